This design comes from an exercise in tuning for small area on the open sky130 flow, not from production work.
The RTL was checked by simulation tests, not by an equivalence proof against the original design.
Order is by start time. A run may have started before the one above it ended, and the first run may already hold edits.
The series may have gaps, and a smaller design here may also do less where the tests do not look.

**run.sh**
```bash
#!/bin/bash
# synth_recipe.tcl (not shown) runs the flow's synth.tcl, then flattens the netlist and writes it again
# the make line also repeats each setting of config.mk as NAME=value (left out here)
make -C /OpenROAD-flow-scripts/flow DESIGN_CONFIG=/design/flow/config.mk WORK_HOME=/design/flow/orfs CLKGATE_MAP_FILE= SYNTH_SCRIPT=/design/flow/synth_recipe.tcl finish
```
**config.mk**
```make
export PLATFORM = sky130hd
export DESIGN_NAME = snake_vga
export DESIGN_NICKNAME = snake_vga
export VERILOG_FILES = /design/flow/design.v
export SDC_FILE = /design/flow/constraint.sdc
export NUM_CORES = 4
export LEC_CHECK = 0
export CAP_MARGIN = 20
export CORE_MARGIN = 2
export CORE_UTILIZATION = 40
export SLEW_MARGIN = 20
```
**constraint.sdc**
```tcl
create_clock -name core_clock -period 20.0 [get_ports {clk}]
set_input_delay 4.0000 -clock core_clock [delete_from_list [all_inputs] [get_ports {clk}]]
set_output_delay 4.0000 -clock core_clock [all_outputs]
set_load 0.01 [all_outputs]
```
**design.v**
```verilog
`timescale 1ns / 1ps
module DifficultySelector(
    input [3:0] ScoreThousands,
	 input [3:0] ScoreHundreds,
	 input [3:0] ScoreTens,
	 input [3:0] ScoreOnes,
    input [7:0] Switches,
	 output [3:0] Difficulty,
	 output [7:0] Leds
    );
	 parameter Score8Thresh = 70;
	 parameter Score7Thresh = 60;
	 parameter Score6Thresh = 50;
	 parameter Score5Thresh = 40;
	 parameter Score4Thresh = 30;
	 parameter Score3Thresh = 20;
	 parameter Score2Thresh = 10;
	 reg	[31:0] totalScore;
	 reg	[3:0] diffReg;
	 reg	[7:0] ledsReg;
	 always @(*)
	 begin
		 totalScore = ScoreThousands * 1000 + ScoreHundreds * 100 + ScoreTens * 10 + ScoreOnes;
		 if( Switches[7] == 1 || totalScore >= Score8Thresh )
		 begin
			diffReg = 8;
			ledsReg = 8'b10000000;
		 end
		 else if( Switches[6] == 1 || totalScore >= Score7Thresh )
		 begin
			diffReg = 7;
			ledsReg = 8'b01000000;
		 end
		 else if( Switches[5] == 1 || totalScore >= Score6Thresh )
		 begin
			diffReg = 6;
			ledsReg = 8'b00100000;
		 end
		 else if( Switches[4] == 1 || totalScore >= Score5Thresh )
		 begin
			diffReg = 5;
			ledsReg = 8'b00010000;
		 end
		 else if( Switches[3] == 1 || totalScore >= Score4Thresh )
		 begin
			diffReg = 4;
			ledsReg = 8'b00001000;
		 end
		 else if( Switches[2] == 1 || totalScore >= Score3Thresh )
		 begin
			diffReg = 3;
			ledsReg = 8'b00000100;
		 end
		 else if( Switches[1] == 1 || totalScore >= Score2Thresh )
		 begin
			diffReg = 2;
			ledsReg = 8'b00000010;
		 end
		 else
		 begin
			diffReg = 1;
			ledsReg = 8'b00000001;
		 end
	 end
	 assign Difficulty = diffReg;
	 assign Leds = ledsReg;
endmodule
`timescale 1ns / 1ps
module Game(
    input Clock,
    input Reset,
    input Tick,
    input [10:0] X,
    input [10:0] Y,
    input [4:0] Buttons,
	 input [3:0] Difficulty,
    output [3:0] ScoreThousands,
	 output [3:0] ScoreHundreds,
	 output [3:0] ScoreTens,
	 output [3:0] ScoreOnes,
    output [2:0] R,
    output [2:0] G,
    output [1:0] B
    );
	 parameter SquareSize = 20;
	 parameter initialX = SquareSize * 3;
	 parameter initialY = SquareSize * 3;
     parameter MAXTAIL = 10;
	 parameter initialFoodX = SquareSize * 15;
	 parameter initialFoodY = SquareSize * 15;
	 parameter foodScore = 5;
	 parameter RIGHT = 0;
	 parameter DOWN = 1;
	 parameter LEFT = 2;
	 parameter UP = 3;
	 parameter RIGHTLIMIT = 800;
	 parameter DOWNLIMIT = 600;
	 parameter LEFTLIMIT = 0;
	 parameter UPLIMIT = 0;
	 reg	GameOver;
	 reg	[10:0] snakeHeadX;
	 reg	[10:0] snakeHeadY;
	 reg	[3:0] numActiveBodyPieces;
	 reg	[10:0] snakeBodyPiecesX [9:0];
	 reg	[10:0] snakeBodyPiecesY [9:0];
	 reg	[10:0] tailToAddX;
	 reg	[10:0] tailToAddY;
	 reg	addPiece;
	 integer	pieceIndex;
	 integer	paintIndex;
	 reg    paintBody;
	 reg	[2:0] red;
	 reg	[2:0] green;
	 reg	[1:0] blue;
	 reg	[3:0] scoreThou;
	 reg	[3:0] scoreHund;
	 reg	[3:0] scoreTen;
	 reg	[3:0] scoreOne;
	 reg	[1:0] direction;
	 reg	[1:0] nextDirection;
     reg    [1:0] tailDirections [9:0];
	 reg	[10:0] foodX;
	 reg	[10:0] foodY;
	 always @(posedge Clock)
	 begin
		if( Reset == 1 )
		begin
			snakeHeadX = initialX;
			snakeHeadY = initialY;
			foodX = initialFoodX;
			foodY = initialFoodY;
			scoreThou = 0;
			scoreHund = 0;
			scoreTen = 0;
			scoreOne = 0;
			addPiece = 0;
			direction = RIGHT;
			nextDirection = RIGHT;
			numActiveBodyPieces = 0;
			GameOver = 0;
		end
		if( Tick == 1 && GameOver == 0 )
		begin
			if( numActiveBodyPieces > 0 )
			begin
                for( pieceIndex = 0; pieceIndex < MAXTAIL; pieceIndex = pieceIndex + 1 )
                if( pieceIndex < numActiveBodyPieces )
                begin
                    if( tailDirections[pieceIndex] == RIGHT )
                    begin
                        snakeBodyPiecesX[pieceIndex] = snakeBodyPiecesX[pieceIndex] + 1;
                    end
                    else if( tailDirections[pieceIndex] == DOWN )
                    begin
                        snakeBodyPiecesY[pieceIndex] = snakeBodyPiecesY[pieceIndex] + 1;
                    end
                    else if( tailDirections[pieceIndex] == LEFT )
                    begin
                        snakeBodyPiecesX[pieceIndex] = snakeBodyPiecesX[pieceIndex] - 1;
                    end
                    else
                    begin
                        snakeBodyPiecesY[pieceIndex] = snakeBodyPiecesY[pieceIndex] - 1;
                    end
                end
            end
			if( direction == RIGHT )
			begin
				snakeHeadX = snakeHeadX + 1;
			end
			else if( direction == DOWN )
			begin
				snakeHeadY = snakeHeadY + 1;
			end
			else if( direction == LEFT )
			begin
				snakeHeadX = snakeHeadX - 1;
			end
			else
			begin
				snakeHeadY = snakeHeadY - 1;
			end
			if( (snakeHeadX - SquareSize) % (SquareSize * 2) == 0 &&
				 (snakeHeadY - SquareSize) % (SquareSize * 2) == 0 )
			begin
                if( numActiveBodyPieces > 0 )
                begin
                    for( pieceIndex = 0; pieceIndex < MAXTAIL - 1; pieceIndex = pieceIndex + 1 )
                    begin
                        if( MAXTAIL - pieceIndex > 0 )
                        begin
                            tailDirections[MAXTAIL - pieceIndex - 1] = tailDirections[MAXTAIL - pieceIndex - 2];
                        end
                    end
                end
                tailDirections[0] = direction;
				direction = nextDirection;
				if( addPiece == 1 )
				begin
					addPiece = 0;
					numActiveBodyPieces = numActiveBodyPieces + 1;
					snakeBodyPiecesX[numActiveBodyPieces - 1] = tailToAddX;
					snakeBodyPiecesY[numActiveBodyPieces - 1] = tailToAddY;
				end
				if( numActiveBodyPieces == 0 )
				begin
					tailToAddX = snakeHeadX;
					tailToAddY = snakeHeadY;
				end
				else
				begin
					tailToAddX = snakeBodyPiecesX[numActiveBodyPieces-1];
					tailToAddY = snakeBodyPiecesY[numActiveBodyPieces-1];
				end
                for( pieceIndex = 0; pieceIndex < MAXTAIL; pieceIndex = pieceIndex + 1 )
                if( pieceIndex < numActiveBodyPieces )
                begin
                    if( snakeHeadX == snakeBodyPiecesX[pieceIndex] &&
                        snakeHeadY == snakeBodyPiecesY[pieceIndex] )
                    begin
                        GameOver = 1;
                    end
                end
			end
			if( snakeHeadX > RIGHTLIMIT - SquareSize || 
				 snakeHeadX < LEFTLIMIT + SquareSize || 
				 snakeHeadY > DOWNLIMIT - SquareSize || 
				 snakeHeadY < UPLIMIT + SquareSize )
			begin
				GameOver = 1;
			end
			if( snakeHeadX == foodX &&
				 snakeHeadY == foodY )
			begin
                if( numActiveBodyPieces < MAXTAIL )
                begin
                    addPiece = 1;
                end
				scoreOne = scoreOne + foodScore;
				if( scoreOne > 9 )  
				begin
					scoreOne = scoreOne - 10;
					if( scoreTen == 9 )  
					begin
						scoreTen = 0;
						if( scoreHund == 9 )  
						begin
							scoreHund = 0;
							if( scoreThou == 9 )  
							begin
								scoreThou = 0;
							end
							else
							begin
								scoreThou = scoreThou + 1;
							end
						end
						else
						begin
							scoreHund = scoreHund + 1;
						end
					end
					else
					begin
						scoreTen = scoreTen + 1;
					end
				end
				foodX = (foodX + SquareSize * 16) % RIGHTLIMIT;
				foodY = (foodY + SquareSize * 22) % DOWNLIMIT;
			end
			if( Buttons[4] == 1 )
			begin
				if( direction == UP || direction == DOWN )
				begin
					nextDirection = RIGHT;
				end
			end
			else if( Buttons[2] == 1 )
			begin
				if( direction == UP || direction == DOWN )
				begin
					nextDirection = LEFT;
				end
			end
			else if( Buttons[1] == 1 )
			begin
				if( direction == LEFT || direction == RIGHT )
				begin
					nextDirection = UP;
				end
			end
			else if( Buttons[3] == 1 )
			begin
				if( direction == LEFT || direction == RIGHT )
				begin
					nextDirection = DOWN;
				end
			end
		 end
	 end
	 always @(*)
	 begin
        paintBody = 0;
        if( numActiveBodyPieces > 0 )
        begin
            for( paintIndex = 0; paintIndex < MAXTAIL; paintIndex = paintIndex + 1 )
            if( paintIndex < numActiveBodyPieces )
            begin
                if( X <= snakeBodyPiecesX[paintIndex] + SquareSize && X + SquareSize >= snakeBodyPiecesX[paintIndex] &&
                    Y <= snakeBodyPiecesY[paintIndex] + SquareSize && Y + SquareSize >= snakeBodyPiecesY[paintIndex] )
                begin
                    paintBody = 1;
                end
            end
        end
		if( X <= snakeHeadX + SquareSize && X + SquareSize >= snakeHeadX &&
			 Y <= snakeHeadY + SquareSize && Y + SquareSize >= snakeHeadY )
		begin
			red = 3'b111;
			green = 3'b111;
			blue = 2'b11;
		end
        else if( paintBody )
        begin
            red = 3'b111;
			green = 3'b111;
			blue = 2'b11;
        end
		else if( X % (SquareSize*2) == 0 )
		begin
			red = 3'b111;
			green = 3'b000;
			blue = 2'b00;
		end
		else if( Y % (SquareSize*2) == 0 )
		begin
			red = 3'b111;
			green = 3'b000;
			blue = 2'b00;
		end
		else if( X <= foodX + SquareSize && X + SquareSize >= foodX &&
					Y <= foodY + SquareSize && Y + SquareSize >= foodY )
		begin
			red = 3'b111;
			green = 3'b000;
			blue = 2'b11;
		end
		else
		begin
			 if( Difficulty == 8 )
			 begin
				red = 3'b100;
				green = 3'b011;
				blue = 2'b01;
			 end
			 else if( Difficulty == 7 )
			 begin
				red = 3'b011;
				green = 3'b011;
				blue = 2'b01;
			 end
			 else if( Difficulty == 6 )
			 begin
				red = 3'b010;
				green = 3'b010;
				blue = 2'b11;
			 end
			 else if( Difficulty == 5 )
			 begin
				red = 3'b101;
				green = 3'b001;
				blue = 2'b01;
			 end
			 else if( Difficulty == 4 )
			 begin
				red = 3'b000;
				green = 3'b001;
				blue = 2'b01;
			 end
			 else if( Difficulty == 3 )
			 begin
				red = 3'b011;
				green = 3'b001;
				blue = 2'b01;
			 end
			 else if( Difficulty == 2 )
			 begin
				red = 3'b000;
				green = 3'b001;
				blue = 2'b10;
			 end
			 else  
			 begin
				red = 3'b000;
				green = 3'b110;
				blue = 2'b11;
			 end
		 end
	end
	assign R = red;
	assign G = green;
	assign B = blue;
	assign ScoreThousands = scoreThou;
	assign ScoreHundreds = scoreHund;
	assign ScoreTens = scoreTen;
	assign ScoreOnes = scoreOne;
endmodule
`timescale 1ns / 1ps
module SevenSegmentDisplay(
    input Clock,
    input Reset,
    input Enable,
    input [3:0] Thousands,
    input [3:0] Hundreds,
    input [3:0] Tens,
    input [3:0] Ones,
    output [3:0] Anodes,
    output [7:0] Cathodes
    );
	reg [1:0] anodeIndex;
	reg [3:0] valueToDisplay;
	reg [3:0] anodeReg;
	reg [7:0] cathodeReg;
	always @ (posedge Clock)
	begin
		if( Reset )
		begin
			anodeIndex = 0;
			valueToDisplay = 0;
			anodeReg = 4'b0000;
			cathodeReg = 8'b11111111;
		end
		else if( Enable )
		begin
			if( anodeIndex == 3 )
			begin
				anodeReg = 4'b0111;
				valueToDisplay = Thousands;
			end
			if( anodeIndex == 2 )
			begin
				anodeReg = 4'b1011;
				valueToDisplay = Hundreds;
			end
			if( anodeIndex == 1 )
			begin
				anodeReg = 4'b1101;
				valueToDisplay[3] = 0;
				valueToDisplay = Tens;
			end
			if( anodeIndex == 0 )
			begin
				anodeReg = 4'b1110;
				valueToDisplay = Ones;
			end
			if(valueToDisplay == 0)
			begin
				cathodeReg = 8'b11000000;
			end
			if(valueToDisplay == 1)
			begin
				cathodeReg = 8'b11111001;
			end
			if(valueToDisplay == 2)
			begin
				cathodeReg = 8'b10100100;
			end
			if(valueToDisplay == 3)
			begin
				cathodeReg = 8'b10110000;
			end
			if(valueToDisplay == 4)
			begin
				cathodeReg = 8'b10011001;
			end
			if(valueToDisplay == 5)
			begin
				cathodeReg = 8'b10010010;
			end
			if(valueToDisplay == 6)
			begin
				cathodeReg = 8'b10000010;
			end
			if(valueToDisplay == 7)
			begin
				cathodeReg = 8'b11111000;
			end
			if(valueToDisplay == 8)
			begin
				cathodeReg = 8'b10000000;
			end
			if(valueToDisplay == 9)
			begin
				 cathodeReg = 8'b10010000;
			end
			if(valueToDisplay > 9)
			begin
				cathodeReg = 8'b10110110;  
			end
			if( anodeIndex == 3 )
			begin
				anodeIndex = 0;
			end
			else
			begin
				anodeIndex = anodeIndex + 1;
			end
		end
	end
	assign Anodes = anodeReg;
	assign Cathodes = cathodeReg;
endmodule
module vga_800x600(input wire Clock,
input wire Reset,
output reg hsync,
output reg vsync,
output reg [10:0] X,
output reg [10:0] Y,
output reg vidon
    );
parameter TotalHorizontalPixels = 11'd1040;
parameter HorizontalSyncWidth = 11'd120;
parameter VerticalSyncWidth = 11'd6;
parameter TotalVerticalLines = 11'd666;
parameter HorizontalBackPorchTime = 11'd184 ;
parameter HorizontalFrontPorchTime = 11'd984 ;
parameter VerticalBackPorchTime = 11'd43 ;
parameter VerticalFrontPorchTime = 11'd643;
reg VerticalSyncEnable;
reg [10:0] HorizontalCounter;
reg [10:0] VerticalCounter;
always @(posedge Clock)
begin
	if( Reset == 1 )
    begin
		HorizontalCounter <= 0;
        VerticalCounter<=0;
        VerticalSyncEnable <= 0;
    end
	else
    begin
        if( HorizontalCounter == TotalHorizontalPixels - 1 )
        begin  
            HorizontalCounter<=0;
            VerticalSyncEnable <= 1;
        end
        else
        begin 
            HorizontalCounter<=HorizontalCounter+1; 
            VerticalSyncEnable <=0;
        end
        if( VerticalSyncEnable == 1 )
        begin
            if( VerticalCounter == TotalVerticalLines - 1 )
            begin
                VerticalCounter<=0;
            end
            else
            begin
                VerticalCounter<=VerticalCounter+1;
            end
        end
    end
end
always @(*)
begin
	if( HorizontalCounter < HorizontalSyncWidth )
    begin
		hsync = 1;
    end
	else
    begin
		hsync = 0;
    end
    if( VerticalCounter < VerticalSyncWidth )
    begin
		vsync = 1;
    end
	else
    begin
		vsync = 0;
    end
end
always @(posedge Clock)
begin
	if( HorizontalCounter < HorizontalFrontPorchTime && 
        HorizontalCounter > HorizontalBackPorchTime && 
        VerticalCounter < VerticalFrontPorchTime && 
        VerticalCounter > VerticalBackPorchTime )
    begin
        vidon <= 1;
        X<= HorizontalCounter - HorizontalBackPorchTime;
        Y<= VerticalCounter - VerticalBackPorchTime;
    end
	else
    begin
        vidon <= 0;
        X<=0;
        Y<=0;
    end
end
endmodule
module snake_vga(input clk,
                 input rst,
                 input [3:0] buttons,
                 input [7:0] switches,
                 input game_tick,
                 input scan_tick,
                 output hsync,
                 output vsync,
                 output [2:0] red,
                 output [2:0] green,
                 output [1:0] blue,
                 output [7:0] leds,
                 output [3:0] anodes,
                 output [7:0] cathodes);
	 wire hsync_out;
	 wire vsync_out;
	 wire vidon;
	 wire [10:0] X;
	 wire [10:0] Y;
	 wire [3:0] ScoreThousands;
	 wire [3:0] ScoreHundreds;
	 wire [3:0] ScoreTens;
	 wire [3:0] ScoreOnes;
	 wire	[3:0] Difficulty;
	 wire	[2:0] R;
	 wire	[2:0] G;
	 wire	[1:0] B;
	 assign hsync = ~hsync_out;
	 assign vsync = ~vsync_out;
	 DifficultySelector diffSel(.ScoreThousands(ScoreThousands),.ScoreHundreds(ScoreHundreds),.ScoreTens(ScoreTens),.ScoreOnes(ScoreOnes),.Switches(switches),.Difficulty(Difficulty),.Leds(leds));
	 Game game(.Clock(clk),.Reset(rst),.Tick(game_tick),.X(X),.Y(Y),.Buttons({buttons, rst}),.Difficulty(Difficulty),.ScoreThousands(ScoreThousands),.ScoreHundreds(ScoreHundreds),.ScoreTens(ScoreTens),.ScoreOnes(ScoreOnes),.R(R),.G(G),.B(B));
	 SevenSegmentDisplay scoreDisplay(.Clock(clk),.Reset(rst),.Enable(scan_tick),.Thousands(ScoreThousands),.Hundreds(ScoreHundreds),.Tens(ScoreTens),.Ones(ScoreOnes),.Anodes(anodes),.Cathodes(cathodes));
	 assign red   = vidon ? R : 3'b000;
	 assign green = vidon ? G : 3'b000;
	 assign blue  = vidon ? B : 2'b00;
	 vga_800x600 display(.Clock(clk),.Reset(rst),.hsync(hsync_out),.vsync(vsync_out),.X(X),.Y(Y),.vidon(vidon));
endmodule
```
==> run notes, run 1 <==
* Cell area after synthesis at about 53000 um2
* Vias after detailed routing at between 50000 and 60000
* Crit path DAT at between 8000 and 9000 ps
* Ranking of synthesized cells by area: ha_1 15%, edfxtp_1 15%, xnor2_1 10%
* Synth Net Count at 7381
* Yosys warning count at 7
* RePlAce Congestion at about 1.1
* Critical path class: flip-flop to primary output
* Max_cap viols at 0
* First-pass GRT wire length at 327000 um
* Period utilization at about three fifths
* Critical Path RT at around 16000 ps
* GR Layer Usage met1 at 43.0%
* Post-route minimum period at roughly 12000 ps
* Core ar. at ~130000 um2
* Post-CTS sizing at 0
* CP Depth at 17
* Worst skew pair latency at between 600 and 700 ps
* Routed len/inst at 26.9 um
* Max Root-Sink Buffers at 3
* Grt met3 use at between 5 and 6%
* Initial antenna violation count at 9
* Worst Skew at around 36 ps
* Final WL at around 230000 um
* Final setup fails at 0
* Flops & latches, synth at 395
* Crit start category: flip-flop
* CTS tree: yes
* Synth unique cells at about 120
* Max H-tree Level at 2
* Gr ovfl total at 0
* Worst Tran Pin Value at roughly 1300 ps
* Ys flop type: edfxtp_1
* Final hold violation count at 0
* Die Y at between 300 and 400 um
* Max Freq at 81.6 MHz
* Yosys top cell by area: ha_1
* Hold depth at 2
* CP Capture Type: primary output
* R2R Setup Slk at 12440 ps
* Ys async rst share at 0%
* Met2 GRT Util at around half
* Die area at about 140000 um2
* Slowest-stage cell, CP: a211oi_1
* CTS sink cnt at between 300 and 400
* Cts hold-fix bufs at 0
* Most frequent cell after synthesis: ha_1
* Post-synth top cells: 657 x ha_1, 621 x xnor2_1, 600 x nor2_1
* Total track usage at between 30% and 40%
* TNS Setup at 0 ps
* HPWL Detailed at between 150000 and 200000 um
* Routed vias/inst at approximately 6.3
* Share of the yosys chip area belonging to registers at slightly below 20%
* Buffer count from post-CTS setup fixing at 0
* NumNets Final at 7292
* Max FO, Critical Path at 19
* Unrepaired setup endpoints after global routing: no
* Max Transition Viols Final at 0
* Buf+Inv Stages, Crit Path at 4
* Initial Util at 40.4%
* Post-route ant nets at 0
* Die Span X at roughly 370 um
* Post-synth top area share at around 15%
* Vias in the first global route at 49100
* Hold/Removal Path Class: flip-flop to flip-flop
* Syn_area_per_cell at between 7 and 8 um2
* TritonCTS buffer count at 53
* DRT iter0 DRCs at around 6400
* FF-to-FF path depth at 21
* Top Family by Delay on Critical Path: compound AO/OA/AOI/OAI gates
* Mapped Cells at about 6700
* CTS clock-pin slew for the worst setup and hold paths at about 60 ps
* Root buffer cell: clkbuf_16
* CP max stage delay at 1150 ps
* I/O Buffers at 43
* Outcome: no timing/DRC/antenna violations
* Ports at 46
* GRT busiest layer: met2
* Ratio of cells with drive above 1 in the final layout at between 6 and 7%
* First-pass DRT Iterations at 6
* Syn-to-layout area delta at 8.24%
* Max_slew headroom at 12.0%
* # rows at around 130
* Crit path cell chain: buf_4 -> ha_1 -> o21ai_0 -> xnor2_2 -> buf_4 -> ha_1 -> a21o_1 -> a21oi_1 -> o21a_1 -> a2111oi_0 -> buf_4 -> a32oi_1 -> nand4_1 -> a211oi_1 -> and4_4 -> a21oi_1 -> clkdlybuf4s50_1
* # DRC at 0
* Post-synth EDFFs at 262
* Largest net degree at the start of global routing at 165
* Most frequent cell on the critical path: buf_4
==> metal layers <==
layer  part of all wire [%]  up-vias
li1                       -    24200
met1                     42    25300
met2                     42     2541
met3                    9.6      580
met4                    6.5        2
met5                 0.0058        -
==> logic make-up after synthesis <==
family / synth area share [%]
compound gates: 20.9
xor+xnor: 12.4
fa+ha+maj: 16.3
buf+inv: 5.67
flops: 19.8
mux: 5.08
other cells: 0.00706
simple gates: 19.9
==> registers in the layout, indices dropped and copies added (netlist names), 11 cells and up <==
signal / count
display.HorizontalCounter: 11
display.VerticalCounter: 11
display.X: 11
display.Y: 11
game.foodX: 11
game.foodY: 11
game.snakeBodyPiecesX: 110
game.snakeBodyPiecesY: 110
game.snakeHeadX: 11
game.snakeHeadY: 11
game.tailDirections: 20
game.tailToAddX: 11
game.tailToAddY: 11
==> cells in the final DEF (no fill, tap or decap), types with 71 or more instances in the layout <==
| cell type | Yosys | routed |
|---|---|---|
| mux2i_1 | 237 | 235 |
| ha_1 | 657 | 657 |
| o21a_1 | 147 | 147 |
| nand3_1 | 191 | 191 |
| inv_1 | 381 | 379 |
| a21o_1 | 183 | 183 |
| nand2_1 | 436 | 435 |
| nor2_1 | 600 | 591 |
| o22ai_1 | 75 | 75 |
| edfxtp_1 | 262 | 262 |
| dfxtp_1 | 133 | 121 |
| a21oi_1 | 435 | 434 |
| a211oi_1 | 71 | 71 |
| xnor2_1 | 621 | 606 |
| xor2_1 | 130 | 129 |
| nand2b_1 | 84 | 84 |
| buf_4 | 12 | 163 |
| o21ai_0 | 379 | 376 |
| nor4_1 | 101 | 101 |
| nor3_1 | 200 | 197 |
| nor2b_1 | 74 | 73 |
| nand4_1 | 157 | 157 |
==> final timing paths <==
kind | to | startpoint
worst min register to register | scoreDisplay.cathodeReg[2] | scoreDisplay.cathodeReg[2]
worst max-delay path | red[1] | display.Y[3]
worst min-delay path | scoreDisplay.cathodeReg[2] | scoreDisplay.cathodeReg[2]
worst max register to register | game.snakeBodyPiecesX[8][8] | game.snakeHeadX[0]
==> tightest hold or removal path, cell delays in order, from the launching register on <==
cell     delay, ps
dfxtp_1        320
a21oi_1         60
nand2_1         60
==> through the flow <==
step	std cells	hold slack (ps)	util (%)	instance area, um2	worst slack (ps)
final	8404	476	43.7	57500	7750
after global routing	8398	488	43.7	57500	8000
after CTS	8398	476	43.7	57500	8190
after detailed placement	8302	459	42.3	55700	8370
after global placement	8302	459	42.3	55700	8530
after floorplan	6691	424	-	53100	8360
==> cell type report <==
| class | instances | area [um2] |
|---|---|---|
| multi-input cells | 5543 | 39800 |
| clock buffers | 71 | 1480 |
| well taps | 1755 | 2200 |
| repair buffers | 206 | 1660 |
| flip-flops and latches | 395 | 10500 |
| diodes | 6 | 15.0 |
| clock inverters | 25 | 254 |
| fillers | 13200 | 74100 |
| inverters | 403 | 1520 |
Power of run 1 is not shown: the default activity estimate is doubtful for this run.
==> run 2, diff against run 1 <==
==> design.v (replaced) <==
module DifficultySelector(
    input [3:0] ScoreThousands,
    input [3:0] ScoreHundreds,
    input [3:0] ScoreTens,
    input [7:0] Switches,
    output [2:0] Level,         
    output [7:0] Leds
    );
    reg [2:0] lvl;
    always @(*)
    begin
        if (Switches[7] || ScoreThousands != 0 || ScoreHundreds != 0 || ScoreTens >= 7) lvl = 3'd7;
        else if (Switches[6] || ScoreTens >= 6) lvl = 3'd6;
        else if (Switches[5] || ScoreTens >= 5) lvl = 3'd5;
        else if (Switches[4] || ScoreTens >= 4) lvl = 3'd4;
        else if (Switches[3] || ScoreTens >= 3) lvl = 3'd3;
        else if (Switches[2] || ScoreTens >= 2) lvl = 3'd2;
        else if (Switches[1] || ScoreTens >= 1) lvl = 3'd1;
        else lvl = 3'd0;
    end
    assign Level = lvl;
    assign Leds = 8'd1 << lvl;
endmodule
module Game(
    input Clock,
    input Reset,
    input Tick,
    input [3:0] Buttons,        
    input [4:0] PX,             
    input [5:0] RX,             
    input [4:0] PY,
    input [5:0] RY,
    input [2:0] Level,          
    output [3:0] ScoreThousands,
    output [3:0] ScoreHundreds,
    output [3:0] ScoreTens,
    output [3:0] ScoreOnes,
    output reg [2:0] R,
    output reg [2:0] G,
    output reg [1:0] B
    );
    localparam RIGHT = 2'd0, DOWN = 2'd1, LEFT = 2'd2, UP = 2'd3;
    function [4:0] incdec5(input [4:0] x, input en, input ng);
        reg c; integer j;
        begin
            c = en;
            for (j = 0; j < 5; j = j + 1) begin
                incdec5[j] = x[j] ^ c;
                c = c & (x[j] ^ ng);
            end
        end
    endfunction
    function [3:0] incdec4(input [3:0] x, input en, input ng);
        reg c; integer j;
        begin
            c = en;
            for (j = 0; j < 4; j = j + 1) begin
                incdec4[j] = x[j] ^ c;
                c = c & (x[j] ^ ng);
            end
        end
    endfunction
    function [5:0] inc6(input [5:0] a);
        reg c; integer j;
        begin
            c = 1'b1;
            for (j = 0; j < 6; j = j + 1) begin
                inc6[j] = a[j] ^ c;
                c = c & a[j];
            end
        end
    endfunction
    function [3:0] inc4(input [3:0] a);
        reg c; integer j;
        begin
            c = 1'b1;
            for (j = 0; j < 4; j = j + 1) begin
                inc4[j] = a[j] ^ c;
                c = c & a[j];
            end
        end
    endfunction
    function [3:0] incbcd(input [3:0] d);
        begin
            incbcd[0] = !d[0];
            incbcd[1] = (d[1] ^ d[0]) && !d[3];
            incbcd[2] = d[2] ^ (d[1] && d[0]);
            incbcd[3] = (d[3] && !d[0]) || (d[2] && d[1] && d[0]);
        end
    endfunction
    reg [4:0] gx;
    reg [3:0] gy;
    reg [5:0] s;
    reg [1:0] dir;
    reg [1:0] ndir;
    reg [19:0] td;
    reg [3:0] n;
    reg addp;
    reg over;
    reg [3:0] fy;           
    reg so;                 
    reg [3:0] sten, shun, stho;
    function [2:0] food_a(input [3:0] y);
        reg [15:0] oh;
        begin
            oh = 16'd1 << y;
            food_a[0] = |(oh & 16'b0011000110001100);
            food_a[1] = |(oh & 16'b0010010100101001);
            food_a[2] = |(oh & 16'b0000100001000010);
        end
    endfunction
    function [3:0] food_next(input [3:0] y);
        reg [15:0] oh;
        begin
            oh = 16'd1 << y;
            food_next[0] = |(oh & 16'b0010101010100101);
            food_next[1] = |(oh & 16'b0100110011001001);
            food_next[2] = |(oh & 16'b0000111100001110);
            food_next[3] = |(oh & 16'b0111000000001111);
        end
    endfunction
    reg [4:0] bgx, ngx;
    reg [3:0] bgy, ngy;
    reg [5:0] bs, ns;
    reg [1:0] bdir, nd;
    reg [1:0] bndir, nnd;
    reg [19:0] ntd;
    reg [3:0] bn, nn;
    reg badd, nadd;
    reg bover, nover;
    reg [3:0] bfy, nfy;
    reg bso, nso;
    reg [3:0] bten, nten, bhun, nhun, btho, ntho;
    reg grid, wall, coll, hit;
    reg [3:0] qx, qy;
    integer m;
    always @(*)
    begin
        if (Reset) begin
            bgx = 5'd1; bgy = 4'd1; bs = 6'd0; bdir = RIGHT; bndir = RIGHT;
            bn = 4'd0; badd = 1'b0; bover = 1'b0; bfy = 4'd7;
            bso = 1'b0; bten = 4'd0; bhun = 4'd0; btho = 4'd0;
        end else begin
            bgx = gx; bgy = gy; bs = s; bdir = dir; bndir = ndir;
            bn = n; badd = addp; bover = over; bfy = fy;
            bso = so; bten = sten; bhun = shun; btho = stho;
        end
        ngx = bgx; ngy = bgy; ns = bs; nd = bdir; nnd = bndir; ntd = td;
        nn = bn; nadd = badd; nover = bover; nfy = bfy;
        nso = bso; nten = bten; nhun = bhun; ntho = btho;
        grid = 1'b0; wall = 1'b0; coll = 1'b0; hit = 1'b0;
        qx = 4'd0; qy = 4'd0;
        if (Tick && !bover) begin
            grid = (bs == 6'd39);
            wall = (bdir == RIGHT && bgx == 5'd19) || (bdir == LEFT && bgx == 5'd0) ||
                   (bdir == DOWN && bgy == 4'd14) || (bdir == UP && bgy == 4'd0);
            ns = grid ? 6'd0 : inc6(bs);
            if (grid) begin
                ngx = incdec5(bgx, !bdir[0], bdir[1]);
                ngy = incdec4(bgy, bdir[0], bdir[1]);
                ntd = {td[17:0], bdir};
                nd = bndir;
                if (badd) begin
                    nadd = 1'b0;
                    nn = inc4(bn);
                end
                for (m = 0; m < 10; m = m + 1) begin
                    qx = incdec4(qx, !ntd[2*m], ntd[2*m+1]);
                    qy = incdec4(qy, ntd[2*m], ntd[2*m+1]);
                    if (m % 2 == 1 && m >= 3 && nn > m && qx == 4'd0 && qy == 4'd0)
                        coll = 1'b1;
                end
                hit = (ngx == {food_a(bfy), 2'b11}) && (ngy == bfy);
            end
            nover = wall || coll;
            if (hit) begin
                if (nn != 4'd10)
                    nadd = 1'b1;
                nso = !bso;
                if (bso) begin
                    nten = incbcd(bten);
                    if (bten == 4'd9) begin
                        nhun = incbcd(bhun);
                        if (bhun == 4'd9)
                            ntho = incbcd(btho);
                    end
                end
                nfy = food_next(bfy);
            end
            if (Buttons[3]) begin
                if (nd[0]) nnd = RIGHT;
            end else if (Buttons[1]) begin
                if (nd[0]) nnd = LEFT;
            end else if (Buttons[0]) begin
                if (!nd[0]) nnd = UP;
            end else if (Buttons[2]) begin
                if (!nd[0]) nnd = DOWN;
            end
        end
    end
    always @(posedge Clock)
    begin
        gx <= ngx; gy <= ngy; s <= ns; dir <= nd; ndir <= nnd; td <= ntd;
        n <= nn; addp <= nadd; over <= nover; fy <= nfy;
        so <= nso; sten <= nten; shun <= nhun; stho <= ntho;
    end
    assign ScoreThousands = stho;
    assign ScoreHundreds = shun;
    assign ScoreTens = sten;
    assign ScoreOnes = {1'b0, so, 1'b0, so};
    function [4:0] sub5(input [4:0] a, input [4:0] b);
        reg c; integer j;
        begin
            c = 1'b1;
            for (j = 0; j < 5; j = j + 1) begin
                sub5[j] = a[j] ^ !b[j] ^ c;
                c = (a[j] && !b[j]) || (a[j] && c) || (!b[j] && c);
            end
        end
    endfunction
    function ge6(input [5:0] a, input [5:0] b);
        reg c; integer j;
        begin
            c = 1'b1;
            for (j = 0; j < 6; j = j + 1)
                c = (a[j] && !b[j]) || (a[j] && c) || (!b[j] && c);
            ge6 = c;
        end
    endfunction
    function [6:0] add6(input [5:0] a, input [5:0] b);
        reg c; integer j;
        begin
            c = 1'b0;
            for (j = 0; j < 6; j = j + 1) begin
                add6[j] = a[j] ^ b[j] ^ c;
                c = (a[j] && b[j]) || (a[j] && c) || (b[j] && c);
            end
            add6[6] = c;
        end
    endfunction
    wire [4:0] rkx [0:9];
    wire [4:0] rky [0:9];
    assign rkx[0] = sub5(PX, gx);
    assign rky[0] = sub5(PY, {1'b0, gy});
    genvar i;
    generate
        for (i = 0; i < 9; i = i + 1) begin : chain
            assign rkx[i+1] = incdec5(rkx[i], !td[2*i], td[2*i+1]);
            assign rky[i+1] = incdec5(rky[i], td[2*i], td[2*i+1]);
        end
    endgenerate
    wire snz = (s != 6'd0);
    wire [6:0] rxs = add6(RX, s);
    wire [6:0] rys = add6(RY, s);
    wire geUx = rxs[6] || (rxs[5] && (rxs[4] || rxs[3]));    
    wire eqUx = (rxs == 7'd40);
    wire geUy = rys[6] || (rys[5] && (rys[4] || rys[3]));
    wire eqUy = (rys == 7'd40);
    wire leUx = !geUx || eqUx, leUy = !geUy || eqUy;
    wire geSx = ge6(RX, s), leSx = ge6(s, RX);
    wire geSy = ge6(RY, s), leSy = ge6(s, RY);
    wire zx = (RX == 6'd0), zy = (RY == 6'd0);
    wire zxs = zx && !snz, zys = zy && !snz;
    function sq(input [1:0] t, input [7:0] e,
                input geSx, input leSx, input geUx, input leUx, input zx, input zxs,
                input geSy, input leSy, input geUy, input leUy, input zy, input zys);
        reg cx, cy;
        begin
            if (t == RIGHT) begin
                cx = (e[0] && geSx) || (e[1] && leSx);
                cy = e[5] || (e[6] && zy);
            end else if (t == LEFT) begin
                cx = (e[1] && geUx) || (e[2] && leUx) || (e[3] && zxs);
                cy = e[5] || (e[6] && zy);
            end else if (t == DOWN) begin
                cy = (e[4] && geSy) || (e[5] && leSy);
                cx = e[1] || (e[2] && zx);
            end else begin
                cy = (e[5] && geUy) || (e[6] && leUy) || (e[7] && zys);
                cx = e[1] || (e[2] && zx);
            end
            sq = cx && cy;
        end
    endfunction
    function [3:0] win(input [4:0] v);    
        begin
            win[0] = (v == 5'd0);
            win[1] = (v == 5'd1);
            win[2] = (v == 5'd2);
            win[3] = (v == 5'd3);
        end
    endfunction
    wire [9:0] body;
    generate
        for (i = 0; i < 10; i = i + 1) begin : pieces
            wire [7:0] e = {win(rky[i]), win(rkx[i])};
            assign body[i] = (n > i) && sq(td[2*i +: 2], e, geSx, leSx, geUx, leUx, zx, zxs,
                                             geSy, leSy, geUy, leUy, zy, zys);
        end
    endgenerate
    function sqh(input [1:0] t, input [5:0] f,
                 input geSx, input leSx, input geUx, input leUx, input zx, input zxs,
                 input geSy, input leSy, input geUy, input leUy, input zy, input zys);
        reg cx, cy;
        begin
            if (t == RIGHT) begin
                cx = (f[1] && geSx) || (f[2] && leSx);
                cy = f[4] || (f[5] && zy);
            end else if (t == LEFT) begin
                cx = (f[0] && geUx) || (f[1] && leUx) || (f[2] && zxs);
                cy = f[4] || (f[5] && zy);
            end else if (t == DOWN) begin
                cy = (f[4] && geSy) || (f[5] && leSy);
                cx = f[1] || (f[2] && zx);
            end else begin
                cy = (f[3] && geUy) || (f[4] && leUy) || (f[5] && zys);
                cx = f[1] || (f[2] && zx);
            end
            sqh = cx && cy;
        end
    endfunction
    wire [3:0] hwx = win(rkx[0]), hwy = win(rky[0]);
    wire [5:0] hf = {hwy[2:0], hwx[2:0]};
    wire head = sqh(dir, hf, geSx, leSx, geUx, leUx, zx, zxs, geSy, leSy, geUy, leUy, zy, zys);
    wire food = (PX == {food_a(fy) + 3'd1, 2'b00}) && (PY == {1'b0, inc4(fy)});
    always @(*)
    begin
        if (head || body != 10'd0) begin
            R = 3'b111; G = 3'b111; B = 2'b11;
        end else if (zx || zy) begin
            R = 3'b111; G = 3'b000; B = 2'b00;
        end else if (food) begin
            R = 3'b111; G = 3'b000; B = 2'b11;
        end else begin
            R = {Level == 3'd7 || Level == 3'd4,
                 Level == 3'd6 || Level == 3'd5 || Level == 3'd2,
                 Level == 3'd6 || Level == 3'd4 || Level == 3'd2};
            G = {Level == 3'd0,
                 Level == 3'd7 || Level == 3'd6 || Level == 3'd5 || Level == 3'd0,
                 Level == 3'd7 || Level == 3'd6 || Level == 3'd4 || Level == 3'd3 || Level == 3'd2 || Level == 3'd1};
            B = {Level == 3'd5 || Level == 3'd1 || Level == 3'd0,
                 Level != 3'd1};
        end
    end
endmodule
module SevenSegmentDisplay(
    input Clock,
    input Reset,
    input Enable,
    input [3:0] Thousands,
    input [3:0] Hundreds,
    input [3:0] Tens,
    input [3:0] Ones,
    output [3:0] Anodes,
    output [7:0] Cathodes
    );
    reg started;
    reg [1:0] idx;      
    reg [3:0] val;      
    wire [1:0] nidx = started ? idx + 2'd1 : 2'd0;
    always @(posedge Clock)
    begin
        if (Reset)
            started <= 1'b0;
        else if (Enable)
            started <= 1'b1;
        if (!Reset && Enable) begin
            idx <= nidx;
            case (nidx)
                2'd0: val <= Ones;
                2'd1: val <= Tens;
                2'd2: val <= Hundreds;
                default: val <= Thousands;
            endcase
        end
    end
    wire [3:0] d = val;
    wire [6:0] seg;
    assign seg[0] = (!d[3] && !d[2] && !d[1] && d[0]) || (d[2] && !d[1] && !d[0]);
    assign seg[1] = d[2] && (d[1] ^ d[0]);
    assign seg[2] = !d[2] && d[1] && !d[0];
    assign seg[3] = (!d[3] && !d[2] && !d[1] && d[0]) || (d[2] && !d[1] && !d[0]) || (d[2] && d[1] && d[0]);
    assign seg[4] = d[0] || (d[2] && !d[1]);
    assign seg[5] = (!d[3] && !d[2] && d[0]) || (!d[2] && d[1]) || (d[1] && d[0]);
    assign seg[6] = (!d[3] && !d[2] && !d[1]) || (d[2] && d[1] && d[0]);
    assign Anodes = started ? ~(4'd1 << idx) : 4'b0000;
    assign Cathodes = {1'b1, started ? seg : 7'b1111111};
endmodule
module vga_800x600(input wire Clock,
                   input wire Reset,
                   output wire hsync,
                   output wire vsync,
                   output wire vidon,
                   output wire [4:0] hc,
                   output wire [5:0] ho,
                   output wire [4:0] vc,
                   output wire [5:0] vo);
function [5:0] inc6(input [5:0] a);
    reg c; integer j;
    begin
        c = 1'b1;
        for (j = 0; j < 6; j = j + 1) begin
            inc6[j] = a[j] ^ c;
            c = c & a[j];
        end
    end
endfunction
function [4:0] inc5(input [4:0] a);
    reg c; integer j;
    begin
        c = 1'b1;
        for (j = 0; j < 5; j = j + 1) begin
            inc5[j] = a[j] ^ c;
            c = c & a[j];
        end
    end
endfunction
reg [4:0] hc_r;
reg [5:0] ho_r;
reg [4:0] vc_r;
reg [5:0] vo_r;
reg Rd;      
reg W;       
reg [4:0] hcn;
reg [5:0] hon;
reg [4:0] vcn;
reg [5:0] von;
wire hend = (hc_r == 5'd22) && (ho_r == 6'd15);    
wire vend = (vc_r == 5'd16) && (vo_r == 6'd22);    
wire hoend = (ho_r == 6'd39);
wire voend = (vo_r == 6'd39);
always @(*)
begin
    if (Rd || hend) begin
        hcn = 5'd28; hon = 6'd16;                   
    end else if (hoend) begin
        hcn = inc5(hc_r); hon = 6'd0;
    end else begin
        hcn = hc_r; hon = inc6(ho_r);
    end
    if (Rd || (W && vend)) begin
        vcn = 5'd31; von = 6'd37;                   
    end else if (W && voend) begin
        vcn = inc5(vc_r); von = 6'd0;
    end else if (W) begin
        vcn = vc_r; von = inc6(vo_r);
    end else begin
        vcn = vc_r; von = vo_r;
    end
end
always @(posedge Clock)
begin
    Rd <= Reset;
    W <= !Rd && hend;
    hc_r <= hcn;
    ho_r <= hon;
    vc_r <= vcn;
    vo_r <= von;
end
assign hsync = (hcn[4:2] == 3'b111 && hcn[1:0] != 2'b11) || (hcn == 5'd31 && !hon[5] && !hon[4]);
assign vsync = (vcn == 5'd31) || (vcn == 5'd0 && von[5:2] == 4'd0 && von[1:0] != 2'b11);
assign vidon = (hc_r != 5'd0) && (hc_r[4:2] == 3'b000 || hc_r[4:2] == 3'b001 || hc_r[4:2] == 3'b010 || hc_r[4:2] == 3'b011 || hc_r == 5'd16 || hc_r == 5'd17 || hc_r == 5'd18 || hc_r == 5'd19 || hc_r == 5'd20) &&
               !(hc_r == 5'd1 && ho_r == 6'd0) &&
               (vc_r != 5'd0) && !vc_r[4] &&
               !(vc_r == 5'd1 && vo_r == 6'd0);
assign hc = hc_r;
assign ho = ho_r;
assign vc = vc_r;
assign vo = vo_r;
endmodule
module snake_vga(input clk,
                 input rst,
                 input [3:0] buttons,
                 input [7:0] switches,
                 input game_tick,
                 input scan_tick,
                 output hsync,
                 output vsync,
                 output [2:0] red,
                 output [2:0] green,
                 output [1:0] blue,
                 output [7:0] leds,
                 output [3:0] anodes,
                 output [7:0] cathodes);
    wire hsync_out;
    wire vsync_out;
    wire vidon;
    wire [4:0] hc, vc;
    wire [5:0] ho, vo;
    wire [3:0] ScoreThousands;
    wire [3:0] ScoreHundreds;
    wire [3:0] ScoreTens;
    wire [3:0] ScoreOnes;
    wire [2:0] Level;
    wire [2:0] R;
    wire [2:0] G;
    wire [1:0] B;
    assign hsync = ~hsync_out;
    assign vsync = ~vsync_out;
    DifficultySelector diffSel(.ScoreThousands(ScoreThousands), .ScoreHundreds(ScoreHundreds),
                               .ScoreTens(ScoreTens), .Switches(switches), .Level(Level), .Leds(leds));
    Game game(.Clock(clk), .Reset(rst), .Tick(game_tick), .Buttons(buttons),
              .PX(hc), .RX(ho), .PY(vc), .RY(vo), .Level(Level),
              .ScoreThousands(ScoreThousands), .ScoreHundreds(ScoreHundreds),
              .ScoreTens(ScoreTens), .ScoreOnes(ScoreOnes), .R(R), .G(G), .B(B));
    SevenSegmentDisplay scoreDisplay(.Clock(clk), .Reset(rst), .Enable(scan_tick),
                                     .Thousands(ScoreThousands), .Hundreds(ScoreHundreds),
                                     .Tens(ScoreTens), .Ones(ScoreOnes),
                                     .Anodes(anodes), .Cathodes(cathodes));
    vga_800x600 display(.Clock(clk), .Reset(rst), .hsync(hsync_out), .vsync(vsync_out), .vidon(vidon),
                        .hc(hc), .ho(ho), .vc(vc), .vo(vo));
    assign red   = vidon ? R : 3'b000;
    assign green = vidon ? G : 3'b000;
    assign blue  = vidon ? B : 2'b00;
endmodule
==> flow/run.sh (new file) <==
#!/bin/bash
# Layout: the standard flow, with an area-oriented synthesis.
# The synthesis is the standard flow's own script (synth_recipe.tcl, hence ORFS's synth.tcl)
# with two changes made by area_synth_pre.tcl: adders are not mapped to
# full/half-adder cells first, and ABC maps with an area script (area.abc).
# The registers come out the same as in the standard synthesis.
set -euo pipefail
here=$(pwd)
export OWN_ABC_ARGS="-script $here/flow/area.abc"
cat flow/area_synth_pre.tcl synth_recipe.tcl > own_synth.tcl
bash standard.sh SYNTH_SCRIPT="$here/own_synth.tcl" finish > flow_make.log 2>&1
==> flow/area.abc (new file) <==
strash
ifraig
scorr
dc2
strash
dc2
dc2
dch -f
amap
==> flow/area_synth_pre.tcl (new file) <==
# Area-oriented variant of the standard synthesis: the same passes, except
# that adders are left to ABC and ABC maps for area.
set ::env(ADDER_MAP_FILE) ""
proc abc {args} {
  set keep {}
  set skip 0
  foreach a $args {
    if { $skip } { set skip 0; continue }
    if { $a eq "-script" || $a eq "-D" || $a eq "-constr" } { set skip 1; continue }
    lappend keep $a
  }
  yosys abc {*}$keep {*}$::env(OWN_ABC_ARGS)
}
==> standard.sh (new file) <==
#!/bin/bash
# synth_recipe.tcl (not shown) runs the flow's synth.tcl, then flattens the netlist and writes it again
# the make line also repeats each setting of config.mk as NAME=value (left out here)
make -C /OpenROAD-flow-scripts/flow DESIGN_CONFIG=/design/flow/config.mk WORK_HOME=/design/flow/orfs CLKGATE_MAP_FILE= SYNTH_SCRIPT=/design/flow/synth_recipe.tcl "${@:-finish}"
removed: run.sh
==> run 2 against run 1 <==
Die area decreased by 81%. Global-route usage fell by 6.6 points. Clock skew down 25 ps. Largest cell class unchanged. Still clean. Synthesized cell count decreased by 75%. Sequential share of layout area grew 0.57 points. Fmax down 15%.
==> run notes, run 2 <==
* Outcome: no timing/DRC/antenna violations
* Max Transition Viols Final at 0
* Hold/Removal Path Class: flip-flop to flip-flop
* Buffer count from post-CTS setup fixing at 0
* Die Y at approximately 160 um
* Cell area after synthesis at 9960 um2
* Most frequent cell after synthesis: nor2_1
* Initial antenna violation count at 0
* Final setup fails at 0
* Worst Skew at 11.1 ps
* Diodes inserted at 0
* Ratio of cells with drive above 1 in the final layout at under 10%
* Routed vias/inst at about 6
* Die Span X at 162 um
* RePlAce Congestion at about 0.9
* TritonCTS buffer count at 9
* Final WL at around 34000 um
* Cts hold-fix bufs at 0
* Max FFs per register at 20
* Max FO, Critical Path at 7
* Critical Path RT at 16000 ps
* Ports at 46
* # rows at 57
* NumNets Final at about 1700
* Share of the yosys chip area belonging to registers at 21.3%
* Ys flop type: dfxtp_1
* Crit path DAT at around 10000 ps
* Worst skew pair latency at roughly 360 ps
* Crit start category: flip-flop
* CTS clock-pin slew for the worst setup and hold paths at 70 ps
* Max_slew headroom at 29.5%
* TNS Setup at 0 ps
* Max H-tree Level at 3
* Flops & latches, synth at 93
* DRT iter0 DRCs at 892
* CP Capture Type: primary output
* Fillers at about 2600
* Final hold violation count at 0
* Post-synth EDFFs at 26
* Worst Tran Pin Value at about 1000 ps
* Most common cell after layout, fill and taps aside: nor2_1
* Post-CTS sizing at 0
* Post-synth top cells: 353 x nor2_1, 281 x clkinv_1, 138 x a21oi_1
* Period utilization at between 70 and 80%
* Die area at 26200 um2
* Most frequent cell on the critical path: clkinv_1
* I/O Buffers at 43
* Reg with most FFs: game.td
* Post-route ant nets at 0
* Commonest cells after routing, fill and taps aside: 352 x nor2_1, 281 x clkinv_1, 138 x a21oi_1
* Max Root-Sink Buffers at 2
* Total track usage at between 20% and 30%
* Max_cap viols at 0
* Syn_area_per_cell at between 6 and 7 um2
* Core ar. at 24400 um2
* Largest net degree at the start of global routing at 36
* Routed len/inst at 16.4 um
* Synth unique cells at 48
* Vias in the first global route at around 11000
* Post-route minimum period at around 14000 ps
* Yosys top cell by area: dfxtp_1
* Root buffer cell: clkbuf_16
* Mapped Cells at approximately 1700
* First-pass DRT Iterations at 7
* # DRC at 0
* Max Freq at 69.3 MHz
* Yosys warning count at 4
* Unrepaired setup endpoints after global routing: no
* Initial Util at about 41%
* Gr ovfl total at 0
* HPWL Detailed at between 20000 and 30000 um
* Ys async rst share at 0%
* CP max stage delay at 570 ps
* First-pass GRT wire length at approximately 55000 um
* CTS tree: yes
* Post-synth top area share at 13.5%
* Ranking of synthesized cells by area: dfxtp_1 13%, nor2_1 13%, clkinv_1 11%
* Critical path class: flip-flop to primary output
* Syn-to-layout area delta at 12.7%
* CTS sink cnt at 93
* Synth Net Count at ~1700
* Vias after detailed routing at 12300
* Slowest-stage cell, CP: clkdlybuf4s50_1
[run 2: cell types whose count changed after synthesis, sizes merged, moves of 237 or more]
cell	change
nand2	-311
a21oi	-299
ha	-657
xnor2	-620
clkinv	+263
o21ai	-280
nor2	-247
inv	-385
clkbuf	-260
mux2i	-237
[run 2: per-stage QoR]
stage | hold WS, ps | setup WS, ps | cell area [um2] | util, % | instances
floorplan | 415 | 8510 | 9960 | - | 1650
global placement | 440 | 6430 | 10900 | 44.7 | 2030
detailed placement | 440 | 6300 | 10900 | 44.7 | 2030
CTS | 449 | 5890 | 11200 | 46.0 | 2046
global route | 477 | 4340 | 11200 | 46.0 | 2046
finish | 446 | 5580 | 11200 | 46.0 | 2046
[run 2: path summary, 6_finish.rpt]
path | from | cells after the start | to | slack [ps]
hold reg to reg | display.Rd | 1 | display.W | 450
setup / recovery | display.vc_r[0] | 36 | red[0] | 5580
setup reg to reg | game.dir[0] | 27 | game.over | 12690
hold / removal | display.Rd | 1 | display.W | 450
[run 2: area by class of cell]
type | instances | area, um2 | area share [%]
multi-input cells | 1275 | 6780 | 60.4
flip-flops and latches | 93 | 2120 | 18.9
inverters | 281 | 1050 | 9.40
repair buffers | 57 | 536 | 4.77
well taps | 324 | 405 | 3.61
clock buffers | 11 | 254 | 2.26
clock inverters | 5 | 66.3 | 0.591
[run 2: worst max-delay path: cells and delay by family, from the launching register on]
family | cells | cell delay (ps)
AO/OA/AOI/OAI | 19 | 5630
buffers and inverters | 13 | 3370
flip-flops | 1 | 420
AND/OR/NAND/NOR | 4 | 620
[run 2: cell families (layout without fill, tap and decap cells)]
group | after synthesis | after routing | share of synthesized area [%]
xor+xnor | 1 | 1 | 0.0880
simple gates | 683 | 683 | 29.7
buf+inv | 282 | 354 | 10.7
other cells | 1 | 1 | 0.0377
compound gates | 590 | 590 | 38.2
flops | 93 | 93 | 21.3
[run 2: routing by layer]
metal	share of wire, %	global-route usage [%]
met1	47	35.1
met2	44	41.2
met3	6.4	3.14
met4	2.6	8.81
met5	0	0
Power of run 2 is not shown: the default activity estimate is doubtful for this run.
==> run 3, diff against run 2 <==
--- a/flow/run.sh
+++ b/flow/run.sh
@@ -2,7 +2,8 @@
 # Layout: the standard flow, with an area-oriented synthesis.
 # The synthesis is the standard flow's own script (synth_recipe.tcl, hence ORFS's synth.tcl)
 # with two changes made by area_synth_pre.tcl: adders are not mapped to
-# full/half-adder cells first, and ABC maps with an area script (area.abc).
+# full/half-adder cells first, and ABC maps with an area script (area.abc:
+# a deep AIG resynthesis, then area-oriented mapping).
 # The registers come out the same as in the standard synthesis.
 set -euo pipefail
 here=$(pwd)
==> flow/area.abc (replaced) <==
strash
ifraig
scorr
dc2
strash
&get -n
&deepsyn -T 240
&put
dch -f
amap
==> run 3 against run 2 <==
First-iteration DRC count decreased by 12%. Largest cell class unchanged. Utilization increased by 0.33 points. Critical endpoint is now red[1]. Still clean. Clock skew decreased by 1.9 ps. Sequential share of layout area increased by 2.9 points. Hold slack improved by 34 ps.
==> run notes, run 3 <==
* Outcome: no timing/DRC/antenna violations
* Worst Tran Pin Value at between 1000 and 1500 ps
* RePlAce Congestion at 0.935
* Crit path DAT at around 11000 ps
* Ranking of synthesized cells by area: dfxtp_1 16%, nor2_1 14%, edfxtp_1 9.1%
* Final WL at between 30000 and 40000 um
* Total track usage at a little over a quarter
* Worst Skew at 9.16 ps
* Final hold violation count at 0
* Ratio of cells with drive above 1 in the final layout at 2.07%
* R2R Setup Slk at around 14000 ps
* Ys async rst share at 0%
* Share of the yosys chip area belonging to registers at about a quarter
* Hold Slack at a little under 500 ps
* Buffer count from post-CTS setup fixing at 0
* Cts hold-fix bufs at 0
* Post-synthesis compound-gate area fraction at a little under two fifths
* TNS Setup at 0 ps
* Reg with most FFs: game.td
* CTS clock-pin slew for the worst setup and hold paths at about 70 ps
* TritonCTS buffer count at 9
* Routed len/inst at approximately 18 um
* Top Family by Delay on Critical Path: compound AO/OA/AOI/OAI gates
* DRT iter0 DRCs at just under 800
* CP Capture Type: primary output
* Critical path class: flip-flop to primary output
* Max_cap viols at 0
* Die area at 22600 um2
* Core ar. at around 21000 um2
* Most common cell after layout, fill and taps aside: nor2_1
* Post-CTS sizing at 0
* Flops & latches, synth at 93
* Largest net degree at the start of global routing at 24
* Critical Path Sink: red[1]
* Max FFs per register at 20
* FF+latch area at 2120 um2
* CTS sink cnt at 93
* Vias after detailed routing at 10400
* Ys flop type: dfxtp_1
* Die Y at around 150 um
* Worst skew pair latency at between 300 and 400 ps
* Worst r2r dst: game.stho[1]
* Post-route minimum period at about 15000 ps
* Max H-tree Level at 3
* Max_slew headroom at between 20% and 30%
* Die Span X at roughly 150 um
* CP max stage delay at ~660 ps
* CP Depth at 48
* CTS tree: yes
* Initial antenna violation count at 0
* Cell area after synthesis at between 8000 and 9000 um2
* Unrepaired setup endpoints after global routing: no
* Routed vias/inst at 6.01
* Area occupied by multi-input gates at about 5800 um2
* I/O Buffers at 43
* Yosys warning count at 4
* Final setup fails at 0
* Syn_area_per_cell at between 6 and 7 um2
* Hold/Removal Path Class: flip-flop to flip-flop
* Worst Setup SP: display.vc_r[0]
* Slowest-stage cell, CP: o21ai_0
* Crit start category: flip-flop
* Diodes inserted at 0
* Xor and xnor fraction of the mapped netlist area at less than 1%
* Fraction of synthesized area in multiplexers at 0%
* Max Freq at between 60 and 70 MHz
* First-pass DRT Iterations at 6
* Yosys top cell by area: dfxtp_1
* Post-synth top cells: 322 x nor2_1, 188 x clkinv_1, 134 x o21ai_0
* Ports at 46
* Mapped Cells at 1380
* Root buffer cell: clkbuf_16
* Post-synth EDFFs at 26
* Reg2Reg Launch Point: game.s[2]
* Post-synth top area share at between 10% and 20%
* Critical Path RT at between 15000 and 20000 ps
* Max FO, Critical Path at 8
* Commonest cells after routing, fill and taps aside: 321 x nor2_1, 188 x clkinv_1, 134 x o21ai_0
* Post-route ant nets at 0
* NumNets Final at approximately 1500
* Max Transition Viols Final at 0
* Synth Area in Adders at 0%
* # DRC at 0
* Period utilization at 76.5%
* Max Root-Sink Buffers at 2
* Most frequent cell after synthesis: nor2_1
* Buf+Inv Stages, Crit Path at 10
* Initial Util at 40.8%
* Synth unique cells at slightly below 60
* Synth Area in Simple Gates at 29.4%
* # rows at 53
* Fillers at between 2000 and 2500
* Syn-to-layout area delta at 13.5%
* Largest family of logic cells by synthesized area: compound AO/OA/AOI/OAI gates
* Synth Net Count at 1396
* HPWL Detailed at around 23000 um
* Most frequent cell on the critical path: nor2_1
* FF-to-FF path depth at 20
* Vias in the first global route at 9309
* Gr ovfl total at 0
* First-pass GRT wire length at slightly below 50000 um
run 3: changes by cell type after synthesis, sizes merged, moves of 7 or more:
cell    delta
o21ai     +10
o221ai    -53
o22a       -7
nor2b      -7
a21oi     -22
a22oi      -7
nand3     -16
o22ai     -41
nor2      -31
clkinv    -93
or3       -12
nand2     -12
run 3: worst register-to-register path, stage by stage (launching register included):
cell      delay [ps]
dfxtp_1          470
clkinv_1         240
nor3_1           180
nand4_1          200
nor2_2           130
buf_4            370
clkinv_1         450
nor2_1           410
clkinv_1         140
nor2_1           100
a21oi_1           50
or4_1            520
or4_1            460
or3_1            360
nand2_1          130
nand3_1          170
nor4_1           390
nand2_1          190
nor3_1           230
clkinv_1         150
o41ai_1          330
run 3: cells by family (layout without fill, tap and decap cells):
logic type                after synthesis  after routing
and+or+nand+nor                       591            591
xor gates and xnor gates                2              2
AOI/OAI and AO/OA                     504            504
DFF                                    93             93
other                                   1              1
buffers and inverters                 189            259
run 3: layer usage:
metal  part of all wire, %  wire length (um)  track usage [%]
met5                     0                 0                0
met2                    44             13500             44.0
met3                   7.2              2170             5.30
met1                    44             13400             35.5
met4                   4.4              1340             12.2
run 3: worst min path at each step:
stage | cells past startpoint | endpoint | from
4_1_cts | 2 | game.ndir[0] | game.ndir[0]
5_1_grt | 1 | game.gy[3] | game.gy[3]
2_1_floorplan | 2 | game.ndir[0] | game.ndir[0]
3_5_place_dp | 2 | game.ndir[0] | game.ndir[0]
3_3_place_gp | 2 | game.ndir[0] | game.ndir[0]
6_report | 2 | game.ndir[0] | game.ndir[0]
run 3: cell type report:
| cell class | instances | area share (%) |
|---|---|---|
| Multi-Input combinational cell | 1098 | 59.2 |
| Clock buffer | 10 | 2.35 |
| Sequential cell | 93 | 21.8 |
| Tap cell | 275 | 3.53 |
| Clock inverter | 6 | 0.578 |
| Inverter | 188 | 7.25 |
| Timing Repair Buffer | 55 | 5.34 |
run 3: stage by stage:
| stage | util [%] | worst slack, ps | instance area [um2] | std cells |
|---|---|---|---|---|
| 2_1_floorplan | - | 8000 | 8580 | 1380 |
| 3_3_place_gp | 44.9 | 5510 | 9450 | 1709 |
| 3_5_place_dp | 44.9 | 5340 | 9450 | 1709 |
| 4_1_cts | 46.3 | 4870 | 9730 | 1725 |
| 5_1_grt | 46.3 | 3460 | 9740 | 1725 |
| 6_report | 46.3 | 4690 | 9740 | 1725 |
Power of run 3 is not shown: the default activity estimate is doubtful for this run.
==> run 4, diff against run 3 <==
--- a/design.v
+++ b/design.v
@@ -100,6 +100,7 @@
     reg [3:0] fy;           
     reg so;                 
     reg [3:0] sten, shun, stho;
+    wire [3:0] hitk;        
     function [2:0] food_a(input [3:0] y);
         reg [15:0] oh;
         begin
@@ -132,7 +133,6 @@
     reg bso, nso;
     reg [3:0] bten, nten, bhun, nhun, btho, ntho;
     reg grid, wall, coll, hit;
-    reg [3:0] qx, qy;
     integer m;
     always @(*)
     begin
@@ -149,7 +149,6 @@
         nn = bn; nadd = badd; nover = bover; nfy = bfy;
         nso = bso; nten = bten; nhun = bhun; ntho = btho;
         grid = 1'b0; wall = 1'b0; coll = 1'b0; hit = 1'b0;
-        qx = 4'd0; qy = 4'd0;
         if (Tick && !bover) begin
             grid = (bs == 6'd39);
             wall = (bdir == RIGHT && bgx == 5'd19) || (bdir == LEFT && bgx == 5'd0) ||
@@ -164,12 +163,8 @@
                     nadd = 1'b0;
                     nn = inc4(bn);
                 end
-                for (m = 0; m < 10; m = m + 1) begin
-                    qx = incdec4(qx, !ntd[2*m], ntd[2*m+1]);
-                    qy = incdec4(qy, ntd[2*m], ntd[2*m+1]);
-                    if (m % 2 == 1 && m >= 3 && nn > m && qx == 4'd0 && qy == 4'd0)
-                        coll = 1'b1;
-                end
+                coll = (nn > 4'd3 && hitk[0]) || (nn > 4'd5 && hitk[1]) ||
+                       (nn > 4'd7 && hitk[2]) || (nn > 4'd9 && hitk[3]);
                 hit = (ngx == {food_a(bfy), 2'b11}) && (ngy == bfy);
             end
             nover = wall || coll;
@@ -218,6 +213,16 @@
             end
         end
     endfunction
+    function [3:0] sub4(input [3:0] a, input [3:0] b);
+        reg c; integer j;
+        begin
+            c = 1'b1;
+            for (j = 0; j < 4; j = j + 1) begin
+                sub4[j] = a[j] ^ !b[j] ^ c;
+                c = (a[j] && !b[j]) || (a[j] && c) || (!b[j] && c);
+            end
+        end
+    endfunction
     function ge6(input [5:0] a, input [5:0] b);
         reg c; integer j;
         begin
@@ -239,14 +244,21 @@
         end
     endfunction
     wire [4:0] rkx [0:9];
-    wire [4:0] rky [0:9];
+    wire [3:0] rky [0:9];
     assign rkx[0] = sub5(PX, gx);
-    assign rky[0] = sub5(PY, {1'b0, gy});
+    assign rky[0] = sub4(PY[3:0], gy);
     genvar i;
     generate
         for (i = 0; i < 9; i = i + 1) begin : chain
             assign rkx[i+1] = incdec5(rkx[i], !td[2*i], td[2*i+1]);
-            assign rky[i+1] = incdec5(rky[i], td[2*i], td[2*i+1]);
+            assign rky[i+1] = incdec4(rky[i], td[2*i], td[2*i+1]);
+        end
+    endgenerate
+    wire [4:0] tx = incdec5(rkx[0], !dir[0], !dir[1]);
+    wire [3:0] ty = incdec4(rky[0], dir[0], !dir[1]);
+    generate
+        for (i = 0; i < 4; i = i + 1) begin : hits
+            assign hitk[i] = (rkx[2*i+3] == tx) && (rky[2*i+3] == ty);
         end
     endgenerate
     wire snz = (s != 6'd0);
@@ -290,10 +302,18 @@
             win[3] = (v == 5'd3);
         end
     endfunction
+    function [3:0] win4(input [3:0] v);
+        begin
+            win4[0] = (v == 4'd0);
+            win4[1] = (v == 4'd1);
+            win4[2] = (v == 4'd2);
+            win4[3] = (v == 4'd3);
+        end
+    endfunction
     wire [9:0] body;
     generate
         for (i = 0; i < 10; i = i + 1) begin : pieces
-            wire [7:0] e = {win(rky[i]), win(rkx[i])};
+            wire [7:0] e = {win4(rky[i]), win(rkx[i])};
             assign body[i] = (n > i) && sq(td[2*i +: 2], e, geSx, leSx, geUx, leUx, zx, zxs,
                                              geSy, leSy, geUy, leUy, zy, zys);
         end
@@ -319,7 +339,7 @@
             sqh = cx && cy;
         end
     endfunction
-    wire [3:0] hwx = win(rkx[0]), hwy = win(rky[0]);
+    wire [3:0] hwx = win(rkx[0]), hwy = win4(rky[0]);
     wire [5:0] hf = {hwy[2:0], hwx[2:0]};
     wire head = sqh(dir, hf, geSx, leSx, geUx, leUx, zx, zxs, geSy, leSy, geUy, leUy, zy, zys);
     wire food = (PX == {food_a(fy) + 3'd1, 2'b00}) && (PY == {1'b0, inc4(fy)});
==> run 4 against run 3 <==
Fmax is 2.5% higher. Via count is 8.4% lower. Hold slack better by 2.2 ps. Die area is 6.0% lower. Global-route usage is 1.6 points lower. Non-clock buffer count is 1 higher. Critical path type unchanged.
==> run notes, run 4 <==
* FF-to-FF path depth at 42
* Max Freq at 67.0 MHz
* CTS tree: yes
* Diodes inserted at 0
* # rows at 51
* TritonCTS buffer count at 9
* Most frequent cell on the critical path: clkinv_1
* Post-synth EDFFs at 26
* Die Span X at 146 um
* CP max stage delay at between 700 and 800 ps
* Critical path class: flip-flop to primary output
* Post-synth top cells: 313 x nor2_1, 207 x clkinv_1, 108 x o21ai_0
* Top Family by Delay on Critical Path: compound AO/OA/AOI/OAI gates
* Yosys top cell by area: dfxtp_1
* RePlAce Congestion at 0.935
* # DRC at 0
* Syn-to-layout area delta at 14.2%
* First-pass GRT wire length at ~45000 um
* Die Y at 146 um
* Highest Signal Layer: met4
* CP Capture Type: primary output
* Hold Slack at about 480 ps
* Mapped Cells at ~1300
* Routed len/inst at 17.3 um
* Worst Setup SP: game.gx[1]
* Worst skew pair latency at around 360 ps
* Critical Path RT at 16000 ps
* Design area at 9200 um2
* Max_slew headroom at between 20% and 30%
* Final setup fails at 0
* DRT iter0 DRCs at a little under 700
* Slowest-stage cell, CP: o32ai_1
* Max_cap viols at 0
* Post-route ant nets at 0
* Crit path DAT at between 10000 and 15000 ps
* Final hold violation count at 0
* Reg2Reg Launch Point: game.gx[1]
* Ports at 46
* Vias in the first global route at ~8400
* Post-CTS sizing at 0
* Share of the yosys chip area belonging to registers at between 20% and 30%
* HPWL Detailed at ~21000 um
* Hold path endpoint: game.shun[1]
* Worst r2r dst: game.over
* Gr ovfl total at 0
* Reg with most FFs: game.td
* Hold/Removal Path Class: flip-flop to flip-flop
* CTS sink cnt at between 90 and 100
* Final WL at between 20000 and 30000 um
* Max Transition Viols Final at 0
* Routed met1 length at about 13000 um
* Worst hold start: game.shun[3]
* Placed instance area at 8910 um2
* Most common cell after layout, fill and taps aside: nor2_1
* Max Root-Sink Buffers at 2
* Syn_area_per_cell at about 6.3 um2
* Worst Skew at roughly 13 ps
* Worst Tran Pin Value at around 1100 ps
* Period utilization at 74.7%
* Max FO, Critical Path at 7
* Hold depth at 1
* Unrepaired setup endpoints after global routing: no
* Initial antenna violation count at 0
* Vias after detailed routing at between 9000 and 10000
* Crit start category: flip-flop
* Core Util, Final at between 40% and 50%
* Fillers at around 2100
* Initial Util at 41.1%
* Ys flop type: dfxtp_1
* Ys async rst share at 0%
* Commonest cells after routing, fill and taps aside: 312 x nor2_1, 207 x clkinv_1, 108 x o21ai_0
* Root buffer cell: clkbuf_16
* Synth unique cells at around 50
* R2R Setup Slk at about 9900 ps
* Largest net degree at the start of global routing at 33
* Post-route minimum period at 14930 ps
* Die area at about 21000 um2
* Core ar. at a little under 20000 um2
* Ratio of cells with drive above 1 in the final layout at a little over 2%
* Ranking of synthesized cells by area: dfxtp_1 17%, nor2_1 15%, edfxtp_1 9.7%
* TNS Setup at 0 ps
* NumNets Final at 1367
* Outcome: no timing/DRC/antenna violations
* Synth Net Count at between 1000 and 1500
* Flops & latches, synth at 93
* Max H-tree Level at 3
* Cell area after synthesis at approximately 8100 um2
* Most frequent cell after synthesis: nor2_1
* Met3 wire length at between 1500 and 2000 um
* Buf+Inv Stages, Crit Path at 14
* I/O Buffers at 43
* Max FFs per register at 20
* Total track usage at 25.7%
* Routed vias/inst at between 5 and 6
* Yosys warning count at 4
* Cts hold-fix bufs at 0
* WL met2 at between 10000 and 15000 um
* Post-synth top area share at roughly 17%
* First-pass DRT Iterations at 6
* Buffer count from post-CTS setup fixing at 0
* CTS clock-pin slew for the worst setup and hold paths at roughly 70 ps
[run 4: cell types whose count changed in the layout (fill, tap and decap cells not counted), sizes merged, moves of 8 or more]
cell    before  now
nor4        19   10
clkinv     191  207
o22ai       67   77
a21oi      116  104
o21ai      134  108
a211oi      12   20
nand2      113   77
nor2       322  313
[run 4: worst max path at each step]
stage | to | slack (ps) | depth (start not counted)
6_report | red[0] | 5070 | 44
2_1_floorplan | red[0] | 8350 | 43
4_1_cts | red[0] | 5280 | 44
5_1_grt | red[1] | 3930 | 44
3_3_place_gp | red[1] | 5740 | 44
3_5_place_dp | red[0] | 5700 | 44
[run 4: layout make-up]
type	instances	area, um2	area share [%]
clock inverters	4	35.0	0.381
flip-flops and latches	93	2120	23.1
multi-input cells	984	5150	56.0
repair buffers	56	528	5.74
inverters	207	777	8.44
well taps	265	332	3.60
clock buffers	12	258	2.80
[run 4: cell families after synthesis]
| group | share of synthesized area [%] |
|---|---|
| and+or+nand+nor | 27.3 |
| buffers and inverters | 9.74 |
| DFF | 26.3 |
| AOI/OAI and AO/OA | 36.5 |
| other | 0.0466 |
| xor gates and xnor gates | 0.109 |
[run 4: metal layers]
layer  GRT usage (%)  vias up
met3            4.42       59
met5               0        -
met4            7.16        0
met1            36.2     4260
li1                -     4834
met2            40.4      340
[run 4: metrics by stage]
step,std cells,worst slack (ps)
CTS,1621,5280
finish,1621,5070
detailed placement,1605,5700
floorplan,1285,8350
global route,1621,3930
global placement,1605,5740
Power of run 4 is not shown: the default activity estimate is doubtful for this run.
==> run 5, diff against run 4 <==
--- a/design.v
+++ b/design.v
@@ -318,30 +318,8 @@
                                              geSy, leSy, geUy, leUy, zy, zys);
         end
     endgenerate
-    function sqh(input [1:0] t, input [5:0] f,
-                 input geSx, input leSx, input geUx, input leUx, input zx, input zxs,
-                 input geSy, input leSy, input geUy, input leUy, input zy, input zys);
-        reg cx, cy;
-        begin
-            if (t == RIGHT) begin
-                cx = (f[1] && geSx) || (f[2] && leSx);
-                cy = f[4] || (f[5] && zy);
-            end else if (t == LEFT) begin
-                cx = (f[0] && geUx) || (f[1] && leUx) || (f[2] && zxs);
-                cy = f[4] || (f[5] && zy);
-            end else if (t == DOWN) begin
-                cy = (f[4] && geSy) || (f[5] && leSy);
-                cx = f[1] || (f[2] && zx);
-            end else begin
-                cy = (f[3] && geUy) || (f[4] && leUy) || (f[5] && zys);
-                cx = f[1] || (f[2] && zx);
-            end
-            sqh = cx && cy;
-        end
-    endfunction
-    wire [3:0] hwx = win(rkx[0]), hwy = win4(rky[0]);
-    wire [5:0] hf = {hwy[2:0], hwx[2:0]};
-    wire head = sqh(dir, hf, geSx, leSx, geUx, leUx, zx, zxs, geSy, leSy, geUy, leUy, zy, zys);
+    wire head = sq(dir, {win4(ty), win(tx)}, geSx, leSx, geUx, leUx, zx, zxs,
+                   geSy, leSy, geUy, leUy, zy, zys);
     wire food = (PX == {food_a(fy) + 3'd1, 2'b00}) && (PY == {1'b0, inc4(fy)});
     always @(*)
     begin
--- a/flow/run.sh
+++ b/flow/run.sh
@@ -9,4 +9,4 @@
 here=$(pwd)
 export OWN_ABC_ARGS="-script $here/flow/area.abc"
 cat flow/area_synth_pre.tcl synth_recipe.tcl > own_synth.tcl
-bash standard.sh SYNTH_SCRIPT="$here/own_synth.tcl" finish > flow_make.log 2>&1
+BUFFER_PORTS_ARGS="-buffer_cell sky130_fd_sc_hd__buf_1" bash standard.sh SYNTH_SCRIPT="$here/own_synth.tcl" finish > flow_make.log 2>&1
==> flow/area.abc (replaced) <==
strash
ifraig
scorr
dc2
strash
&get -n
&deepsyn -T 60
&put
dch -f
amap
--- a/config.mk
+++ b/config.mk
@@ -5,7 +5,8 @@
 export SDC_FILE = /design/flow/constraint.sdc
 export NUM_CORES = 4
 export LEC_CHECK = 0
-export CAP_MARGIN = 20
+export CAP_MARGIN = 0
 export CORE_MARGIN = 2
-export CORE_UTILIZATION = 40
-export SLEW_MARGIN = 20
+export CORE_UTILIZATION = 60
+export CTS_BUF_LIST = sky130_fd_sc_hd__clkbuf_8
+export SLEW_MARGIN = 0
==> run 5 against run 4 <==
Synthesized cell count about the same. Fmax decreased by 1.7%. Via count up 3.7%. Sequential share of layout area grew 1.1 points. Still clean on timing, DRC and antenna. Clock-buffer cell count fell by 1. Non-clock buffer count is the same. First-iteration DRC count grew 47%. Critical path depth fell by 6. Critical path type unchanged. Wire length fell by 4.1%. Area after synthesis grew 0.62%. Die area shrank 32%.
==> run notes, run 5 <==
* Largest net degree at the start of global routing at 31
* Final hold violation count at 0
* Crit path DAT at about 11000 ps
* Gr ovfl total at 0
* Max_cap viols at 0
* Critical Path Sink: red[0]
* Die Y at 120 um
* Post-CTS sizing at 0
* Initial Util at roughly three fifths
* Yosys top cell by area: dfxtp_1
* Reg2Reg Launch Point: game.gx[0]
* Worst Skew at between 15 and 20 ps
* Area occupied by multi-input gates at approximately 5200 um2
* Max FFs per register at 20
* Post-synth EDFFs at 26
* Buffer count from post-CTS setup fixing at 0
* Vias in the first global route at 8624
* Max_slew headroom at around 8.6%
* CP Depth at 38
* Core ar. at around 13000 um2
* I/O Buffers at 43
* Max FO, Critical Path at 8
* Post-synth top area share at 16.6%
* Routed vias/inst at around 6.4
* Cell area after synthesis at just over 8000 um2
* Most frequent cell after synthesis: nor2_1
* # rows at 42
* Die area at about 14000 um2
* Post-route minimum period at ~15000 ps
* Most common cell after layout, fill and taps aside: nor2_1
* CTS clock-pin slew for the worst setup and hold paths at around 100 ps
* Outcome: no timing/DRC/antenna violations
* Core Util, Final at between 60% and 70%
* Share of the yosys chip area belonging to registers at a little over a quarter
* Vias after detailed routing at just under 10000
* Routed len/inst at 17.5 um
* Top Family by Delay on Critical Path: compound AO/OA/AOI/OAI gates
* Diodes inserted at 0
* R2R Setup Slk at 10460 ps
* Worst Setup SP: display.vc_r[0]
* Reg with most FFs: game.td
* TNS Setup at 0 ps
* DRT iter0 DRCs at about 1000
* Ratio of cells with drive above 1 in the final layout at under 10%
* Synth unique cells at 49
* Syn_area_per_cell at 6.30 um2
* Post-synth top cells: 284 x nor2_1, 218 x clkinv_1, 114 x o21ai_0
* Ports at 46
* Most frequent cell on the critical path: clkinv_1
* CP Capture Type: primary output
* Buf+Inv Stages, Crit Path at 11
* Fillers at 1259
* Synth Net Count at between 1000 and 1500
* Die Span X at ~120 um
* # DRC at 0
* Yosys warning count at 4
* Crit start category: flip-flop
* Post-route ant nets at 0
* Commonest cells after routing, fill and taps aside: 283 x nor2_1, 218 x clkinv_1, 114 x o21ai_0
* Mapped Cells at ~1300
* Critical path class: flip-flop to primary output
* Ys flop type: dfxtp_1
* CTS tree: yes
* Max H-tree Level at 3
* CTS sink cnt at 93
* Root buffer cell: clkbuf_8
* Max Root-Sink Buffers at 2
* Ranking of synthesized cells by area: dfxtp_1 17%, nor2_1 13%, clkinv_1 10%
* Period utilization at between 70% and 80%
* NumNets Final at ~1400
* First-pass DRT Iterations at 5
* First-pass GRT wire length at ~42000 um
* Ys async rst share at 0%
* RePlAce Congestion at about 1
* Total track usage at a little under two fifths
* Max Freq at ~66 MHz
* HPWL Detailed at between 20000 and 25000 um
* Hold/Removal Path Class: flip-flop to flip-flop
* TritonCTS buffer count at 9
* Slowest-stage cell, CP: a2111oi_0
* Critical Path RT at 16000 ps
* Final WL at approximately 27000 um
* Flops & latches, synth at 93
* FF-to-FF path depth at 36
* Final setup fails at 0
* Cts hold-fix bufs at 0
* Initial antenna violation count at 0
* FF+latch area at 2120 um2
* Worst r2r dst: game.over
* Worst Tran Pin Value at ~1400 ps
* Unrepaired setup endpoints after global routing: no
* CP max stage delay at 850 ps
* Worst skew pair latency at 390 ps
* Max Transition Viols Final at 0
* Syn-to-layout area delta at 8.52%
==> run 5: worst min-delay path, cell delays in order (launching register included) <==
cell	delay (ps)
dfxtp_1	330
clkinv_1	50
o21bai_1	50
==> run 5: cell type report <==
cell class,count,area share (%)
multi-input combinational,974,58.7
tap,176,2.50
inverter,218,9.30
sequential,93,24.1
clock buffer,11,1.72
clock inverter,5,0.740
timing repair buffer,56,2.94
==> run 5: layer usage <==
| metal | part of all wire [%] | track usage (%) | up-vias |
|---|---|---|---|
| met4 | 3.3 | 15.0 | 0 |
| met2 | 43 | 56.9 | 513 |
| li1 | - | - | 4866 |
| met1 | 44 | 52.2 | 4390 |
| met3 | 9.8 | 4.58 | 75 |
| met5 | 0 | 0 | - |
==> run 5: worst min-delay path by stage <==
stage	cells after the start	to	slack (ps)	startpoint
floorplan	2	game.over	430	game.over
global placement	2	game.over	440	game.over
detailed placement	2	game.over	450	game.over
CTS	2	game.over	470	game.over
global route	2	game.over	510	game.over
finish	2	game.over	460	game.over
==> run 5: through the flow <==
stage               area [um2]  cells  setup slack, ps  hold WS [ps]
floorplan                 8100   1286             8270           431
global placement          8580   1517             5930           444
detailed placement        8580   1517             5730           451
CTS                       8790   1533             5220           467
global route              8790   1533             3760           507
finish                    8790   1533             4820           465
==> run 5: logic make-up after synthesis <==
family,after synthesis,synth area share (%)
XOR/XNOR,1,0.108
other,1,0.0463
buffers and inverters,219,10.2
flip-flops,93,26.2
AO/OA/AOI/OAI,472,37.1
AND/OR/NAND/NOR,500,26.3
Power of run 5 is not shown: the default activity estimate is doubtful for this run.
==> run 6, diff against run 5 <==
==> flow/area.abc (replaced) <==
strash
ifraig
scorr
dc2
strash
&get -n
&deepsyn -T 240
&put
dch -f
amap
==> run 6 against run 5 <==
Setup slack improved by 500 ps. Sequential cell count unchanged. Via count decreased by 1.8%. Fmax increased by 3.4%. Still clean on timing, DRC and antenna. Area after synthesis decreased by 1.4%. First-iteration DRC count increased by 28%. Final cell count decreased by 1.8%. Sequential share of layout area increased by 0.43 points.
==> run notes, run 6 <==
* Outcome: no timing/DRC/antenna violations
* Routed len/inst at approximately 17 um
* Hold depth at 1
* Post-route minimum period at 14680 ps
* Synth Net Count at about 1300
* Post-synth EDFFs at 26
* Max Freq at between 60 and 70 MHz
* Total track usage at between 30% and 40%
* CP Depth at 42
* Finished Layout Cells at around 1500
* # rows at 42
* First-pass GRT wire length at 41600 um
* Vias after detailed routing at ~9700
* Fillers at 1243
* GRT busiest layer: met2
* Post-synth top cells: 278 x nor2_1, 208 x clkinv_1, 120 x o21ai_0
* Post-route ant nets at 0
* CP max stage delay at approximately 600 ps
* Most common cell after layout, fill and taps aside: nor2_1
* Vias in the first global route at about 8400
* HPWL Detailed at about 20000 um
* Hold/Removal Path Class: flip-flop to flip-flop
* Ys flop type: dfxtp_1
* CP Capture Type: primary output
* Die Y at 119 um
* TNS Setup at 0 ps
* DP Cell Count at 1490
* Ratio of cells with drive above 1 in the final layout at ~2.1%
* Max_slew headroom at ~29%
* Crit start category: flip-flop
* Final WS setup at approximately 5300 ps
* First-pass DRT Iterations at 7
* Gr ovfl total at 0
* Max_cap viols at 0
* Die area at about 14000 um2
* Period utilization at between 70% and 80%
* Share of the yosys chip area belonging to registers at 26.6%
* Largest net degree at the start of global routing at 30
* Synth Area in Adders at 0%
* Synth Area in Simple Gates at roughly 26%
* Max Root-Sink Buffers at 2
* Critical path class: flip-flop to primary output
* Grt met3 use at 6.66%
* Worst Tran Pin Value at 1060 ps
* Cts hold-fix bufs at 0
* Most frequent cell on the critical path: clkinv_1
* Root buffer cell: clkbuf_8
* Max H-tree Level at 3
* CTS clock-pin slew for the worst setup and hold paths at roughly 100 ps
* Yosys top cell by area: dfxtp_1
* Max Transition Viols Final at 0
* Synth unique cells at 53
* Final WL at roughly 26000 um
* Worst Skew at around 17 ps
* Syn_area_per_cell at around 6.3 um2
* Reg with most FFs: game.td
* Ranking of synthesized cells by area: dfxtp_1 17%, nor2_1 13%, clkinv_1 9.8%
* Unrepaired setup endpoints after global routing: no
* Worst skew pair latency at approximately 400 ps
* Xor and xnor fraction of the mapped netlist area at 0.219%
* Design area at 8640 um2
* CTS sink cnt at 93
* Mapped Cells at 1260
* Crit path DAT at between 10000 and 15000 ps
* TritonCTS buffer count at 9
* Buffer count from post-CTS setup fixing at 0
* RePlAce Congestion at 0.991
* Routed vias/inst at 6.42
* Met2 GRT Util at 56.6%
* Max FO, Critical Path at 8
* CTS tree: yes
* Worst slack at placement at about 6100 ps
* Post-CTS sizing at 0
* DRT iter0 DRCs at around 1300
* FF-to-FF path depth at 36
* Post-synthesis compound-gate area fraction at 37.3%
* Critical Path RT at approximately 16000 ps
* # DRC at 0
* Top Family by Delay on Critical Path: compound AO/OA/AOI/OAI gates
* Initial antenna violation count at 0
* Core ar. at roughly 13000 um2
* Syn-to-layout area delta at 8.13%
* Diodes inserted at 0
* NumNets Final at around 1300
* Cell area after synthesis at roughly 8000 um2
* Fraction of synthesized area in multiplexers at 0%
* Most frequent cell after synthesis: nor2_1
* Ys async rst share at 0%
* Buf+Inv Stages, Crit Path at 12
* Commonest cells after routing, fill and taps aside: 277 x nor2_1, 208 x clkinv_1, 120 x o21ai_0
* Placed instance area at 8460 um2
* Die Span X at 119 um
* Final setup fails at 0
* Initial Util at approximately three fifths
* Largest family of logic cells by synthesized area: compound AO/OA/AOI/OAI gates
* GR Layer Usage met1 at about half
* Slowest-stage cell, CP: o21ai_0
* Ports at 46
* Flops & latches, synth at 93
* Max FFs per register at 20
* I/O Buffers at between 40 and 50
* Post-synth top area share at 16.8%
* Yosys warning count at 4
* Final hold violation count at 0
## run 6: changes by cell type after synthesis, moves of 5 or more
cell,before,now
clkinv_1,218,208
nor4_1,15,9
o21ai_0,114,120
a22oi_1,23,14
o22ai_1,77,71
or2_0,9,15
nand2_1,94,83
or4_1,10,4
a32oi_1,5,10
nor2_1,284,278
nor3_1,43,56
## run 6: stage by stage
stage          utilization [%]  hold slack (ps)
2_1_floorplan                -              433
3_3_place_gp              64.4              450
3_5_place_dp              64.4              461
4_1_cts                   65.8              482
5_1_grt                   65.8              485
6_report                  65.8              491
## run 6: worst paths after layout
check                               endpoint  slack, ps         start
worst min-delay path            game.sten[1]        490  game.sten[3]
worst max register to register     game.over      10580    game.gy[0]
worst max-delay path                  red[0]       5320    game.gy[0]
worst min register to register  game.sten[1]        490  game.sten[3]
## run 6: worst register-to-register path: cells and delay by family, from the launching register on
family	cells	cell delay (ps)
buffers and inverters	11	2420
AND/OR/NAND/NOR	7	1320
flip-flops	1	360
AO/OA/AOI/OAI	18	5280
## run 6: logic make-up after synthesis
| group | Yosys count |
|---|---|
| AOI/OAI and AO/OA | 466 |
| xor gates and xnor gates | 2 |
| buffers and inverters | 209 |
| DFF | 93 |
| other | 1 |
| and+or+nand+nor | 489 |
## run 6: layout make-up
class	instances	area [um2]	area share, %
multi-input cells	958	5080	58.8
flip-flops and latches	93	2120	24.6
inverters	208	781	9.04
repair buffers	55	251	2.91
well taps	176	220	2.55
clock buffers	9	124	1.43
clock inverters	7	58.8	0.681
## run 6: per-layer routing
| layer | vias to the layer above | part of all wire, % | wire [um] |
|---|---|---|---|
| met5 | - | 0 | 0 |
| met4 | 0 | 3.7 | 965 |
| met3 | 78 | 9.6 | 2490 |
| met2 | 496 | 43 | 11100 |
| met1 | 4327 | 44 | 11400 |
| li1 | 4761 | - | - |
Power of run 6 is not shown: the default activity estimate is doubtful for this run.
==> run 7, diff against run 6 <==
==> flow/area.abc (replaced) <==
strash
ifraig
scorr
dc2
strash
&get -n
&deepsyn -T 60
&put
dch -f
amap
--- a/config.mk
+++ b/config.mk
@@ -7,6 +7,6 @@
 export LEC_CHECK = 0
 export CAP_MARGIN = 0
 export CORE_MARGIN = 2
-export CORE_UTILIZATION = 60
+export CORE_UTILIZATION = 75
 export CTS_BUF_LIST = sky130_fd_sc_hd__clkbuf_8
 export SLEW_MARGIN = 0
==> run 7 against run 6 <==
Still clean on timing, DRC and antenna. Sequential cell count is the same. Fmax shrank 4.1%. Global-route usage grew 9.5 points. Sequential share of layout area shrank 0.23 points. Final cell count shrank 1.1%. Non-clock buffer count shrank 2. Wire length grew 3.2%. Area after synthesis grew 1.4%. Clock skew shrank 4.1 ps. Critical path type unchanged. Critical endpoint unchanged. Largest cell class unchanged. Highest routed layer is now met5.
==> run notes, run 7 <==
* Commonest cells after routing, fill and taps aside: 283 x nor2_1, 218 x clkinv_1, 114 x o21ai_0
* Most frequent cell after synthesis: nor2_1
* Die area at about 12000 um2
* Most frequent cell on the critical path: clkinv_1
* TritonCTS buffer count at 9
* HPWL Detailed at roughly 20000 um
* Cell area after synthesis at 8100 um2
* CP Capture Type: primary output
* Outcome: no timing/DRC/antenna violations
* Post-synth top cells: 284 x nor2_1, 218 x clkinv_1, 114 x o21ai_0
* Post-synth top area share at 16.6%
* CP max stage delay at between 900 and 1000 ps
* Die Span X at 108 um
* FF-to-FF path depth at 32
* RePlAce Congestion at between 1 and 1.5
* Vias after detailed routing at 10400
* # DRC at 0
* Most common cell after layout, fill and taps aside: nor2_1
* Worst skew pair latency at 390 ps
* Initial Util at 77.8%
* Reg with most FFs: game.td
* Worst hold start: game.over
* Fillers at approximately 740
* Post-route ant nets at 0
* First-pass DRT Iterations at 8
* Yosys top cell by area: dfxtp_1
* Max H-tree Level at 3
* First-pass GRT wire length at ~43000 um
* Diodes inserted at 0
* # rows at 37
* Ports at between 40 and 50
* Post-CTS sizing at 0
* Buffer count from post-CTS setup fixing at 0
* NumNets Final at roughly 1400
* Mapped Cells at approximately 1300
* R2R Setup Slk at approximately 11000 ps
* Hold/Removal Path Class: flip-flop to flip-flop
* Post-route minimum period at around 15000 ps
* Unrepaired setup endpoints after global routing: no
* Hold depth at 2
* Final setup fails at 0
* Initial antenna violation count at 1
* Routed len/inst at between 15 and 20 um
* Syn_area_per_cell at approximately 6.3 um2
* DRT iter0 DRCs at 1637
* TNS Setup at 0 ps
* Worst Tran Pin Value at about 1200 ps
* Ys async rst share at 0%
* CTS tree: yes
* Flops & latches, synth at slightly above 90
* Die Y at 108 um
* Syn-to-layout area delta at 7.63%
* Max Root-Sink Buffers at 2
* I/O Buffers at 43
* Max_slew headroom at approximately 20%
* Area occupied by multi-input gates at slightly above 5000 um2
* Max_cap viols at 0
* Core ar. at about 10000 um2
* Hold path endpoint: game.over
* Worst r2r dst: game.over
* Final WL at ~27000 um
* Synth Net Count at approximately 1300
* Gr ovfl total at 0
* Synth unique cells at 49
* Share of the yosys chip area belonging to registers at between 20% and 30%
* Ratio of cells with drive above 1 in the final layout at approximately 2%
* Max Freq at around 65 MHz
* Final hold violation count at 0
* Period utilization at between 70 and 80%
* Reg2Reg Launch Point: display.vc_r[0]
* Cts hold-fix bufs at 0
* Total track usage at 45.8%
* Slowest-stage cell, CP: a2111oi_0
* Max Transition Viols Final at 0
* Max FO, Critical Path at 8
* Worst Skew at 13.3 ps
* Post-synth EDFFs at 26
* Ys flop type: dfxtp_1
* Max FFs per register at 20
* FF+latch area at between 2000 and 2500 um2
* Critical path class: flip-flop to primary output
* CTS clock-pin slew for the worst setup and hold paths at approximately 100 ps
* Routed vias/inst at ~7.0
* Vias in the first global route at just over 9000
* Yosys warning count at 4
* Largest net degree at the start of global routing at 31
* Ranking of synthesized cells by area: dfxtp_1 17%, nor2_1 13%, clkinv_1 10%
* CTS sink cnt at 93
* Root buffer cell: clkbuf_8
* Critical Path RT at 16000 ps
* Crit start category: flip-flop
* Crit path DAT at roughly 11000 ps
-- run 7: changes by cell type in the layout (fill, tap and decap cells not counted), moves of 9 or more --
| cell | change |
|---|---|
| nor3_1 | -13 |
| clkinv_1 | +10 |
| nand2_1 | +11 |
| a22oi_1 | +9 |
-- run 7: how the worst max path moves through the flow --
stage / from / end / slack [ps]
floorplan: display.vc_r[0] / red[1] / 8270
detailed placement: display.vc_r[0] / red[0] / 5750
global placement: display.vc_r[0] / red[0] / 6250
finish: display.vc_r[0] / red[0] / 4690
global route: game.gx[0] / red[0] / 3760
CTS: display.vc_r[0] / red[0] / 5270
-- run 7: metrics by stage --
stage          hold slack (ps)  setup slack [ps]  util, %  instances  cell area [um2]
2_1_floorplan              431              8270        -       1286             8100
3_3_place_gp               445              6250     81.7       1474             8510
4_1_cts                    467              5270     83.7       1490             8720
5_1_grt                    492              3760     83.7       1490             8720
6_report                   467              4690     83.7       1490             8720
3_5_place_dp               454              5750     81.7       1474             8510
-- run 7: kinds of logic after synthesis --
logic type	share of synthesized area, %
xor gates and xnor gates	0.108
DFF	26.2
and+or+nand+nor	26.3
buffers and inverters	10.2
AOI/OAI and AO/OA	37.1
other	0.0463
-- run 7: routing by layer --
metal	global-route usage, %	vias up	routed length (um)	part of all wire (%)
li1	-	4851	-	-
met1	59.4	4534	10100	37
met2	71.4	807	11200	42
met3	11.0	179	3930	15
met4	23.3	2	1590	5.9
met5	0	-	9	0.034
-- run 7: area by class of cell --
type,instances,area share [%]
multi-input combinational,974,59.1
clock buffer,11,1.74
tap,136,1.95
inverter,218,9.38
timing repair buffer,53,2.71
sequential,93,24.3
clock inverter,5,0.746
-- run 7: critical path, delay by kind of cell, from the launching register on --
| kind | cells | cell delay (ps) |
|---|---|---|
| AO/OA/AOI/OAI | 16 | 6120 |
| flip-flops | 1 | 490 |
| AND/OR/NAND/NOR | 11 | 1690 |
| buffers and inverters | 11 | 2620 |
Power of run 7 is not shown: the default activity estimate is doubtful for this run.
==> run 8, diff against run 7 <==
--- a/flow/run.sh
+++ b/flow/run.sh
@@ -5,6 +5,7 @@
 # full/half-adder cells first, and ABC maps with an area script (area.abc:
 # a deep AIG resynthesis, then area-oriented mapping).
 # The registers come out the same as in the standard synthesis.
+# Every port still gets a buffer, with the smallest buffer cell (buf_1).
 set -euo pipefail
 here=$(pwd)
 export OWN_ABC_ARGS="-script $here/flow/area.abc"
==> flow/area.abc (replaced) <==
strash
ifraig
scorr
dc2
strash
&get -n
&deepsyn -T 600
&put
dch -f
amap
--- a/config.mk
+++ b/config.mk
@@ -7,6 +7,6 @@
 export LEC_CHECK = 0
 export CAP_MARGIN = 0
 export CORE_MARGIN = 2
-export CORE_UTILIZATION = 75
+export CORE_UTILIZATION = 60
 export CTS_BUF_LIST = sky130_fd_sc_hd__clkbuf_8
 export SLEW_MARGIN = 0
==> run 8 against run 7 <==
Synthesized cell count decreased by 2.1%. Area after synthesis shrank 1.2%. Via count shrank 6.0%. Critical path depth decreased by 1. Critical path type unchanged. Die area up 23%. Clock-buffer cell count is 2 lower. First-iteration DRC count shrank 21%. Fmax grew 5.7%. Largest cell class unchanged. Still clean. Cell area about the same.
==> run notes, run 8 <==
* Most frequent cell on the critical path: clkinv_1
* Cts hold-fix bufs at 0
* Post-synth EDFFs at 26
* DRT iter0 DRCs at between 1000 and 1500
* Post-CTS sizing at 0
* Max H-tree Level at 3
* Post-route ant nets at 0
* Placed instance area at between 8000 and 9000 um2
* Max Transition Viols Final at 0
* Ys flop type: dfxtp_1
* RePlAce Congestion at around 1.0
* Vias in the first global route at a little over 8000
* Critical path class: flip-flop to primary output
* Max FFs per register at 20
* Max FO, Critical Path at 10
* Gr ovfl total at 0
* First-pass GRT wire length at around 42000 um
* Routed vias/inst at 6.48
* Final hold violation count at 0
* CP Capture Type: primary output
* GRT busiest layer: met2
* Cell area after synthesis at roughly 8000 um2
* Max_slew headroom at between 10% and 20%
* Core ar. at 13100 um2
* Commonest cells after routing, fill and taps aside: 275 x nor2_1, 191 x clkinv_1, 110 x o21ai_0
* Critical Path RT at about 16000 ps
* CTS tree: yes
* Syn_area_per_cell at 6.36 um2
* Buffer count from post-CTS setup fixing at 0
* Most common cell after layout, fill and taps aside: nor2_1
* Initial antenna violation count at 0
* Worst Tran Pin Value at roughly 1200 ps
* Ranking of synthesized cells by area: dfxtp_1 17%, nor2_1 13%, edfxtp_1 9.8%
* Worst skew pair latency at ~400 ps
* Synth unique cells at 53
* Share of the yosys chip area belonging to registers at 26.5%
* Post-synth top area share at 16.8%
* First-pass DRT Iterations at 7
* Syn-to-layout area delta at 8.88%
* Ratio of cells with drive above 1 in the final layout at 2.18%
* Die Span X at 120 um
* Mapped Cells at between 1000 and 1500
* Ys async rst share at 0%
* Total track usage at between 30 and 40%
* Post-synth top cells: 276 x nor2_1, 191 x clkinv_1, 110 x o21ai_0
* Hold Slack at just under 500 ps
* Largest net degree at the start of global routing at 29
* Flops & latches, synth at 93
* NumNets Final at between 1000 and 1500
* GR Layer Usage met1 at between 50% and 60%
* Vias after detailed routing at between 9000 and 10000
* Yosys top cell by area: dfxtp_1
* Met2 GRT Util at 53.7%
* Period utilization at between 70% and 80%
* Initial Util at between 60% and 70%
* # rows at between 40 and 50
* Slowest-stage cell, CP: o22ai_1
* Synth Net Count at ~1300
* Unrepaired setup endpoints after global routing: no
* Max Root-Sink Buffers at 2
* Design area at roughly 8700 um2
* TritonCTS buffer count at 9
* Root buffer cell: clkbuf_8
* Grt met3 use at under 10%
* Hold/Removal Path Class: flip-flop to flip-flop
* Outcome: no timing/DRC/antenna violations
* I/O Buffers at 43
* Most frequent cell after synthesis: nor2_1
* Final setup fails at 0
* Reg with most FFs: game.td
* R2R Setup Slk at around 10000 ps
* Ports at 46
* Worst Skew at 9.44 ps
* Diodes inserted at 0
* Max_cap viols at 0
* Post-route minimum period at between 10000 and 15000 ps
* # DRC at 0
* Die area at about 14000 um2
* Crit start category: flip-flop
* Max Freq at ~69 MHz
* Final WL at between 20000 and 30000 um
* Core Util, Final at between 60% and 70%
* CTS clock-pin slew for the worst setup and hold paths at roughly 110 ps
* HPWL Detailed at between 20000 and 25000 um
* Die Y at between 100 and 150 um
* Routed len/inst at ~18 um
* TNS Setup at 0 ps
* Crit path DAT at ~10000 ps
* CP max stage delay at 540 ps
* CTS sink cnt at 93
* Yosys warning count at 4
## run 8: cell types whose count changed after synthesis, moves of 8 or more
cell / change
a22oi_1: -12
clkinv_1: -27
o22ai_1: -9
nor3_1: +10
nand2_1: +8
nor2_1: -8
## run 8: area by class of cell
cell class	instances	area, um2
flip-flops and latches	93	2120
fillers	1267	4420
clock inverters	7	120
well taps	176	220
repair buffers	55	251
clock buffers	9	124
inverters	191	717
multi-input cells	974	5160
## run 8: critical path, delay by kind of cell, from the launching register on
family | cells | cell delay, ps
AO/OA/AOI/OAI | 15 | 4780
AND/OR/NAND/NOR | 13 | 2330
buffers and inverters | 9 | 2520
flip-flops | 1 | 450
## run 8: kinds of logic (layout without fill, tap and decap cells)
group                  after synthesis  in the layout  share of synthesized area [%]
AO/OA/AOI/OAI                      461            461                           37.0
XOR/XNOR                             2              2                          0.219
buffers and inverters              192            262                           9.05
flip-flops                          93             93                           26.5
other                                1              1                         0.0468
AND/OR/NAND/NOR                    510            510                           27.1
## run 8: path summary, 6_finish.rpt
check / to / cells after the start / from
min: game.stho[3] / 2 / game.stho[2]
max reg2reg: game.over / 34 / display.vc_r[0]
max: red[0] / 37 / display.vc_r[0]
min reg2reg: game.stho[3] / 2 / game.stho[2]
## run 8: stage by stage
stage,setup WS (ps),cells
6_report,5520,1505
5_1_grt,4760,1505
2_1_floorplan,8480,1259
4_1_cts,5910,1505
3_5_place_dp,6410,1489
3_3_place_gp,6540,1489
## run 8: metal layers
metal | vias up | share of wire [%]
li1 | 4796 | -
met1 | 4325 | 44
met2 | 542 | 41
met3 | 92 | 12
met4 | 0 | 3.2
met5 | - | 0
Power of run 8 is not shown: the default activity estimate is doubtful for this run.
==> run 9, diff against run 8 <==
--- a/flow/run.sh
+++ b/flow/run.sh
@@ -5,7 +5,6 @@
 # full/half-adder cells first, and ABC maps with an area script (area.abc:
 # a deep AIG resynthesis, then area-oriented mapping).
 # The registers come out the same as in the standard synthesis.
-# Every port still gets a buffer, with the smallest buffer cell (buf_1).
 set -euo pipefail
 here=$(pwd)
 export OWN_ABC_ARGS="-script $here/flow/area.abc"
==> flow/area.abc (replaced) <==
strash
ifraig
scorr
dc2
strash
&get -n
&deepsyn -T 60
&put
dch -f
amap
--- a/config.mk
+++ b/config.mk
@@ -9,4 +9,6 @@
 export CORE_MARGIN = 2
 export CORE_UTILIZATION = 60
 export CTS_BUF_LIST = sky130_fd_sc_hd__clkbuf_8
+export CTS_CLUSTER_DIAMETER = 60
+export CTS_CLUSTER_SIZE = 24
 export SLEW_MARGIN = 0
==> run 9 against run 8 <==
Setup slack worse by 840 ps. Cell area increased by 2.0%. Critical path depth is 1 higher. Via count up 5.0%. Final cell count rose by 3.7%. Critical endpoint unchanged. Global-route usage up 1.2 points. Area after synthesis increased by 2.6%. Register-to-register slack worse by 480 ps. Wire length grew 5.3%.
==> run notes, run 9 <==
* Core ar. at roughly 13000 um2
* Unrepaired setup endpoints after global routing: no
* R2R Setup Slk at around 9900 ps
* Most common cell after layout, fill and taps aside: nor2_1
* Placed instance area at ~8700 um2
* DRT iter0 DRCs at 1100
* Crit path DAT at approximately 11000 ps
* Cell area after synthesis at approximately 8200 um2
* Flops & latches, synth at 93
* Post-synth top cells: 292 x nor2_1, 214 x clkinv_1, 135 x o21ai_0
* Period utilization at between 70% and 80%
* Outcome: no timing/DRC/antenna violations
* Most frequent cell after synthesis: nor2_1
* Root buffer cell: clkbuf_8
* NumNets Final at 1395
* Ports at 46
* Post-route minimum period at between 15000 and 20000 ps
* Max H-tree Level at 3
* Routed vias/inst at about 6.6
* Worst Skew at between 10 and 15 ps
* Synth unique cells at about 50
* Die Y at 121 um
* Buffer count from post-CTS setup fixing at 0
* Synth Net Count at around 1300
* Critical path class: flip-flop to primary output
* Final setup fails at 0
* First-pass DRT Iterations at 6
* Post-synth top area share at between 10% and 20%
* CP max stage delay at roughly 760 ps
* Ys flop type: dfxtp_1
* # DRC at 0
* Area occupied by multi-input gates at ~5300 um2
* Max FFs per register at 20
* Hold Slack at ~490 ps
* Reg with most FFs: game.td
* Crit start category: flip-flop
* Worst r2r dst: game.over
* Max Freq at between 60 and 70 MHz
* CTS clock-pin slew for the worst setup and hold paths at between 100 and 150 ps
* FF-to-FF path depth at 36
* Max Transition Viols Final at 0
* Initial antenna violation count at 0
* Worst hold start: display.Rd
* Total track usage at between 30% and 40%
* Die Span X at around 120 um
* Hold depth at 1
* Hold/Removal Path Class: flip-flop to flip-flop
* Slowest-stage cell, CP: a2111oi_0
* Most frequent cell on the critical path: nor2_1
* First-pass GRT wire length at about 45000 um
* RePlAce Congestion at a little over 1
* Fillers at 1251
* Ys async rst share at 0%
* Worst Tran Pin Value at ~1200 ps
* Syn_area_per_cell at 6.26 um2
* Commonest cells after routing, fill and taps aside: 291 x nor2_1, 214 x clkinv_1, 134 x o21ai_0
* Share of the yosys chip area belonging to registers at 25.8%
* Vias after detailed routing at 10200
* # rows at 42
* Max_slew headroom at about a fifth
* Largest net degree at the start of global routing at 25
* Yosys warning count at 4
* Hold path endpoint: display.ho_r[3]
* Max_cap viols at 0
* Syn-to-layout area delta at 8.26%
* CTS tree: yes
* Routed len/inst at roughly 18 um
* Reg2Reg Launch Point: display.vc_r[0]
* TNS Setup at 0 ps
* Final WL at between 20000 and 30000 um
* Post-route ant nets at 0
* CTS sink cnt at between 90 and 100
* Vias in the first global route at slightly below 9000
* Ranking of synthesized cells by area: dfxtp_1 16%, nor2_1 13%, clkinv_1 9.8%
* Max FO, Critical Path at 9
* Final WS setup at around 4700 ps
* CP Capture Type: primary output
* Max Root-Sink Buffers at 2
* Diodes inserted at 0
* Ratio of cells with drive above 1 in the final layout at under 10%
* Initial Util at between 60% and 70%
* Mapped Cells at between 1000 and 1500
* Die area at around 15000 um2
* Design area at 8890 um2
* Gr ovfl total at 0
* Cts hold-fix bufs at 0
* TritonCTS buffer count at 9
* Post-CTS sizing at 0
* Worst slack at placement at between 5000 and 6000 ps
* Final hold violation count at 0
* Worst skew pair latency at 380 ps
* FF+latch area at 2120 um2
* Post-synth EDFFs at 26
* Critical Path RT at approximately 16000 ps
* Yosys top cell by area: dfxtp_1
* HPWL Detailed at 21400 um
* I/O Buffers at 43
-- run 9: changes by cell type after synthesis, moves of 5 or more --
cell,change
nor2_1,+16
a211oi_1,-6
nand2_1,+13
or2_0,-7
a21oi_1,-21
or3_1,-7
a31oi_1,-7
a2111oi_0,+5
a32oi_1,+8
clkinv_1,+23
o21ai_0,+25
nor3_1,+9
-- run 9: layout make-up --
class / instances / area share [%]
Clock buffer: 9 / 1.39
Clock inverter: 7 / 0.732
Inverter: 214 / 9.04
Multi-Input combinational cell: 1003 / 59.4
Sequential cell: 93 / 23.9
Tap cell: 176 / 2.48
Timing Repair Buffer: 58 / 3.08
-- run 9: cell families (layout without fill, tap and decap cells) --
kind of cell | after synthesis | after routing | synth area share (%)
xor+xnor | 1 | 1 | 0.107
compound gates | 473 | 473 | 37.3
buf+inv | 215 | 288 | 9.88
other cells | 1 | 1 | 0.0457
flops | 93 | 93 | 25.8
simple gates | 528 | 528 | 26.9
-- run 9: worst max-delay path by stage --
stage | startpoint | slack (ps) | end | cells past startpoint
floorplan | game.gx[0] | 8090 | red[0] | 39
global placement | display.vc_r[0] | 5680 | red[0] | 38
detailed placement | display.vc_r[0] | 5680 | red[0] | 38
CTS | display.vc_r[0] | 5180 | red[0] | 38
global route | display.vc_r[0] | 3490 | red[1] | 38
finish | display.vc_r[0] | 4680 | red[0] | 38
-- run 9: worst max-delay path: cells and delay by family, from the launching register on --
kind            cells  cell delay [ps]
compound gates     16             5920
buf+inv             9             2330
simple gates       13             2190
flops               1              480
-- run 9: through the flow --
| stage | cells | util, % |
|---|---|---|
| floorplan | 1311 | - |
| global placement | 1544 | 65.4 |
| detailed placement | 1544 | 65.4 |
| CTS | 1560 | 66.9 |
| global route | 1560 | 66.9 |
| finish | 1560 | 66.9 |
-- run 9: metal layers --
metal  routed length [um]  GRT usage [%]
met1                11400           48.7
met2                12600           61.8
met3                 2910           6.81
met4                 1430           18.7
met5                    0              0
Power of run 9 is not shown: the default activity estimate is doubtful for this run.
==> run 10, diff against run 9 <==
--- a/flow/run.sh
+++ b/flow/run.sh
@@ -5,6 +5,7 @@
 # full/half-adder cells first, and ABC maps with an area script (area.abc:
 # a deep AIG resynthesis, then area-oriented mapping).
 # The registers come out the same as in the standard synthesis.
+# Every port still gets a buffer, with the smallest buffer cell (buf_1).
 set -euo pipefail
 here=$(pwd)
 export OWN_ABC_ARGS="-script $here/flow/area.abc"
==> flow/area.abc (replaced) <==
strash
ifraig
scorr
dc2
strash
&get -n
&deepsyn -T 240
&put
dch -f
amap
--- a/config.mk
+++ b/config.mk
@@ -7,8 +7,6 @@
 export LEC_CHECK = 0
 export CAP_MARGIN = 0
 export CORE_MARGIN = 2
-export CORE_UTILIZATION = 60
+export CORE_UTILIZATION = 70
 export CTS_BUF_LIST = sky130_fd_sc_hd__clkbuf_8
-export CTS_CLUSTER_DIAMETER = 60
-export CTS_CLUSTER_SIZE = 24
 export SLEW_MARGIN = 0
==> run 10 against run 9 <==
Final cell count shrank 5.8%. Still clean on timing, DRC and antenna. Critical path type unchanged. Utilization grew 9.1 points. First-iteration DRC count grew 9.7%. Register-to-register slack gained 630 ps.
==> run notes, run 10 <==
* Outcome: no timing/DRC/antenna violations
* TNS Setup at 0 ps
* CP max stage delay at around 600 ps
* Yosys top cell by area: dfxtp_1
* Cts hold-fix bufs at 0
* Flops & latches, synth at between 90 and 100
* Reg2Reg Launch Point: game.gy[0]
* Post-route minimum period at 14760 ps
* Hold depth at 1
* Vias in the first global route at about 8800
* # DRC at 0
* Worst Skew at about 18 ps
* Worst skew pair latency at around 400 ps
* Worst Setup SP: game.gy[0]
* WL met2 at between 10000 and 15000 um
* Area occupied by multi-input gates at roughly 5000 um2
* Unrepaired setup endpoints after global routing: no
* Worst hold start: game.sten[3]
* Routed vias/inst at 6.74
* Syn_area_per_cell at approximately 6.3 um2
* CTS tree: yes
* Max Transition Viols Final at 0
* FF+latch area at about 2100 um2
* Max Root-Sink Buffers at 2
* Ys flop type: dfxtp_1
* Max_cap viols at 0
* Diodes inserted at 0
* Most frequent cell on the critical path: clkinv_1
* CTS clock-pin slew for the worst setup and hold paths at 100 ps
* Initial Util at between 70 and 80%
* Ratio of cells with drive above 1 in the final layout at between 1.5 and 2%
* Max FFs per register at 20
* Share of the yosys chip area belonging to registers at roughly a quarter
* Syn-to-layout area delta at 7.22%
* FF-to-FF path depth at 36
* Max_slew headroom at between 20 and 30%
* Hold/Removal Path Class: flip-flop to flip-flop
* RePlAce Congestion at 1.02
* # rows at 39
* Period utilization at between 70% and 80%
* Ports at between 40 and 50
* HPWL Detailed at just under 20000 um
* Core ar. at around 11000 um2
* Slowest-stage cell, CP: o21ai_0
* Ranking of synthesized cells by area: dfxtp_1 17%, nor2_1 13%, clkinv_1 9.8%
* Initial antenna violation count at 0
* Crit start category: flip-flop
* Post-CTS sizing at 0
* Highest Signal Layer: met4
* Post-route ant nets at 0
* Final hold violation count at 0
* NumNets Final at ~1300
* Die Y at 111 um
* CTS sink cnt at between 90 and 100
* Post-synth top cells: 278 x nor2_1, 208 x clkinv_1, 120 x o21ai_0
* Largest net degree at the start of global routing at 30
* Critical Path RT at 16000 ps
* Max Freq at 67.8 MHz
* Commonest cells after routing, fill and taps aside: 277 x nor2_1, 209 x clkinv_1, 120 x o21ai_0
* Post-synth top area share at about 17%
* Most frequent cell after synthesis: nor2_1
* Crit path DAT at roughly 11000 ps
* Most common cell after layout, fill and taps aside: nor2_1
* Max FO, Critical Path at 8
* Critical path class: flip-flop to primary output
* Final setup fails at 0
* CP Capture Type: primary output
* Die area at about 12000 um2
* Buffer count from post-CTS setup fixing at 0
* Vias after detailed routing at about 10000
* Gr ovfl total at 0
* Synth Net Count at roughly 1300
* I/O Buffers at 43
* Root buffer cell: clkbuf_8
* Die Span X at between 100 and 150 um
* First-pass DRT Iterations at 6
* Final WL at around 26000 um
* Ys async rst share at 0%
* DRT iter0 DRCs at roughly 1200
* Total track usage at 42.0%
* Yosys warning count at 4
* Mapped Cells at ~1300
* TritonCTS buffer count at 9
* Cell area after synthesis at approximately 8000 um2
* Fillers at roughly 940
* Met3 wire length at between 3000 and 4000 um
* First-pass GRT wire length at around 43000 um
* Routed len/inst at approximately 18 um
* Max H-tree Level at 3
* Worst Tran Pin Value at between 1000 and 1500 ps
* Post-synth EDFFs at 26
* Synth unique cells at 53
* Routed met1 length at ~10000 um
* Reg with most FFs: game.td
==> run 10: cell types whose count changed after synthesis, moves of 5 or more <==
cell / change
nor4_1: -5
a21oi_1: +16
o32ai_1: -5
o311ai_0: +5
clkinv_1: -6
nor3_1: -6
o221ai_1: -6
a31oi_1: +6
nand2_1: -32
or2_0: +11
o21ai_0: -15
nor2_1: -14
==> run 10: worst paths after layout <==
kind,end,slack [ps]
setup / recovery,red[1],5240
hold / removal,game.sten[1],490
setup reg to reg,game.over,10560
hold reg to reg,game.sten[1],490
==> run 10: cells by family (layout without fill, tap and decap cells) <==
| family | after synthesis | in the layout | synth area share, % |
|---|---|---|---|
| xor gates and xnor gates | 2 | 2 | 0.219 |
| other | 1 | 1 | 0.0469 |
| and+or+nand+nor | 489 | 489 | 26.0 |
| buffers and inverters | 209 | 276 | 9.87 |
| DFF | 93 | 93 | 26.6 |
| AOI/OAI and AO/OA | 466 | 466 | 37.3 |
==> run 10: per-stage QoR <==
stage / hold WS [ps] / cell area, um2 / cells / setup slack (ps) / utilization (%)
2_1_floorplan: 433 / 7990 / 1260 / 8140 / -
3_3_place_gp: 444 / 8390 / 1454 / 6360 / 74.5
3_5_place_dp: 469 / 8390 / 1454 / 6230 / 74.5
4_1_cts: 489 / 8570 / 1470 / 5670 / 76.0
5_1_grt: 501 / 8570 / 1470 / 3990 / 76.0
6_report: 492 / 8570 / 1470 / 5240 / 76.0
==> run 10: layout make-up <==
cell class | count | area share, %
clock buffer | 9 | 1.45
clock inverter | 7 | 0.584
multi-input combinational | 958 | 59.3
sequential | 93 | 24.8
timing repair buffer | 52 | 2.67
tap | 143 | 2.09
inverter | 208 | 9.11
==> run 10: critical path: cells and delay by family, from the launching register on <==
kind | cells | cell delay (ps)
DFF | 1 | 360
AOI/OAI and AO/OA | 19 | 6000
and+or+nand+nor | 10 | 1420
buffers and inverters | 12 | 2570
==> run 10: routing by layer <==
layer	track usage, %	vias up
li1	-	4766
met1	54.9	4362
met2	64.5	657
met3	10.9	128
met4	20.8	0
met5	0	-
Power of run 10 is not shown: the default activity estimate is doubtful for this run.

[separate check: timing with driven ports]
The results above use ideal ports. As a check the final layouts listed here were re-extracted and re-timed, cells and wires unchanged.
Step 1, drivers: a clkbuf_16 drives clk and a buf_2 each remaining input, both assumed.
Step 2, shift: input delay + t, output delay - t, t = (earliest + latest rising clock arrival at the registers) / 2. This alone moves slack from input paths to output paths.
Three values: ideal, step 1, step 2; two values: the first two.
run | shift t [ns] | setup slack, ns | worst register clock-pin slew, ns
run 1 | 0.734 | 7.752 / 7.684 / 8.164 | 0.06 / 0.06
run 2 | 0.406 | 5.576 / 5.527 / 5.934 | 0.08 / 0.08
run 3 | 0.409 | 4.693 / 4.644 / 5.053 | 0.08 / 0.08
run 4 | 0.397 | 5.069 / 5.023 / 5.419 | 0.08 / 0.08
run 5 | 0.423 | 4.818 / 4.781 / 5.205 | 0.11 / 0.11
run 6 | 0.430 | 5.315 / 5.273 / 5.703 | 0.11 / 0.11
run 7 | 0.424 | 4.691 / 4.653 / 5.077 | 0.11 / 0.11
run 8 | 0.432 | 5.519 / 5.479 / 5.911 | 0.11 / 0.11
run 9 | 0.416 | 4.678 / 4.639 / 5.055 | 0.12 / 0.12
run 10 | 0.426 | 5.243 / 5.205 / 5.631 | 0.11 / 0.11
After both steps every run listed still meets setup and hold.
